This is an optimization exercise on Yosys and OpenROAD, whose aim is small area and a short achievable clock period, not a production implementation. RTL that was checked went through simulation tests only; none was proved equivalent to the original. Order is by start time. A run may have started before the one above it ended, and the first run may already hold edits. Not every run is shown, and edits may drop behaviour that the tests do not exercise. The RTL of run 2 was laid out without a check of its function. Power is estimated from default activity; no workload was simulated.

===== design/flow/config.mk =====
export PLATFORM = sky130hd
export DESIGN_NAME = ARMS2
export DESIGN_NICKNAME = ARMS2
export VERILOG_FILES = /design/flow/design.v
export SDC_FILE = /design/flow/constraint.sdc
export NUM_CORES = 4
export LEC_CHECK = 0
export CAP_MARGIN = 20
export CORE_MARGIN = 2
export CORE_UTILIZATION = 40
export SLEW_MARGIN = 20

===== design/flow/constraint.sdc =====
create_clock -name core_clock -period 15.0 [get_ports {clk}]
set_input_delay 3.0000 -clock core_clock [delete_from_list [all_inputs] [get_ports {clk}]]
set_output_delay 3.0000 -clock core_clock [all_outputs]
set_load 0.01 [all_outputs]

===== design/flow/design.v =====
module ARMS2( clk, ibus, enable, dataFromMuxAfterCache, reset,  daddrbus, dataFromProcessorToArbiter, opcode3, iaddrbus);
	input clk; 
	input [31:0] ibus; 
	input reset; 
	input enable; 
	input [63:0] dataFromMuxAfterCache; 
	output [63:0] dataFromProcessorToArbiter; 
	output [63:0] iaddrbus; 
	output [10:0] opcode3;  		 
	output [63:0] daddrbus; 
	wire [31:0] ibus_hold2;
	wire [31:0] ibus_hold3;
	wire [31:0] ibus_hold4;
	wire [63:0] currentAddress; 
	wire [63:0] oldAddress1; 
	wire [63:0] oldAddress2; 
	wire [31:0] ibus_hold; 
	wire Cin_hold1; 
	wire Cin; 
	wire [2:0] S_hold1; 
    wire [2:0] S; 
	wire [63:0] sign_hold1; 
	wire [63:0] sign_hold2; 
	wire [63:0] signed_address; 
	wire [31:0] Aselect; 
	wire [63:0] abus_hold1; 
	wire [63:0] abus; 
	wire [63:0] abus_hold2; 
    wire [31:0] Bselect; 
	wire [63:0] bbus_hold1; 
	wire [63:0] bbus_hold2; 
    wire [63:0] bbus; 
	wire [63:0] databusBuff; 
    wire [63:0] databus_hold1; 
	wire [63:0] dbus_hold0; 
	wire [63:0] dbus_hold1; 
	wire [63:0] daddrbus_hold1; 
	wire [63:0] dbus_hold2; 
	wire [31:0] Dselect;	   
	wire [31:0] Dselect_hold1; 
	wire [31:0] Dselect_hold2; 
	wire [31:0] Dselect_hold3; 
	wire [31:0] Dselect_hold4; 
	wire [10:0] opcode1; 		 
	wire [10:0] opcode2;  		 
	wire [10:0] opcode4;  		 
    wire [63:0] movedOutput1;	 
    wire [63:0] movedOutput2;	 
	wire Imm_hold1; 
	wire Imm_hold2; 
	wire branchFlag; 
	wire V; 
	wire C; 
	wire [3:0] NZVC;  
	wire [5:0] shamt1; 
	wire [5:0] shamt2;
	wire [5:0] shamt3;
	wire [5:0] shamt4;
	wire [63:0] shiftedValue1; 
	wire [63:0] shiftedValue2;
	wire [63:0] shiftedValue3;
	wire [63:0] shiftedValue4;
	wire [8:0]  DT_address1; 
	wire [8:0]  DT_address2;
	wire [63:0] DT_address_hold2; 
	wire [63:0] DT_address_hold3_OR_bbus; 
	wire [63:0] BR_address1; 
	wire [63:0] COND_BR_address1; 
	wire [31:0] Tselect; 
	wire [63:0] tbus_hold1; 
	wire [63:0] tbus_hold2; 
	wire [63:0] tbus_hold3; 
	wire [63:0] tbus_hold4; 
    wire [31:0] instructionAddressBus;
    wire [31:0] ibus;
	pc programCounterOLD(.clk(clk), .reset(reset), .enable(enable), .iaddrbus_in(currentAddress), .iaddrbus_out(iaddrbus));
	branchALUs branchALUS(.iaddrbus(iaddrbus), .sign_hold1(signed_address),  .oldAddress_in(oldAddress2),  .branchFlag2(branchFlag), .reset(reset), .clk(clk),
	                                                            .oldAddress_out(oldAddress1), .currentAddress(currentAddress) );
	instFetchBus IF_ID(.clk(clk),  	.ibus(ibus),            .oldAddress1(oldAddress1), .reset(reset), .enable(enable),
	                        	   	.ibus_hold(ibus_hold),  .oldAddress2(oldAddress2) );
    ARMdecoder myARM_Decoder( .ibus_hold(ibus_hold), 		.reset(reset), 
    						  .Aselect(Aselect), 			.Bselect(Bselect),	 		.Dselect_hold1(Dselect_hold1), 
                                           .Imm(Imm_hold1),   			.S(S_hold1),       			.Cin(Cin_hold1), 
                                           .opcode(opcode1), 	 		.sign_hold1(sign_hold1),	.shamt(shamt1),		 			 
                                           .DT_address(DT_address1), 	.BR_address(BR_address1), 	.COND_BR_address(COND_BR_address1), 
                                           .Tselect(Tselect),			.movedOutput(movedOutput1) 
                                           );
	assign signed_address = (reset == 1'b1) ? 64'h0000000000000000 :
							(opcode1 == 11'h0A0) ? BR_address1 :
							((opcode1 == 11'h2A0) ||  
							 (opcode1 == 11'h2A8) ||  
							 (opcode1 == 11'h2B8) ||  
							 (opcode1 == 11'h2C0) ||  
							 (opcode1 == 11'h5A0) ||  
							 (opcode1 == 11'h5A8)	  
							 ) ? COND_BR_address1 : 
							 COND_BR_address1;
	regfile myRegFile(.clk(clk), .Aselect(Aselect), .Bselect(Bselect), .Dselect(Dselect), .Tselect(Tselect), .dbus(dbus_hold2),
	               .Aaddr(ibus_hold[9:5]), .Baddr(ibus_hold[20:16]), .Taddr(ibus_hold[4:0]),
	                .abus(abus_hold1), .bbus(bbus_hold1), .tbus(tbus_hold1));
	logicalShifter ARM_LS(.abus_hold1(abus_hold1), .shamt1(shamt1), .opcode1(opcode1), .shiftedValue(shiftedValue1));
	ARM_BranchDecisions ARM_BranchDecisions(.reset(reset), .abus_hold1(abus_hold1), .bbus_hold1(bbus_hold1), .opcode1(opcode1), .branchFlag(branchFlag), .NZVC(NZVC), .tbus_hold1(tbus_hold1));
	executionBus exBus(	.clk(clk), .reset(reset),
	                    .enable(enable),
	           			.Imm_in(Imm_hold1),                 .Imm(Imm_hold2),
	           			.Cin_in(Cin_hold1),                 .Cin(Cin),
	           			.S_in(S_hold1),                     .S(S),
	           			.abus_hold(abus_hold1),             .abus(abus),
	           			.bbus_hold1(bbus_hold1),            .bbus_hold2(bbus_hold2),
	           			.sign_hold1(sign_hold1),            .sign_hold2(sign_hold2),
	           			.Dselect_hold1(Dselect_hold1),      .Dselect_hold2(Dselect_hold2), 
	           			.opcode_in(opcode1),                .opcode_out(opcode2), 
		       			.movedOutput1(movedOutput1),		.movedOutput2(movedOutput2),
		       			.shiftedValue1(shiftedValue1),		.shiftedValue2(shiftedValue2),
		       			.tbus_hold1(tbus_hold1),			.tbus_hold2(tbus_hold2),
		       			.DT_address1(DT_address1),          .DT_address2(DT_address2),
		       			.ibus_hold(ibus_hold),              .ibus_hold2(ibus_hold2)
		         		);
	myMux mux2(.ifTrue(sign_hold2), .ifFalse(bbus_hold2), .Imm(Imm_hold2), .mux_out(bbus));
    assign abus_hold2 = abus; 
    assign DT_address_hold2 = (DT_address2[8]) ? {55'h7F_FFFF_FFFF_FFFF, DT_address2} : {55'b0, DT_address2} ;
    assign DT_address_hold3_OR_bbus = (opcode2 == 11'h7C0 || opcode2 == 11'h7C2) ? DT_address_hold2 : bbus;
    assign tbus_hold3 = (opcode2 == 11'h7C0) ? tbus_hold2 : abus_hold2;
	alu64 alu64(.a(abus), .b(DT_address_hold3_OR_bbus), .d(dbus_hold0), .Cin(Cin), .S(S), .Cout(C), .V(V)); 
	NZVC_Register NZVC_Flags(.opcode2(opcode2), .dbus_hold0(dbus_hold0), .V(V), .C(C), .NZVC(NZVC));
	assign dbus_hold1 = (opcode2 == 11'h694) ? movedOutput2 :	 
						(opcode2 == 11'h69B || opcode2 == 11'h69A) ? shiftedValue2 :  
						dbus_hold0;
	memoryBus memBus(	.clk(clk), .reset(reset),
	                    .enable(enable),
						.dbus_hold(dbus_hold1), 			.dbus(daddrbus),
						.Dselect_hold2(Dselect_hold2),  	.Dselect(Dselect_hold3),
						.opcode_in(opcode2),  				.opcode_out(opcode3),
						.C(C),  				 			.C_hold1(C_hold1),
						.shiftedValue2(shiftedValue2), 		.shiftedValue3(shiftedValue3),
						.tbus_hold3(tbus_hold3),			.tbus_hold4(tbus_hold4),
						.ibus_hold2(ibus_hold2),            .ibus_hold3(ibus_hold3)
	           			);
    assign dataFromProcessorToArbiter = tbus_hold4; 
	writeback	wb(	.clk(clk), .reset(reset),
	                .enable(enable),
					.databus_in(dataFromMuxAfterCache),			.databus_out(databus_hold1),
					.daddrbus_in(daddrbus),      				.daddrbus_out(daddrbus_hold1),
					.Dselect_hold3(Dselect_hold3),  			.Dselect(Dselect_hold4),
					.opcode_in(opcode3),    					.opcode_out(opcode4),
					.shiftedValue3(shiftedValue3),				.shiftedValue4(shiftedValue4),
					.ibus_hold3(ibus_hold3),                    .ibus_hold4(ibus_hold4)
	          		);
	assign dbus_hold2 = (opcode4 == 11'h7C0 || opcode4 == 11'h7C2) ? databus_hold1 : daddrbus_hold1;
	assign Dselect = ( 	(opcode4 == 11'h7C0) ||  
						(opcode4 == 11'h2A0) ||  
						(opcode4 == 11'h2A1) ||  
						(opcode4 == 11'h2B8) ||  
						(opcode4 == 11'h2C0) ||  
						(opcode4 == 11'h0A0) ||  
						(opcode4 == 11'h5A8) ||  
						(opcode4 == 11'h5A0)
					 ) ? 64'h8000000000000000 : Dselect_hold4;
endmodule
module pc(clk, reset, enable, iaddrbus_in, iaddrbus_out);
    input clk;
    input reset;
    input enable;
    input [63:0] iaddrbus_in;
    output reg [63:0] iaddrbus_out; 
    always @(posedge clk) begin        
        if(enable) iaddrbus_out <= (reset) ? 32'b0 : iaddrbus_in;
    end
endmodule
module branchALUs(iaddrbus, sign_hold1, oldAddress_in, branchFlag2, reset, currentAddress, oldAddress_out, clk);
    input clk;
    input [63:0] iaddrbus; 
    input [63:0] sign_hold1;
    input [63:0] oldAddress_in;
    input branchFlag2;
    input reset;
    output [63:0] currentAddress; 
    output [63:0] oldAddress_out; 
    wire [63:0] oldAddress_out2; 
    wire [63:0] newAddress, newAddress2; 
    wire [63:0] sign_shift, sign_shift2; 
    wire [63:0] test; 
    assign sign_shift      = (reset == 1'b1) ? 64'h0000000000000000 : sign_shift2; 
    assign newAddress      = (reset == 1'b1) ? 64'h0000000000000000 : newAddress2;
    assign oldAddress_out  = (reset == 1'b1) ? 64'h0000000000000000 : oldAddress_out2;
    assign test = (reset) ? 64'h0000000000000000 : 64'h0000000000000004;
    assign branchFlag = (reset == 1'b1) ? 1'b0 : branchFlag2;
    assign sign_shift2 = sign_hold1 << 2;
    alu64 SignALU( .d(newAddress2), .Cout(), .V(), .a(sign_shift2), .b(oldAddress_in), .Cin(1'b0), .S(3'b010)); 
    assign currentAddress = (reset == 1'b1) ? 64'b0 : ( (branchFlag) ? newAddress : oldAddress_out);  
    alu64 pcALU(.d(oldAddress_out2), .Cout(), .V(), .a(test), .b(iaddrbus), .Cin(1'b0), .S(3'b010)); 
endmodule
module instFetchBus(clk, ibus, ibus_hold, oldAddress1, oldAddress2, reset, enable);
	input clk;
	input reset;
	input [31:0] ibus;
	input [63:0] oldAddress1;
	input enable;
	output reg [31:0] ibus_hold;
	output reg [63:0] oldAddress2;
	always @(posedge clk) begin
	   if(enable)begin
           if(reset)begin
              ibus_hold <= 32'b0;
              oldAddress2 <= 64'b0; 
           end else begin
              ibus_hold <= ibus;
              oldAddress2 <= oldAddress1;
           end
	   end
	end
endmodule
module ARMdecoder(ibus_hold, reset, Aselect, Bselect, Dselect_hold1, Imm, S, Cin, opcode, sign_hold1, DT_address, BR_address, COND_BR_address, movedOutput, shamt, Tselect);
    input reset;
    input  [31:0] ibus_hold;
    output [31:0] Aselect, Bselect;
    output [31:0] Tselect; 
    output [31:0] Dselect_hold1;
    output [2:0] S;
    output Imm;
    output Cin;
    output [10:0] opcode; 
    output [63:0] sign_hold1; 
    output [8:0] DT_address; 
    output [63:0] BR_address; 
    output [63:0] COND_BR_address; 
    output [63:0] movedOutput; 
    output [5:0] shamt; 
    wire [15:0] MOVE_immediate; 
 	assign Tselect = Dselect_hold1;
    assign shamt = ibus_hold[15:10];
    assign DT_address = ibus_hold[20:12];
    assign MOVE_immediate = ibus_hold[20:5];
    ARMopcode ARMopcode_decoder(.ibus_hold(ibus_hold), .Imm(Imm), .S(S), .Cin(Cin), .gen_opcode(opcode) ); 
    ARM_rn_decoder rnDecoderA(.rnBits(ibus_hold[9:5]  ), .rn_out(Aselect)); 
    ARM_rm_decoder rmDecoderB(.rmBits(ibus_hold[20:16]), .rm_out(Bselect)); 
    ARM_rd_decoder rdDecoderD(.rdBits(ibus_hold[4:0]  ), .rd_out(Dselect_hold1)); 
    ARM_sign_extension ARM_Sign_Extend(.ibus_hold(ibus_hold), .sign_hold1(sign_hold1) ); 
    branchExtension BranchExtension(.ibus_hold(ibus_hold), .branchAddress(BR_address));
    CondBranchExtension CondBranchExtension(.ibus_hold(ibus_hold), .COND_BR_address(COND_BR_address));
    ARM_Moves ARM_MoveWide(.ibus_hold(ibus_hold), .MOVE_immediate(MOVE_immediate), .movedOutput(movedOutput));
endmodule
module ARMopcode(ibus_hold, Imm, S, Cin, gen_opcode);
    input [31:0] ibus_hold;
    output reg [2:0] S;
    output reg Imm;
    output reg Cin;
    output reg [10:0] gen_opcode; 
    reg [10:0] opcodeZ;
    always @(*) begin
    	opcodeZ = ibus_hold[31:21];
		Imm = 1'b0;
		S = 3'b000;
		Cin = 1'b0;
		gen_opcode = 11'b00000000000;
		if(opcodeZ[10:5] == 6'b000101)begin 
			Imm = 1'b0;
			S = 3'b010;
			Cin = 1'b0;
			gen_opcode = 11'b00010100000;
		end
		else if(opcodeZ[10:3] == 8'b01010101)begin 
			Imm = 1'b0;
			S = 3'b010;
			Cin = 1'b0;
			gen_opcode = 11'b01010101000;
		end
		else if(opcodeZ[10:3] == 8'b01010110)begin 
			Imm = 1'b0;
			S = 3'b010;
			Cin = 1'b0;	
			gen_opcode = 11'b01010110000;
		end
		else if(opcodeZ[10:3] == 8'b01010111)begin 
			Imm = 1'b0;
			S = 3'b010;
			Cin = 1'b0;
			gen_opcode = 11'b01010111000;	
		end
		else if(opcodeZ[10:3] == 8'b01011000)begin 
			Imm = 1'b0;
			S = 3'b010;
			Cin = 1'b0;
			gen_opcode = 11'b01011000000;	
		end
		else if(opcodeZ[10:3] == 8'b10110101)begin 
			Imm = 1'b0;
			S = 3'b010;
			Cin = 1'b0;
			gen_opcode = 11'b10110101000;
		end
		else if(opcodeZ[10:3] == 8'b10110100)begin 
			Imm = 1'b0;
			S = 3'b010;
			Cin = 1'b0;
			gen_opcode = 11'b10110100000;
		end
		else if((opcodeZ[4:1] == 4'b0100 || opcodeZ[4:1] == 4'b1000) && opcodeZ[7:5] == 3'b100)begin
			gen_opcode = opcodeZ[10:1] << 1; 
			case(opcodeZ[10:8])
				3'b100:	begin
							case(opcodeZ[4])
								1'b1:	begin 
											S = 3'b110;
											Cin = 1'b0;
											Imm = 1'b1;
										end
								1'b0:	begin 
											S = 3'b010;
											Cin = 1'b0;
											Imm = 1'b1;
										end
							endcase
						end
				3'b101:	begin
							case(opcodeZ[4])
								1'b1:	begin 
											S = 3'b100;
											Cin = 1'b0;
											Imm = 1'b1;
										end
								1'b0:	begin 
											S = 3'b010;
											Cin = 1'b0;
											Imm = 1'b1;
										end
							endcase
						end
				3'b110:	begin
							case(opcodeZ[4])
								1'b1:	begin 
											S = 3'b000;
											Cin = 1'b0;
											Imm = 1'b1;
										end
								1'b0:	begin 
								        	S = 3'b011;
											Cin = 1'b1;
											Imm = 1'b1;
										end
							endcase
						end
				3'b111:	begin
							case(opcodeZ[4])
								1'b1:	begin 
                   							S = 3'b110;
											Cin = 1'b0;
											Imm = 1'b1;
										end
								1'b0:	begin 
											S = 3'b011;
											Cin = 1'b1;
											Imm = 1'b1;
										end
							endcase
						end
			endcase
		end
		else if(opcodeZ == 11'b11111000010)begin 
			S = 3'b010; 
			Cin = 1'b0; 
			Imm = 1'b0;
			gen_opcode = opcodeZ;
		end
		else if(opcodeZ == 11'b11111000000)begin 
			S = 3'b010; 
			Cin = 1'b0; 
			Imm = 1'b0;
			gen_opcode = opcodeZ;
		end
		else if(opcodeZ[10:2] == 9'b110100101)begin 
			S = 3'b010;
			Cin = 1'b0;
			Imm = 1'b1;
			gen_opcode = 11'b11010010100;
		end
		else if(opcodeZ[2:0] == 3'b000 && opcodeZ[6:4] == 3'b101)begin
			gen_opcode = opcodeZ;
			case(opcodeZ[10:7])
				4'b1000:	begin
								case(opcodeZ[3])
									1'b1:	begin 
						                    	S = 3'b010;
												Cin = 1'b0;
												Imm = 1'b0;	
											end
									1'b0: 	begin 
								            	S = 3'b110;
												Cin = 1'b0;
												Imm = 1'b0;
											end
								endcase
							end
				4'b1010:	begin
								case(opcodeZ[3])
									1'b1:	begin 
												S = 3'b010;
												Cin = 1'b0;
												Imm = 1'b0;
											end
									1'b0: 	begin 
												S = 3'b100;
												Cin = 1'b0;
												Imm = 1'b0;
											end
								endcase
							end
				4'b1100:	begin
								case(opcodeZ[3])
									1'b1:	begin 
												S = 3'b011;
												Cin = 1'b1;
												Imm = 1'b0;
											end
									1'b0: 	begin 
												S = 3'b000;
												Cin = 1'b0;
												Imm = 1'b0;
											end
								endcase
							end
				4'b1110:	begin
								case(opcodeZ[3])
									1'b1:	begin 
												S = 3'b011;
												Cin = 1'b1;
												Imm = 1'b0;
											end
									1'b0: 	begin 
                   								S = 3'b110;
												Cin = 1'b0;
												Imm = 1'b0;
											end
								endcase
							end
			endcase
		end 
		else if(opcodeZ == 11'b11010011011)begin 
			S = 3'b010;
			Cin = 1'b0;
			Imm = 1'b0;
			gen_opcode = opcodeZ;
		end
		else if(opcodeZ == 11'b11010011010)begin 
			S = 3'b010;
			Cin = 1'b0;
			Imm = 1'b0;
			gen_opcode = opcodeZ;
		end
    end 
endmodule
module ARM_rn_decoder(rnBits, rn_out);
	input [4:0] rnBits;
	output [31:0] rn_out;
	wire [31:0] slider;
	assign slider = 32'h00000001;
	assign rn_out = slider << rnBits;
endmodule
module ARM_rm_decoder(rmBits, rm_out);
	input [4:0] rmBits;
	output [31:0] rm_out;
	wire [31:0] slider;
	assign slider = 32'h00000001;
	assign rm_out = slider << rmBits;
endmodule
module ARM_rd_decoder(rdBits, rd_out);
	input [4:0] rdBits;
	output [31:0] rd_out;
	wire [31:0] slider;
	assign slider = 32'h00000001;
	assign rd_out = slider << rdBits;
endmodule
module ARM_sign_extension(ibus_hold, sign_hold1);
    input [31:0] ibus_hold;
    output [63:0] sign_hold1;
    assign sign_hold1[63:12] = 52'h0000000000000;
    assign sign_hold1[11:0]  = ibus_hold[21:10]; 
endmodule
module branchExtension(ibus_hold, branchAddress);
	input [31:0] ibus_hold;
	output reg [63:0] branchAddress;
	always @(*)begin
		case(ibus_hold[25])
			1'b1:	branchAddress[63:26] = 38'h3FFFFFFFFF;
			1'b0:	branchAddress[63:26] = 38'h0000000000;
			default: branchAddress = 64'h0000000000000000;
		endcase
		branchAddress[25:0] = ibus_hold[25:0];
	end
endmodule
module CondBranchExtension(ibus_hold, COND_BR_address);
	input [31:0] ibus_hold;
	output reg [63:0] COND_BR_address;
	always @(*)begin
		case(ibus_hold[23])
			1'b1:	COND_BR_address[63:19] = 45'h1FFFFFFFFFFF;
			1'b0:	COND_BR_address[63:19] = 45'h000000000000;
			default:	COND_BR_address = 64'h0000000000000000;
		endcase
		COND_BR_address[18:0] = ibus_hold[23:5];
	end
endmodule
module ARM_Moves(ibus_hold, MOVE_immediate, movedOutput);
	input [31:0] ibus_hold;
	input [15:0] MOVE_immediate;
	output reg [63:0] movedOutput;
	always @(*)begin
		movedOutput = 64'h0000000000000000;
		case(ibus_hold[31:23]) 
			11'b110100101:	begin 
								case(ibus_hold[22:21]) 
									2'b00:	movedOutput = MOVE_immediate << 0; 
									2'b01:	movedOutput = MOVE_immediate << 16; 
									2'b10:	movedOutput = MOVE_immediate << 32; 
									2'b11:  movedOutput = MOVE_immediate << 48; 
								endcase
							end
		endcase
	end
endmodule
module regfile(clk, Aselect, Bselect, Dselect, Tselect, Aaddr, Baddr, Taddr, dbus, abus, bbus, tbus);
	input clk;
	input [31:0] Aselect, Bselect, Dselect, Tselect; 
	input [4:0] Aaddr, Baddr, Taddr; 
	input [63:0] dbus; 
	output [63:0] abus, bbus, tbus;
	reg [63:0] registerVal [0:30];
	reg [4:0] Daddr; 
	integer k;
	always @(*) begin
		Daddr = 5'd0;
		for(k = 0; k < 31; k = k + 1)
			if(Dselect[k]) Daddr = Daddr | k[4:0];
	end
	always @(negedge clk)begin
		if(|Dselect[30:0]) registerVal[Daddr] <= dbus;
	end
	assign abus = (Aaddr == 5'd31) ? 64'b0 : registerVal[Aaddr];
	assign bbus = (Baddr == 5'd31) ? 64'b0 : registerVal[Baddr];
	assign tbus = (Taddr == 5'd31) ? 64'b0 : registerVal[Taddr];
endmodule
module logicalShifter(abus_hold1, shamt1, opcode1, shiftedValue);
	input [63:0] abus_hold1;
	input [5:0] shamt1; 
	input [10:0] opcode1; 
	output [63:0] shiftedValue;
	assign shiftedValue = 	(opcode1 == 11'h69B) ? abus_hold1 << shamt1 :
						  	(opcode1 == 11'h69A) ? abus_hold1 >> shamt1 : 
						  	64'b0;
endmodule
module ARM_BranchDecisions(reset, abus_hold1, bbus_hold1, ibus_hold, opcode1, branchFlag, NZVC, tbus_hold1);
    input reset;
    input [3:0] NZVC;
    input [31:0] ibus_hold;
    input [63:0] abus_hold1;
    input [63:0] bbus_hold1;
    input [63:0] tbus_hold1;
    input [10:0] opcode1;
    output reg branchFlag;
	always @(*)begin
		if(reset)begin
			branchFlag = 1'b0;
		end 
		else begin
			branchFlag =( opcode1 == 11'h0A0) ? 1'b1 :  
						((opcode1 == 11'h5A0) && (tbus_hold1 == 64'b0)) ? 1'b1 :  
						((opcode1 == 11'h5A8) && (tbus_hold1 != 64'b0)) ? 1'b1 :  
						((opcode1 == 11'h2A8) && (NZVC[2] == 1'b1)) ? 1'b1 :  
						((opcode1 == 11'h2B0) && (NZVC[2] == 1'b0)) ? 1'b1 :  
						((opcode1 == 11'h2B8) && (NZVC[3] != NZVC[1])) ? 1'b1 :  
						((opcode1 == 11'h2C0) && (NZVC[3] == NZVC[1])) ? 1'b1 :  
						1'b0;
		end
	end
endmodule
module executionBus(clk, 
					reset,
					enable, 
					Imm_in, 			Imm, 
					Cin_in, 			Cin, 
					S_in, 				S, 
					abus_hold, 			abus, 
					bbus_hold1, 		bbus_hold2, 
					sign_hold1, 		sign_hold2, 
					Dselect_hold1, 		Dselect_hold2, 
					opcode_in, 			opcode_out, 
					movedOutput1, 		movedOutput2, 
					shiftedValue1, 		shiftedValue2,  
					tbus_hold1, 		tbus_hold2,
					DT_address1,        DT_address2,
					ibus_hold,          ibus_hold2
					);
	input clk;							
	input reset;
	input enable;                    	
	input Imm_in;                   	output reg Imm;                                 
	input Cin_in;                   	output reg Cin;                 
	input [2:0] S_in;               	output reg [2:0] S;             
	input [63:0] abus_hold;         	output reg [63:0] abus;         
	input [63:0] bbus_hold1;        	output reg [63:0] bbus_hold2;   
	input [63:0] sign_hold1;	    	output reg [63:0] sign_hold2;   
	input [31:0] Dselect_hold1;     	output reg [31:0] Dselect_hold2;
	input [10:0] opcode_in;         	output reg [10:0] opcode_out;      
	input [63:0] movedOutput1;      	output reg [63:0] movedOutput2; 
	input [63:0] shiftedValue1;     	output reg [63:0] shiftedValue2;
	input [63:0] tbus_hold1;        	output reg [63:0] tbus_hold2;   
	input [8:0] DT_address1;            output reg [8:0] DT_address2;
	input [31:0] ibus_hold;             output reg [31:0]ibus_hold2;
	always @(posedge clk) begin
	   if(enable)begin
           if(reset)begin
                Imm <= 1'b0;
                Cin <= 1'b0;
                S <= 3'b0;
                abus <= 64'b0;
                bbus_hold2 <= 64'b0;
                sign_hold2 <= 64'b0;
                Dselect_hold2 <= 32'b0;
                opcode_out <= 12'b0;
                movedOutput2 <= 64'b0;
                shiftedValue2 <= 64'b0;
                tbus_hold2 <= 64'b0;
                DT_address2 <= 9'b0;
                ibus_hold2 <= 32'b0;
           end else begin
                Imm <= Imm_in;
                Cin <= Cin_in;
                S <= S_in;
                abus <= abus_hold;
                bbus_hold2 <= bbus_hold1;
                sign_hold2 <= sign_hold1;
                Dselect_hold2 <= Dselect_hold1;
                opcode_out <= opcode_in;
                movedOutput2 <= movedOutput1;
                shiftedValue2 <= shiftedValue1;
                tbus_hold2 <= tbus_hold1;
                DT_address2 <= DT_address1;
                ibus_hold2 <= ibus_hold;
           end
       end
	end
endmodule
module myMux(ifTrue, ifFalse, Imm, mux_out);
	input [63:0] ifTrue;
	input [63:0] ifFalse;
	input Imm;
	output [63:0] mux_out;
	assign mux_out = Imm ? ifTrue : ifFalse;
endmodule
module alu64 (d, Cout, V, a, b, Cin, S);
   output[63:0] d;
   output Cout, V;
   input [63:0] a, b;
   input Cin;
   input [2:0] S;
   wire [63:0] c, g, p;
   wire gout, pout;
   alu_cell mycell[63:0] (.d(d), .g(g), .p(p), .a(a), .b(b), .c(c), .S(S));
   lac6 lac(.c(c), .gout(gout), .pout(pout), .Cin(Cin), .g(g), .p(p));
   overflow ov(.Cout(Cout), .V(V), .g(gout), .p(pout), .c31(c[63]), .Cin(Cin));   
endmodule
module alu_cell (d, g, p, a, b, c, S);
   output d, g, p;
   input a, b, c;
   input [2:0] S;      
   reg g,p,d,cint,bint;
   always @(*) begin 
     bint = S[0] ^ b;
     g = a & bint;
     p = a ^ bint;
     cint = S[1] & c;
      if(S[2]==0)
         begin
            d = p ^ cint;
         end
       else
          begin
             if((S[1]==0) & (S[0]==0)) begin
                d = a | b;
                end
             else if ((S[1]==0) & (S[0]==1)) begin
                d = ~(a | b);
                end
             else if ((S[1]==1) & (S[0]==0)) begin
                d = (a & b);
                end   
             else
                d = 0;
                end
       end             
endmodule
module overflow (Cout, V, g, p, c31, Cin);
   output Cout, V;
   input g, p, c31, Cin;
   assign Cout = g|(p&Cin);
   assign V = Cout^c31;   
endmodule
module lac(c, gout, pout, Cin, g, p);
   output [1:0] c;
   output gout;
   output pout;
   input Cin;
   input [1:0] g;
   input [1:0] p;
   assign c[0] = Cin;
   assign c[1] = g[0] | ( p[0] & Cin );
   assign gout = g[1] | ( p[1] & g[0] );
   assign pout = p[1] & p[0];
endmodule
module lac2 (c, gout, pout, Cin, g, p);
   output [3:0] c;
   output gout, pout;
   input Cin;
   input [3:0] g, p;
   wire [1:0] cint, gint, pint;
   lac leaf0(.c(c[1:0]), .gout(gint[0]), .pout(pint[0]), .Cin(cint[0]), .g(g[1:0]), .p(p[1:0]));
   lac leaf1(.c(c[3:2]), .gout(gint[1]), .pout(pint[1]), .Cin(cint[1]), .g(g[3:2]), .p(p[3:2]));
   lac root(.c(cint), .gout(gout), .pout(pout), .Cin(Cin), .g(gint), .p(pint) );
endmodule   
module lac3 (c, gout, pout, Cin, g, p);
   output [7:0] c;
   output gout, pout;
   input Cin;
   input [7:0] g, p;
   wire [1:0] cint, gint, pint;
   lac2 leaf0( .c(c[3:0]), .gout(gint[0]), .pout(pint[0]), .Cin(cint[0]), .g(g[3:0]), .p(p[3:0]));
   lac2 leaf1(.c(c[7:4]), .gout(gint[1]), .pout(pint[1]), .Cin(cint[1]), .g(g[7:4]), .p(p[7:4]));
   lac root(.c(cint), .gout(gout), .pout(pout), .Cin(Cin), .g(gint), .p(pint));
endmodule
module lac4 (c, gout, pout, Cin, g, p);
   output [15:0] c;
   output gout, pout;
   input Cin;
   input [15:0] g, p;
   wire [1:0] cint, gint, pint;
   lac3 leaf0(.c(c[7:0]), .gout(gint[0]), .pout(pint[0]), .Cin(cint[0]), .g(g[7:0]), .p(p[7:0]));
   lac3 leaf1(.c(c[15:8]), .gout(gint[1]), .pout(pint[1]), .Cin(cint[1]), .g(g[15:8]), .p(p[15:8]));
   lac root(.c(cint), .gout(gout), .pout(pout), .Cin(Cin), .g(gint), .p(pint));
endmodule
module lac5 (c, gout, pout, Cin, g, p);
   output [31:0] c;
   output gout, pout;
   input Cin;
   input [31:0] g, p;
   wire [1:0] cint, gint, pint;
   lac4 leaf0(.c(c[15:0]), .gout(gint[0]), .pout(pint[0]), .Cin(cint[0]), .g(g[15:0]), .p(p[15:0]));
   lac4 leaf1(.c(c[31:16]), .gout(gint[1]), .pout(pint[1]), .Cin(cint[1]), .g(g[31:16]), .p(p[31:16]));
   lac root(.c(cint), .gout(gout), .pout(pout), .Cin(Cin), .g(gint), .p(pint));
endmodule
module lac6(c, gout, pout, Cin, g, p);
	output [63:0] c;
   output gout, pout;
   input Cin;
   input [63:0] g, p;
	wire [1:0] cint, gint, pint;
	lac5 leaf0( .c(c[31:0]), .gout(gint[0]), .pout(pint[0]), .Cin(cint[0]), .g(g[31:0]), .p(p[31:0]) );
	lac5 leaf1( .c(c[63:32]), .gout(gint[1]), .pout(pint[1]), .Cin(cint[1]), .g(g[63:32]), .p(p[63:32]) );
	lac root(.c(cint), .gout(gout), .pout(pout), .Cin(Cin), .g(gint), .p(pint));
endmodule
module NZVC_Register(opcode2, dbus_hold0, V, C, NZVC);
	input [10:0] opcode2; 
	input [63:0] dbus_hold0; 
	input V; 
	input C; 
	output reg [3:0] NZVC; 
	always @(*)begin
		NZVC[3] = (dbus_hold0[63] == 1'b1) ? 1'b1 : 1'b0; 
		NZVC[2] = (dbus_hold0 == 64'b0) ? 1'b1 : 1'b0; 
		NZVC[1] = V; 
		NZVC[0] = C; 
	end
endmodule
module memoryBus(	clk, 
					reset,
					enable, 
					dbus_hold, 		dbus, 
					Dselect_hold2, 	Dselect, 
					opcode_in, 		opcode_out, 
					C, 				C_hold1, 
					shiftedValue2, 	shiftedValue3, 
					tbus_hold3, 	tbus_hold4,
					ibus_hold2,     ibus_hold3 
					);
	input clk;
	input reset;
	input enable;
	input [63:0] dbus_hold;				output reg [63:0] dbus;
	input [31:0] Dselect_hold2;			output reg [31:0] Dselect;
	input C;							output reg C_hold1;
	input [10:0] opcode_in;				output reg [10:0] opcode_out;
	input [63:0] shiftedValue2;			output reg [63:0] shiftedValue3;
	input [63:0] tbus_hold3;			output reg [63:0] tbus_hold4;
	input [31:0] ibus_hold2;            output reg [31:0] ibus_hold3;
	always @(posedge clk) begin
           if(enable)begin
           if(reset) begin
                dbus <= 64'b0;
                Dselect <= 32'b0;
                C_hold1 <= 1'b0;
                opcode_out <= 12'b0;
                shiftedValue3 <= 64'b0;
                tbus_hold4 <= 64'b0;
                ibus_hold3 <= 32'b0;
           end else begin
                dbus <= dbus_hold;
                Dselect <= Dselect_hold2;
                C_hold1 <= C;
                opcode_out <= opcode_in;
                shiftedValue3 <= shiftedValue2;
                tbus_hold4 <= tbus_hold3;
                ibus_hold3 <= ibus_hold2;
           end
        end
	end
endmodule
module ARM_databus_driver(databus, reset, tbus_hold4_buff, opcode3, databus_out);
	inout [63:0] databus;
	input reset;
	input [63:0] tbus_hold4_buff;
	input [10:0] opcode3;
	output [63:0] databus_out;
	assign databus 		= (reset == 1'b1) ? 64'h0000000000000000 : (opcode3 == 11'h7C0) ? tbus_hold4_buff : 64'bzzzzzzzzzzzzzzzzzzzzzzzzzzzzzzzzzzzzzzzzzzzzzzzzzzzzzzzzzzzzzzzz; 
    assign databus_out	= (reset == 1'b1) ? 64'h0000000000000000 : databus ;   
endmodule
module writeback(	clk, 
					reset,
					enable,
					databus_in, 	databus_out,
					daddrbus_in,  	daddrbus_out, 
					Dselect_hold3, 	Dselect, 
					opcode_in, 		opcode_out,  
					shiftedValue3, 	shiftedValue4,
					ibus_hold3,     ibus_hold4
					);
    input clk;
    input reset;
    input enable;    
    input [63:0] databus_in;		    output reg [63:0] databus_out;
    input [63:0] daddrbus_in;		    output reg [63:0] daddrbus_out;
    input [10:0] opcode_in;			    output reg [10:0] opcode_out;
    input [31:0] Dselect_hold3;		    output reg [31:0] Dselect;
    input [63:0] shiftedValue3;		    output reg [63:0] shiftedValue4;
    input [31:0] ibus_hold3;            output reg [31:0] ibus_hold4;
    always @(posedge clk)begin
        if(enable)begin
            if(reset) begin
                databus_out <= 64'b0;  
                daddrbus_out <= 64'b0;
                Dselect <= 32'b0;
                opcode_out <= 12'b0;
                shiftedValue4 <= 64'b0;
                ibus_hold4 <= 32'b0;
            end else begin
                databus_out <= databus_in;
                daddrbus_out <= daddrbus_in;
                Dselect <= Dselect_hold3;
                opcode_out <= opcode_in;
                shiftedValue4 <= shiftedValue3;
                ibus_hold4 <= ibus_hold3;
            end
        end
    end
endmodule

===== design/flow/run.sh =====
#!/bin/bash
# synth_recipe.tcl (not shown) runs the flow's synth.tcl, then flattens the netlist and writes it again
# the make line also repeats each setting of config.mk as NAME=value (left out here)
make -C /OpenROAD-flow-scripts/flow DESIGN_CONFIG=/design/flow/config.mk WORK_HOME=/design/flow/orfs CLKGATE_MAP_FILE= SYNTH_SCRIPT=/design/flow/synth_recipe.tcl finish

==> results.ini, run 1 <==
[outcome]
status = timing/DRC/antenna clean

[route]
wl_per_cell_um = 34.2
num_vias = 114000
via_per_inst = 6.35
drc = 0
final_antenna_net_count = 0
drt_first_pass_iters = 12
drt_iter0_markers = 15600
wirelength_um = 617000

[placement]
placed_cells = 15400
dpl_cell_area_sq_um = 170000
gp_congestion = 0.997
portBuffers = 301
place_hpwl_um = 386000

[clock_tree]
clk_pin_slew_worst_paths_ps = 60
cts-root-buf = clkbuf_16
cts_max_level = 5
cts_resized = 0
clockBufferDepth = 4
cts_made_buffers = 326
tritoncts = yes
holdBufCountCts = 0
clock_latency_ps = 970
cts_setup_buffers = 0
clock_sinks = 2863

[layout]
fin_cells = 18000
largest_reg_flops = 1984
nFillCells = 34900
syn_to_final_growth_pct = 17.3
nets = 12700
top_register = myRegFile.registerVal
post-route-cell-area_sq_um = 189000
drive_gt1_frac = 0.221

[worst_setup_path]
rr_endpoint = programCounterOLD.iaddrbus_out[1]$_SDFFCE_PP0P_
critPathMaxFanout = 47
crit_slowest_cell = a21oi_1
crit_start = myRegFile.registerVal[10][9]$_DFFE_NP_
max_stage_delay_ps = 970
cp-start-kind = flop
worstPathRequired_ps = 15680
regToRegStartpoint = myRegFile.registerVal[10][9]$_DFFE_NP_
path_class = flop to flop
r2r_cells = 13
path_cells = mux4_2, mux4_2, nor2b_1, a21oi_1, nand4_1, nor4_1, nand4_1, mux2i_1, o21ai_0, a221oi_2, o21ai_4, buf_12, mux2_2
critPathTopFamily = simple AND/OR/NAND/NOR gates
end_kind = flop
cp.arrival_ps = 14600
cp_num_buf_inv = 1
regToRegSetupSlack_ps = 1080

[global_route]
grt-ovfl-total = 0
grt_pass1_wl_um = 855000
grt_usage = 0.297
grt_pass1_vias = 115000
antenna_found_initial = 49
grt_start_max_net_pins = 171

[logic_synthesis]
syn_area_sq_um = 161000
synthAdderAreaFrac = 0.0183
synth_mux_area_frac = 0.289
synth_cells = 10500
yosysSeqAreaShare = 0.534
synth_top_family_by_area = multiplexers
synth_compound_area_frac = 0.0491
synth_common_cells = 2863 x edfxtp_1, 1731 x mux4_2, 771 x nor2_1
synthTopCellsByArea = edfxtp_1 53%, mux4_2 24%, mux2i_1 3.4%
synth_area_per_cell_sq_um = 15.3
synth_top_area_share = 0.534
synthSimpleGateAreaFrac = 0.0738
ys_warn_count = 16
ys_seq_elements = 2863
yosys_most_used_dff = edfxtp_1
synth-xor-area-share = 0.00909
post-synth-top-count-cell = edfxtp_1
ys_types = 96
synth-edff-count = 2863
synth-async-reset-ratio = 0
yosysTopAreaCell = edfxtp_1

[sta]
clock_skew_ps = 68.3
tns_ps = 0
hold_viol = 0
worst_pin_slew_ps = 1290
setup_violations = 0
rsz0062_at_grt = false
finalMaxSlewViolations = 0
relSlewSlack = 0.141

[pwr]
ir_drop_mv = 0.0954
powerDensity_nw_per_um2 = 127
leakagePower_nw = 70.6

[floorplanning]
die_y_um = 638
dieWidth_um = 638
ios = 302
fp.dieArea_sq_um = 407000
core_sq_um = 400000
rows = 232
start_util = 0.402

[hold_path]
min_path_cells = 1
min_path_type = flop to flop
min_from = exBus.Dselect_hold2[2]$_SDFFCE_PP0P_
hold_path_end = memBus.Dselect[2]$_SDFFCE_PP0P_

[job]
maxCapViolations = 0

-- report_power, final --
group / switching (mW) / internal (mW)
clock network: 4.98 / 5.68
registers: 0.177 / 9.12
logic: 2.45 / 1.54
total: 7.61 / 16.3
-- cell usage in the layout, fill, tap and decap left out, types with 32 or more instances in the layout --
master / count
a211oi_1: 92
a21o_1: 59
a21oi_1: 479
and2_1: 155
buf_12: 57
buf_4: 214
bufinv_16: 43
clkbuf_1: 32
clkbuf_16: 336
clkdlybuf4s50_1: 299
clkinvlp_2: 38
edfxtp_1: 2863
ha_1: 154
inv_1: 2140
maj3_1: 40
mux2_2: 103
mux2_4: 60
mux2i_1: 535
mux4_2: 1731
nand2_1: 597
nand3_1: 35
nand4_1: 73
nor2_1: 735
nor2_4: 33
nor2b_1: 482
nor3_1: 159
o211ai_1: 46
o21ai_0: 328
o22ai_1: 55
xnor2_1: 117
xor2_1: 50
-- routing by layer --
metal  global-route usage  vias up  routed length, um
met1                0.385    59200             228000
met4                0.169       20              37300
li1                     -    46300                  -
met5                    0        -                120
met3               0.0819     1440              71300
met2                0.451     7494             280000
-- how the worst max path moves through the flow --
| stage | endpoint | slack, ps | depth (start not counted) |
|---|---|---|---|
| after detailed placement | programCounterOLD.iaddrbus_out[1]$_SDFFCE_PP0P_ | 1260 | 13 |
| final | programCounterOLD.iaddrbus_out[1]$_SDFFCE_PP0P_ | 1080 | 13 |
| after global routing | programCounterOLD.iaddrbus_out[1]$_SDFFCE_PP0P_ | 1110 | 13 |
| after floorplan | myRegFile.registerVal[6][0]$_DFFE_NP_ | 830 | 11 |
| after global placement | programCounterOLD.iaddrbus_out[1]$_SDFFCE_PP0P_ | 970 | 13 |
| after CTS | programCounterOLD.iaddrbus_out[1]$_SDFFCE_PP0P_ | 1280 | 13 |
-- final cells by class --
cell class,instances,area (sq um),area share
clock inverters,2200,9950,0.0527
flip-flops and latches,2863,86000,0.456
multi-input cells,6581,71100,0.377
clock buffers,384,8750,0.0464
inverters,131,497,0.00263
repair buffers,573,5780,0.0306
well taps,5265,6590,0.0349
diodes,31,77.6,0.000411
-- cell families (layout without fill, tap and decap cells) --
kind of cell | Yosys count | in the layout
flops | 2863 | 2863
simple gates | 2452 | 2452
mux | 2435 | 2435
compound gates | 1302 | 1302
buf+inv | 1040 | 3288
fa+ha+maj | 225 | 225
xor+xnor | 167 | 167
other cells | 0 | 31
-- through the flow --
step	hold slack [ps]	worst slack (ps)	util	power (mW)
finish	530	1080	0.472	23.9
global route	550	1110	0.472	24.9
CTS	533	1280	0.471	24.0
detailed placement	518	1260	0.425	14.1
global placement	513	973	0.425	14.1
floorplan	509	831	-	12.5
==> run 2: changes to the inputs <==
==> design/flow/design.v (replaced) <==
module ARMS2( clk, ibus, enable, dataFromMuxAfterCache, reset, daddrbus, dataFromProcessorToArbiter, opcode3, iaddrbus);
	input clk;
	input [31:0] ibus;
	input reset;
	input enable;
	input [63:0] dataFromMuxAfterCache;
	output [63:0] dataFromProcessorToArbiter;
	output [63:0] iaddrbus;
	output [10:0] opcode3;
	output [63:0] daddrbus;
	reg [63:2] pc;           
	reg [31:0] ir;           
	reg [63:2] npc;          
	reg [63:0] ex_a;         
	reg [63:0] ex_b;         
	reg [11:0] ex_imm;       
	reg        ex_fill;      
	reg        ex_useimm;    
	reg [1:0]  ex_op;        
	reg        ex_cin;
	reg        ex_sh;        
	reg        ex_lsr;
	reg        ex_movz;
	reg [5:0]  ex_shamt;
	reg [15:0] ex_imm16;
	reg        ex_we;
	reg [4:0]  ex_rd;
	reg        ex_ld, ex_st;
	reg [63:0] mem_d;        
	reg [63:0] mem_sd;       
	reg        mem_we;
	reg [4:0]  mem_rd;
	reg        mem_ld, mem_st;
	reg        wb_we;        
	reg [4:0]  wb_rd;
	reg [15:0] wb_zp;        
	wire [64*32-1:0] rfv;    
	wire [31:0] zf;          
	assign iaddrbus = {pc, 2'b00};
	assign daddrbus = mem_d;
	assign dataFromProcessorToArbiter = mem_sd;
	assign opcode3 = {{5{mem_ld | mem_st}}, 4'b0000, mem_ld, 1'b0};
	wire [10:0] opZ = ir[31:21];
	reg [2:0] S;
	reg Imm, Cin;
	reg [10:0] gop;
	always @(*) begin
		Imm = 1'b0; S = 3'b000; Cin = 1'b0; gop = 11'b0;
		if (opZ[10:5] == 6'b000101) begin S = 3'b010; gop = 11'h0A0; end
		else if (opZ[10:3] == 8'b01010101) begin S = 3'b010; gop = 11'h2A8; end
		else if (opZ[10:3] == 8'b01010110) begin S = 3'b010; gop = 11'h2B0; end
		else if (opZ[10:3] == 8'b01010111) begin S = 3'b010; gop = 11'h2B8; end
		else if (opZ[10:3] == 8'b01011000) begin S = 3'b010; gop = 11'h2C0; end
		else if (opZ[10:3] == 8'b10110101) begin S = 3'b010; gop = 11'h5A8; end
		else if (opZ[10:3] == 8'b10110100) begin S = 3'b010; gop = 11'h5A0; end
		else if ((opZ[4:1] == 4'b0100 || opZ[4:1] == 4'b1000) && opZ[7:5] == 3'b100) begin
			gop = {opZ[10:1], 1'b0};
			case (opZ[10:8])
				3'b100: begin Imm = 1'b1; S = opZ[4] ? 3'b110 : 3'b010; end
				3'b101: begin Imm = 1'b1; S = opZ[4] ? 3'b100 : 3'b010; end
				3'b110: begin Imm = 1'b1; S = opZ[4] ? 3'b000 : 3'b011; Cin = ~opZ[4]; end
				3'b111: begin Imm = 1'b1; S = opZ[4] ? 3'b110 : 3'b011; Cin = ~opZ[4]; end
				default: ;
			endcase
		end
		else if (opZ == 11'h7C2) begin S = 3'b010; gop = opZ; end
		else if (opZ == 11'h7C0) begin S = 3'b010; gop = opZ; end
		else if (opZ[10:2] == 9'b110100101) begin S = 3'b010; Imm = 1'b1; gop = 11'h694; end
		else if (opZ[2:0] == 3'b000 && opZ[6:4] == 3'b101) begin
			gop = opZ;
			case (opZ[10:7])
				4'b1000: S = opZ[3] ? 3'b010 : 3'b110;
				4'b1010: S = opZ[3] ? 3'b010 : 3'b100;
				4'b1100: begin S = opZ[3] ? 3'b011 : 3'b000; Cin = opZ[3]; end
				4'b1110: begin S = opZ[3] ? 3'b011 : 3'b110; Cin = opZ[3]; end
				default: ;
			endcase
		end
		else if (opZ == 11'h69B) begin S = 3'b010; gop = opZ; end
		else if (opZ == 11'h69A) begin S = 3'b010; gop = opZ; end
	end
	wire d_B    = (gop == 11'h0A0);
	wire d_BEQ  = (gop == 11'h2A8);
	wire d_BNE  = (gop == 11'h2B0);
	wire d_BLT  = (gop == 11'h2B8);
	wire d_BGE  = (gop == 11'h2C0);
	wire d_CBZ  = (gop == 11'h5A0);
	wire d_CBNZ = (gop == 11'h5A8);
	wire d_LD   = (gop == 11'h7C2);
	wire d_ST   = (gop == 11'h7C0);
	wire d_MOVZ = (gop == 11'h694);
	wire d_LSL  = (gop == 11'h69B);
	wire d_LSR  = (gop == 11'h69A);
	wire d_we   = ~(d_ST | d_BLT | d_BGE | d_B | d_CBNZ | d_CBZ) & (ir[4:0] != 5'd31);
	wire st_raw = (ir[31:21] == 11'h7C0);
	wire [4:0] ra = ir[9:5];
	wire [4:0] rb = st_raw ? ir[4:0] : ir[20:16];
	wire [4:0] rt = ir[4:0];
	wire [63:0] rdA = rfv[64*ra +: 64];
	wire [63:0] rdB = rfv[64*rb +: 64];
	wire t_zero = (wb_we && wb_rd == rt) ? (&wb_zp) : zf[rt];
	wire [63:0] bop = {ex_useimm ? {52{ex_fill}} : ex_b[63:12], ex_useimm ? ex_imm : ex_b[11:0]};
	wire [63:0] p = ex_a ^ bop;
	wire [65:0] sum2 = {1'b0, ex_a, 1'b1} + {1'b0, bop, ex_cin};
	wire [64:0] sum = sum2[65:1];
	wire c64 = sum[64];
	wire c63 = p[63] ^ sum[63];
	reg  [63:0] alu;
	always @(*) begin
		case (ex_op)
			2'd0: alu = p;
			2'd1: alu = sum[63:0];
			2'd2: alu = ex_a | bop;
			default: alu = ex_a & bop;
		endcase
	end
	wire [63:0] zadd = ~(p ^ {ex_a[62:0] | bop[62:0], ex_cin});
	reg fZ;
	always @(*) begin
		case (ex_op)
			2'd0: fZ = ~|p;
			2'd1: fZ = &zadd;
			2'd2: fZ = ~|(ex_a | bop);
			default: fZ = ~|(ex_a & bop);
		endcase
	end
	wire fN = alu[63];
	wire fV = c64 ^ c63;
	function [63:0] rev64;
		input [63:0] x;
		integer k;
		begin
			for (k = 0; k < 64; k = k + 1) rev64[k] = x[63 - k];
		end
	endfunction
	wire [63:0] sh_in  = ex_movz ? {48'b0, ex_imm16} : (ex_lsr ? rev64(ex_a) : ex_a);
	wire [63:0] sh_l   = sh_in << ex_shamt;
	wire [63:0] sh_out = ex_lsr ? rev64(sh_l) : sh_l;
	wire [63:0] ex_res = ex_sh ? sh_out : alu;
	wire taken = d_B | (d_CBZ & t_zero) | (d_CBNZ & ~t_zero) |
	             (d_BEQ & fZ) | (d_BNE & ~fZ) |
	             (d_BLT & (fN ^ fV)) | (d_BGE & ~(fN ^ fV));
	wire [63:2] boff   = d_B ? {{38{ir[25]}}, ir[25:0]} : {{45{ir[23]}}, ir[23:5]};
	wire [63:2] target = npc + boff;
	wire [63:2] pc4    = pc + 62'd1;
	wire [63:0] wdata = mem_ld ? dataFromMuxAfterCache : mem_d;
	wire        wen   = enable & ~reset & mem_we;
	wire [15:0] wzp;
	assign rfv[64*31 +: 64] = 64'b0;
	assign zf[31] = 1'b1;
	genvar gi;
	generate
		for (gi = 0; gi < 16; gi = gi + 1) begin : g_zp
			assign wzp[gi] = ~|wdata[4*gi+3:4*gi];
		end
		for (gi = 0; gi < 31; gi = gi + 1) begin : g_rf
			reg [63:0] x;
			reg z;
			always @(posedge clk) begin
				if (wen && mem_rd == gi) x <= wdata;
				if (wb_we && wb_rd == gi) z <= &wb_zp;
			end
			assign rfv[64*gi +: 64] = x;
			assign zf[gi] = z;
		end
	endgenerate
	always @(posedge clk) begin
		wb_we <= wen;
		wb_rd <= mem_rd;
		wb_zp <= wzp;
	end
	always @(posedge clk) begin
		if (enable) begin
			pc  <= reset ? 62'b0 : (taken ? target : pc4);
			ir  <= reset ? 32'b0 : ibus;
			npc <= pc4;
			ex_a      <= rdA;
			ex_b      <= rdB ^ {64{S[0] & ~Imm}};
			ex_imm    <= ((d_LD | d_ST) ? {{3{ir[20]}}, ir[20:12]} : ir[21:10]) ^ {12{S[0]}};
			ex_fill   <= ((d_LD | d_ST) & ir[20]) ^ S[0];
			ex_useimm <= Imm | d_LD | d_ST;
			ex_op     <= (S[2:1] == 2'b00) ? 2'd0 : (S[2:1] == 2'b01) ? 2'd1 : (S[2:1] == 2'b10) ? 2'd2 : 2'd3;
			ex_cin    <= Cin;
			ex_sh     <= d_LSL | d_LSR | d_MOVZ;
			ex_lsr    <= d_LSR;
			ex_movz   <= d_MOVZ;
			ex_shamt  <= d_MOVZ ? {ir[22:21], 4'b0} : ir[15:10];
			ex_imm16  <= ir[20:5];
			ex_rd     <= ir[4:0];
			ex_we     <= reset ? 1'b0 : d_we;
			ex_ld     <= reset ? 1'b0 : d_LD;
			ex_st     <= reset ? 1'b0 : d_ST;
			mem_d  <= ex_res;
			mem_sd <= ex_b;
			mem_rd <= ex_rd;
			mem_we <= reset ? 1'b0 : ex_we;
			mem_ld <= reset ? 1'b0 : ex_ld;
			mem_st <= reset ? 1'b0 : ex_st;
		end
	end
endmodule
==> run 2 against run 1 <==
Design area shrank 22%. Critical path type unchanged. Cell count down 15%. Clock power decreased by 34%. Sequential share of layout area is 5.3 points higher. Count of clock-buffer cells in the layout is 37 lower. Non-clock buffer count shrank 53. Highest routed layer unchanged. Register-to-register slack improved by 6500 ps. Sequential cell count fell by 356. Critical path depth increased by 4. Via count decreased by 14%. Die area decreased by 19%.
==> results.ini, run 2 <==
[outcome]
status = timing/DRC/antenna clean

[route]
drt_iter0_markers = 16600
wl_per_cell_um = 35.1
drc = 0
drt_first_pass_iters = 6
wirelength_um = 537000
num_vias = 98900
via_per_inst = 6.46
final_antenna_net_count = 0

[hold_path]
min_path_type = flop to flop
min_path_cells = 0

[logic_synthesis]
synth-edff-count = 2485
ys_warn_count = 1
synth_cells = 10700
yosys_most_used_dff = edfxtp_1
yosysTopAreaCell = edfxtp_1
ys_seq_elements = 2507
synth_top_area_share = 0.570
syn_area_sq_um = 131000
synthTopCellsByArea = edfxtp_1 57%, mux4_2 11%, nand2_1 5.8%
ys_types = 95
post-synth-top-count-cell = edfxtp_1
synth_common_cells = 2485 x edfxtp_1, 2014 x nand2_1, 1072 x a21oi_1
synth_area_per_cell_sq_um = 12.2
yosysSeqAreaShare = 0.573
synth-async-reset-ratio = 0

[sta]
clock_skew_ps = 75.6
relSlewSlack = 0.0831
worst_pin_slew_ps = 1360
max_freq_mhz = 135
tns_ps = 0
hold_viol = 0
setup_violations = 0
rsz0062_at_grt = false
finalMaxSlewViolations = 0
finalCritPeriodShare = 0.494
holdWs_ps = 418
min_period_ps = 7410

[placement]
gp_congestion = 1.02
place_hpwl_um = 339000
portBuffers = 294
placed_cells = 14800
dpl_cell_area_sq_um = 138000

[clock_tree]
clockBufferDepth = 4
cts_setup_buffers = 0
cts_max_level = 5
holdBufCountCts = 0
tritoncts = yes
cts_made_buffers = 282
cts_resized = 0
cts-root-buf = clkbuf_16
clk_pin_slew_worst_paths_ps = 60
clock_latency_ps = 940
clock_sinks = 2507

[pwr]
pwr-share-comb = 0.192
leakagePower_nw = 50.8
switching_share = 0.301
switching_power_mw = 5.76
ir_drop_mv = 0.0939
powerDensity_nw_per_um2 = 130
cellInternalPower_mw = 13.4
p_clk_frac = 0.369
pwr-share-seq = 0.440

[worst_setup_path]
path_class = flop to flop
critPathMaxFanout = 59
cp-start-kind = flop
r2r_cells = 17
worstPathRequired_ps = 15740
end_kind = flop
cp.arrival_ps = 8160

[global_route]
grt_pass1_vias = 94400
antenna_found_initial = 56
grt_start_max_net_pins = 140
grt-ovfl-total = 0
grt_pass1_wl_um = 737000
grt_usage = 0.315

[floorplanning]
start_util = 0.401
fp.dieArea_sq_um = 332000
die_y_um = 576
ios = 302
dieWidth_um = 576
core_sq_um = 327000
rows = 210

[layout]
fin_cells = 15300
largest_reg_flops = 1984
mostFrequentLayoutCells = 2485 x edfxtp_1, 2010 x nand2_1, 1072 x a21oi_1
post-route-cell-area_sq_um = 148000
nets = 11000
final_common_cell = edfxtp_1
drive_gt1_frac = 0.141
syn_to_final_growth_pct = 12.7
top_register = g_rf.x

[job]
maxCapViolations = 0

## run 2: cell types whose count changed in the layout (fill, tap and decap cells not counted), sizes merged, moves of 159 or more
cell | previous run | this run
nand2 | 598 | 2016
nor4 | 32 | 191
mux4 | 1731 | 628
a21oi | 482 | 1073
nand3 | 35 | 280
inv | 2196 | 207
mux2i | 541 | 298
edfxtp | 2863 | 2485
nor2b | 483 | 57
nor2 | 771 | 488
## run 2: critical path: stages (launching register included)
cell	delay, ps
edfxtp_1	920
and2_2	570
buf_4	590
a21oi_1	120
ha_1	620
nand4_1	250
nor4_1	660
nand4_1	210
or3_1	340
o22a_1	270
a211o_1	330
a21o_1	220
a21oi_2	440
nand2_1	290
a31o_2	290
buf_4	320
or4_1	590
a21oi_1	160
## run 2: metal layers
metal,vias to the layer above,global-route usage,routed length [um]
li1,40600,-,-
met5,-,0,194
met3,1199,0.0767,68300
met2,7199,0.467,232000
met1,49900,0.438,209000
met4,26,0.138,27300
## run 2: cell type report
type                            instances  area (sq um)
Antenna cell                           11          27.5
Clock buffer                          347          7600
Clock inverter                        155          1710
Fill cell                           29000        179000
Inverter                              196           737
Multi-Input combinational cell       7222         52200
Sequential cell                      2507         75100
Tap cell                             4346          5440
Timing Repair Buffer                  520          4800
## run 2: logic make-up (layout without fill, tap and decap cells)
family	count (synthesis)	count (layout)	synth area share
other	1	18	0.0000286
DFF	2507	2507	0.573
AOI/OAI and AO/OA	2098	2098	0.0922
xor gates and xnor gates	317	317	0.0212
buffers and inverters	1004	1218	0.0315
and+or+nand+nor	3501	3501	0.117
adders and majority gates	195	195	0.0187
muxes	1104	1104	0.146
## run 2: path summary, 6_finish.rpt
check / slack [ps] / startpoint / endpoint
max reg2reg: 7590 / ex_useimm$_DFFE_PP_ / pc[7]$_SDFFCE_PP0P_
max: 7590 / ex_useimm$_DFFE_PP_ / pc[7]$_SDFFCE_PP0P_
min: 420 / ex_rd[0]$_DFFE_PP_ / mem_rd[0]$_DFFE_PP_
min reg2reg: 420 / ex_rd[0]$_DFFE_PP_ / mem_rd[0]$_DFFE_PP_
## run 2: power by group through the flow
| stage | combinational (mW) | clock, mW | sequential [mW] |
|---|---|---|---|
| after CTS | 3.57 | 7.11 | 8.40 |
| after floorplan | 2.14 | 0 | 8.34 |
| final | 3.67 | 7.06 | 8.42 |
| after detailed placement | 3.56 | 0 | 8.55 |
| after global placement | 3.56 | 0 | 8.54 |
| after global routing | 3.84 | 7.39 | 8.42 |
## run 2: metrics by stage
| stage | util | setup WS [ps] | power [mW] |
|---|---|---|---|
| floorplan | - | 6470 | 10.5 |
| global placement | 0.423 | 7940 | 12.1 |
| detailed placement | 0.423 | 7850 | 12.1 |
| CTS | 0.452 | 7840 | 19.1 |
| global route | 0.452 | 7480 | 19.6 |
| finish | 0.452 | 7590 | 19.2 |
==> run 3: changes to the inputs <==
--- a/design/flow/design.v
+++ b/design/flow/design.v
@@ -12,9 +12,8 @@
 	reg [31:0] ir;           
 	reg [63:2] npc;          
+	reg [25:0] boff;         
 	reg [63:0] ex_a;         
 	reg [63:0] ex_b;         
-	reg [11:0] ex_imm;       
-	reg        ex_fill;      
-	reg        ex_useimm;    
+	reg [63:0] ex_sd;        
 	reg [1:0]  ex_op;        
 	reg        ex_cin;
@@ -31,5 +30,5 @@
 	reg        mem_we;
 	reg [4:0]  mem_rd;
-	reg        mem_ld, mem_st;
+	reg        mem_ld, mem_ls;   
 	reg        wb_we;        
 	reg [4:0]  wb_rd;
@@ -40,5 +39,5 @@
 	assign daddrbus = mem_d;
 	assign dataFromProcessorToArbiter = mem_sd;
-	assign opcode3 = {{5{mem_ld | mem_st}}, 4'b0000, mem_ld, 1'b0};
+	assign opcode3 = {{5{mem_ls}}, 4'b0000, mem_ld, 1'b0};
 	wire [10:0] opZ = ir[31:21];
 	reg [2:0] S;
@@ -80,25 +79,32 @@
 		else if (opZ == 11'h69A) begin S = 3'b010; gop = opZ; end
 	end
-	wire d_B    = (gop == 11'h0A0);
-	wire d_BEQ  = (gop == 11'h2A8);
-	wire d_BNE  = (gop == 11'h2B0);
-	wire d_BLT  = (gop == 11'h2B8);
-	wire d_BGE  = (gop == 11'h2C0);
-	wire d_CBZ  = (gop == 11'h5A0);
-	wire d_CBNZ = (gop == 11'h5A8);
-	wire d_LD   = (gop == 11'h7C2);
-	wire d_ST   = (gop == 11'h7C0);
-	wire d_MOVZ = (gop == 11'h694);
-	wire d_LSL  = (gop == 11'h69B);
-	wire d_LSR  = (gop == 11'h69A);
+	wire d_B    = (opZ[10:5] == 6'b000101);
+	wire d_BEQ  = (opZ[10:3] == 8'b01010101);
+	wire d_BNE  = (opZ[10:3] == 8'b01010110);
+	wire d_BLT  = (opZ[10:3] == 8'b01010111);
+	wire d_BGE  = (opZ[10:3] == 8'b01011000);
+	wire d_CBZ  = (opZ[10:3] == 8'b10110100);
+	wire d_CBNZ = (opZ[10:3] == 8'b10110101);
+	wire d_LD   = (opZ == 11'h7C2);
+	wire d_ST   = (opZ == 11'h7C0);
+	wire d_MOVZ = (opZ[10:2] == 9'b110100101);
+	wire d_LSL  = (opZ == 11'h69B);
+	wire d_LSR  = (opZ == 11'h69A);
 	wire d_we   = ~(d_ST | d_BLT | d_BGE | d_B | d_CBNZ | d_CBZ) & (ir[4:0] != 5'd31);
-	wire st_raw = (ir[31:21] == 11'h7C0);
 	wire [4:0] ra = ir[9:5];
-	wire [4:0] rb = st_raw ? ir[4:0] : ir[20:16];
+	wire [4:0] rb = d_ST ? ir[4:0] : ir[20:16];
 	wire [4:0] rt = ir[4:0];
-	wire [63:0] rdA = rfv[64*ra +: 64];
-	wire [63:0] rdB = rfv[64*rb +: 64];
+	reg [63:0] rdA, rdB;
+	integer k;
+	always @(*) begin
+		rdA = 64'b0;
+		rdB = 64'b0;
+		for (k = 0; k < 31; k = k + 1) begin
+			rdA = rdA | ({64{ra == k}} & rfv[64*k +: 64]);
+			rdB = rdB | ({64{rb == k}} & rfv[64*k +: 64]);
+		end
+	end
 	wire t_zero = (wb_we && wb_rd == rt) ? (&wb_zp) : zf[rt];
-	wire [63:0] bop = {ex_useimm ? {52{ex_fill}} : ex_b[63:12], ex_useimm ? ex_imm : ex_b[11:0]};
+	wire [63:0] bop = ex_b;
 	wire [63:0] p = ex_a ^ bop;
 	wire [65:0] sum2 = {1'b0, ex_a, 1'b1} + {1'b0, bop, ex_cin};
@@ -125,6 +131,5 @@
 		endcase
 	end
-	wire fN = alu[63];
-	wire fV = c64 ^ c63;
+	wire fLT = (ex_op == 2'd1) ? (p[63] ^ c64) : (alu[63] ^ c64 ^ c63);
 	function [63:0] rev64;
 		input [63:0] x;
@@ -140,7 +145,6 @@
 	wire taken = d_B | (d_CBZ & t_zero) | (d_CBNZ & ~t_zero) |
 	             (d_BEQ & fZ) | (d_BNE & ~fZ) |
-	             (d_BLT & (fN ^ fV)) | (d_BGE & ~(fN ^ fV));
-	wire [63:2] boff   = d_B ? {{38{ir[25]}}, ir[25:0]} : {{45{ir[23]}}, ir[23:5]};
-	wire [63:2] target = npc + boff;
+	             (d_BLT & fLT) | (d_BGE & ~fLT);
+	wire [63:2] target = npc + {{36{boff[25]}}, boff};
 	wire [63:2] pc4    = pc + 62'd1;
 	wire [63:0] wdata = mem_ld ? dataFromMuxAfterCache : mem_d;
@@ -175,9 +179,8 @@
 			ir  <= reset ? 32'b0 : ibus;
 			npc <= pc4;
+			boff <= (ibus[31:26] == 6'b000101) ? ibus[25:0] : {{7{ibus[23]}}, ibus[23:5]};
 			ex_a      <= rdA;
-			ex_b      <= rdB ^ {64{S[0] & ~Imm}};
-			ex_imm    <= ((d_LD | d_ST) ? {{3{ir[20]}}, ir[20:12]} : ir[21:10]) ^ {12{S[0]}};
-			ex_fill   <= ((d_LD | d_ST) & ir[20]) ^ S[0];
-			ex_useimm <= Imm | d_LD | d_ST;
+			ex_b      <= ((d_LD | d_ST) ? {{55{ir[20]}}, ir[20:12]} : Imm ? {52'b0, ir[21:10]} : rdB) ^ {64{S[0]}};
+			ex_sd     <= rdB;
 			ex_op     <= (S[2:1] == 2'b00) ? 2'd0 : (S[2:1] == 2'b01) ? 2'd1 : (S[2:1] == 2'b10) ? 2'd2 : 2'd3;
 			ex_cin    <= Cin;
@@ -192,9 +195,9 @@
 			ex_st     <= reset ? 1'b0 : d_ST;
 			mem_d  <= ex_res;
-			mem_sd <= ex_b;
+			mem_sd <= ex_sd;
 			mem_rd <= ex_rd;
 			mem_we <= reset ? 1'b0 : ex_we;
 			mem_ld <= reset ? 1'b0 : ex_ld;
-			mem_st <= reset ? 1'b0 : ex_st;
+			mem_ls <= reset ? 1'b0 : (ex_ld | ex_st);
 		end
 	end
==> design/flow/flow/run.sh (new file) <==
#!/bin/bash
# Standard layout, but with repair_timing asked for extra setup margin so that the
# optimiser works towards a shorter period than the 15 ns clock needs.
set -euo pipefail
bash standard.sh synth > synth.log 2>&1
bash standard.sh SETUP_SLACK_MARGIN=10.5 finish > layout.log 2>&1
==> design/flow/standard.sh (new file) <==
#!/bin/bash
# synth_recipe.tcl (not shown) runs the flow's synth.tcl, then flattens the netlist and writes it again
# the make line also repeats each setting of config.mk as NAME=value (left out here)
make -C /OpenROAD-flow-scripts/flow DESIGN_CONFIG=/design/flow/config.mk WORK_HOME=/design/flow/orfs CLKGATE_MAP_FILE= SYNTH_SCRIPT=/design/flow/synth_recipe.tcl "${@:-finish}"
removed: design/flow/run.sh
==> run 3 against run 2 <==
Still clean on timing, DRC and antenna. Worst hold slack worse by 8.4 ps. Register-to-register slack gained 2600 ps. Sequential power up 2%. First-iteration DRC count is 63% higher. Design area decreased by 0.34%. Via count rose by 9.3%. Non-clock buffer count grew 437. Maximum frequency up 54%.
==> results.ini, run 3 <==
[placement]
place_hpwl_um = 374000
portBuffers = 294
pre_cts_ws_ps = 8330
gp_congestion = 1.04

[layout]
syn_to_final_growth_pct = 19.2
mostFrequentLayoutCells = 2561 x edfxtp_1, 1163 x a22oi_1, 409 x buf_4
nFillCells = 26400
drive_gt1_frac = 0.195
final_common_cell = edfxtp_1
top_register = g_rf.x
nets = 9991
seqCellArea_sq_um = 77300
multi_input_area_sq_um = 44600
largest_reg_flops = 1984

[route]
drt_first_pass_iters = 14
drc = 0
drt_iter0_markers = 27000
num_vias = 108000
final_antenna_net_count = 0
wl_per_cell_um = 48.1
wirelength_um = 678000
via_per_inst = 7.66

[floorplanning]
ios = 302
rows = 203
dieWidth_um = 559
start_util = 0.403
die_y_um = 559
core_sq_um = 306000
fp.dieArea_sq_um = 313000

[worst_setup_path]
worstPathRequired_ps = 15570
path_class = flop to flop
cp.arrival_ps = 5400
critPathMaxFanout = 32
cp-start-kind = flop
end_kind = flop

[logic_synthesis]
synth-edff-count = 2561
ys_seq_elements = 2583
synth_cells = 9133
yosysSeqAreaShare = 0.627
synth_area_per_cell_sq_um = 13.5
syn_area_sq_um = 123000
synth-async-reset-ratio = 0
synthTopCellsByArea = edfxtp_1 62%, a22oi_1 7.1%, a22o_1 2.2%
yosys_most_used_dff = edfxtp_1
synth_common_cells = 2561 x edfxtp_1, 1168 x a22oi_1, 437 x clkbuf_1
ys_warn_count = 1
yosysTopAreaCell = edfxtp_1
synth_top_area_share = 0.623
ys_types = 97
post-synth-top-count-cell = edfxtp_1

[clock_tree]
clock_sinks = 2583
holdBufCountCts = 0
clockBufferDepth = 4
cts_max_level = 5
clock_latency_ps = 920
cts_made_buffers = 282
cts-root-buf = clkbuf_16
clk_pin_slew_worst_paths_ps = 70
tritoncts = yes

[global_route]
grt_start_max_net_pins = 165
grt_pass1_vias = 96900
grt_usage = 0.402
grt-ovfl-total = 0
antenna_found_initial = 95
grt_pass1_wl_um = 861000

[sta]
finalMaxSlewViolations = 0
finalCritPeriodShare = 0.321
max_freq_mhz = 207
worst_pin_slew_ps = 1440
tns_ps = 0
holdWs_ps = 410
setup_violations = 0
finalWorstSetupSlack_ps = 10180
clock_skew_ps = 71.0
relSlewSlack = 0.0379
hold_viol = 0
min_period_ps = 4820
rsz0062_at_grt = true

[pwr]
leakagePower_nw = 49.5
power_mw = 20.1
ir_drop_mv = 0.0922
powerDensity_nw_per_um2 = 137

[job]
maxCapViolations = 0

[outcome]
status = timing/DRC/antenna clean

[hold_path]
min_path_type = flop to flop

run 3: changes by cell type after synthesis, moves of 301 or more:
cell / delta
nand2_1: -1669
a22oi_1: +1162
a21oi_1: -754
mux4_2: -550
a22o_1: +312
a221oi_1: +301
run 3: path summary, 6_finish.rpt:
kind | start | end | slack (ps) | cells past startpoint
hold reg to reg | ex_sd[31]$_DFFE_PP_ | mem_sd[31]$_DFFE_PP_ | 410 | 0
setup reg to reg | ir[6]$_SDFFCE_PP0P_ | ex_a[31]$_DFFE_PP_ | 10180 | 7
setup / recovery | ir[6]$_SDFFCE_PP0P_ | ex_a[31]$_DFFE_PP_ | 10180 | 7
hold / removal | ex_sd[31]$_DFFE_PP_ | mem_sd[31]$_DFFE_PP_ | 410 | 0
run 3: layout make-up:
class,count,share of cell area
Timing Repair Buffer,957,0.0680
Sequential cell,2583,0.526
Inverter,191,0.00491
Clock inverter,147,0.0101
Multi-Input combinational cell,5685,0.303
Tap cell,4100,0.0349
Antenna cell,103,0.00175
Clock buffer,347,0.0515
run 3: layer usage:
metal	vias up	track usage	share of wire
li1	38800	-	-
met1	52500	0.481	0.32
met5	-	0.00991	0.0029
met3	3959	0.200	0.18
met2	12800	0.560	0.39
met4	81	0.278	0.10
run 3: critical path, stage by stage, from the launching register on:
cell      delay, ps
edfxtp_1        510
nand2b_1        600
nor2_4          590
buf_4           920
buf_4           790
a22oi_1         190
nand3_1         150
or4_1           650
run 3: kinds of logic after synthesis:
kind of cell | share of synthesized area
multiplexers | 0.0435
flip-flops | 0.627
XOR/XNOR | 0.0209
adder cells (fa/ha/maj) | 0.0196
other | 0.0000304
AO/OA/AOI/OAI | 0.174
buffers and inverters | 0.0311
AND/OR/NAND/NOR | 0.0838
run 3: through the flow:
stage               instances  instance area [sq um]  utilization
detailed placement      13100                 131000        0.429
CTS                     13800                 143000        0.468
floorplan                9139                 124000            -
global placement        13100                 131000        0.429
global route            14000                 147000        0.480
finish                  14100                 147000        0.480
run 3: what timing repair did:
item	in CTS	in global routing
buffers inserted	163	185
gates resized for setup	1188	269
pin swaps	54	113
setup endpoints to repair	1900	788
cloned	25	39
run 3: where the power goes:
part	switching, mW	total (mW)	internal, mW
Combinational	2.98	4.38	1.41
Sequential	0.175	8.59	8.41
Clock	3.08	7.13	4.05
Total	6.23	20.1	13.9
==> run 4: changes to the inputs <==
--- a/design/flow/design.v
+++ b/design/flow/design.v
@@ -39,5 +39,5 @@
 	assign daddrbus = mem_d;
 	assign dataFromProcessorToArbiter = mem_sd;
-	assign opcode3 = {{5{mem_ls}}, 4'b0000, mem_ld, 1'b0};
+	assign opcode3 = {mem_ls, 4'b1111, 4'b0000, mem_ld, 1'b0};   
 	wire [10:0] opZ = ir[31:21];
 	reg [2:0] S;
==> run 4 against run 3 <==
Worst hold slack improved by 2.4 ps. Sequential share of layout area is 0.25 points lower. Design area is 0.48% higher. Non-clock buffer count shrank 18. Still clean on timing, DRC and antenna. Via count increased by 0.67%. Critical path type unchanged.
==> results.ini, run 4 <==
[outcome]
status = timing/DRC/antenna clean

[placement]
gp_congestion = 1.05
place_hpwl_um = 366000
portBuffers = 290

[route]
drt_first_pass_iters = 14
drt_iter0_markers = 27600
final_antenna_net_count = 0
drc = 0
wl_per_cell_um = 47.8
via_per_inst = 7.71
wirelength_um = 675000
num_vias = 109000

[floorplanning]
ios = 302
die_y_um = 559
start_util = 0.403
fp.dieArea_sq_um = 313000
core_sq_um = 306000
dieWidth_um = 559
rows = 203

[logic_synthesis]
synth_cells = 9134
yosys_most_used_dff = edfxtp_1
synthTopCellsByArea = edfxtp_1 62%, a22oi_1 7.1%, a22o_1 2.2%
ys_types = 97
ys_seq_elements = 2583
ys_warn_count = 1
synth-edff-count = 2561
yosysSeqAreaShare = 0.627
synth_top_area_share = 0.623
syn_area_sq_um = 123000
synth_area_per_cell_sq_um = 13.5
yosysTopAreaCell = edfxtp_1
post-synth-top-count-cell = edfxtp_1
synth_common_cells = 2561 x edfxtp_1, 1168 x a22oi_1, 437 x clkbuf_1
synth-async-reset-ratio = 0

[pwr]
power_mw = 20.1
powerDensity_nw_per_um2 = 136
switching_power_mw = 6.21
leakagePower_nw = 49.5
cellInternalPower_mw = 13.9
pwr-share-comb = 0.217
ir_drop_mv = 0.0903
p_clk_frac = 0.355
pwr-share-seq = 0.428
switching_share = 0.309

[worst_setup_path]
cp-start-kind = flop
max_stage_delay_ps = 710
regToRegSetupSlack_ps = 10160
crit_top_cell = buf_12
end_kind = flop
cp_num_buf_inv = 6
worstPathRequired_ps = 15660
crit_slowest_cell = buf_6
r2r_cells = 15
cp.arrival_ps = 5500
path_class = flop to flop
crit_start = ir[26]$_SDFFCE_PP0P_
rr_endpoint = ex_b[54]$_DFFE_PP_
critPathMaxFanout = 33
regToRegStartpoint = ir[26]$_SDFFCE_PP0P_
crit_cells = 15
critPathCapture = ex_b[54]$_DFFE_PP_
path_cells = or3_4, nor4_4, buf_12, buf_4, buf_4, mux2_8, buf_12, nor4_4, buf_12, buf_6, a22oi_1, nand4_1, or3_4, a21oi_1, xnor2_1
critPathTopFamily = buffers and inverters

[clock_tree]
cts_max_level = 5
clock_sinks = 2583
holdBufCountCts = 0
clockBufferDepth = 4
clk_pin_slew_worst_paths_ps = 60
clock_latency_ps = 950
cts_made_buffers = 279
cts-root-buf = clkbuf_16
tritoncts = yes

[layout]
nets = 9974
drive_gt1_frac = 0.192
nFillCells = 26300
final_common_cell = edfxtp_1
top_register = g_rf.x
seqCellArea_sq_um = 77300
multi_input_area_sq_um = 44800
largest_reg_flops = 1984
syn_to_final_growth_pct = 19.8
mostFrequentLayoutCells = 2561 x edfxtp_1, 1162 x a22oi_1, 369 x nand3_1

[sta]
tns_ps = 0
relSlewSlack = 0.154
clock_skew_ps = 92.9
worst_pin_slew_ps = 1270
finalMaxSlewViolations = 0
min_period_ps = 4840
holdWs_ps = 412
rsz0062_at_grt = true
hold_viol = 0
max_freq_mhz = 206
setup_violations = 0
finalCritPeriodShare = 0.323

[global_route]
grt_pass1_vias = 96000
grt_start_max_net_pins = 118
grt-ovfl-total = 0
antenna_found_initial = 95
grt_usage = 0.397
grt_pass1_wl_um = 851000

[hold_path]
min_path_type = flop to flop
min_from = ex_sd[36]$_DFFE_PP_

[job]
maxCapViolations = 0

## run 4: how the worst min path moves through the flow
stage,end,slack [ps],depth (start not counted)
6_report,mem_sd[36]$_DFFE_PP_,410,0
5_1_grt,mem_sd[27]$_DFFE_PP_,420,0
4_1_cts,mem_sd[36]$_DFFE_PP_,410,0
3_5_place_dp,mem_sd[53]$_DFFE_PP_,400,0
3_3_place_gp,mem_sd[36]$_DFFE_PP_,400,0
2_1_floorplan,wb_rd[0]$_DFF_P_,350,0
## run 4: power by group through the flow
stage | Combinational, mW | Sequential, mW | Clock (mW)
global placement | 3.57 | 8.77 | 0
CTS | 3.83 | 8.60 | 7.06
global route | 4.39 | 8.61 | 7.35
floorplan | 1.90 | 8.71 | 0
detailed placement | 3.58 | 8.78 | 0
finish | 4.37 | 8.60 | 7.13
## run 4: timing repair
item | CTS | global route
setup buffers | 156 | 183
pin swaps | 38 | 122
setup endpoints to repair | 2457 | 514
gates cloned | 22 | 39
gates resized for setup | 1136 | 345
## run 4: layout make-up
class	instances	area share
timing repair buffer	939	0.0707
multi-input combinational	5689	0.303
clock inverter	151	0.0120
antenna	126	0.00213
inverter	191	0.00488
tap	4100	0.0347
clock buffer	339	0.0492
sequential	2583	0.523
## run 4: per-stage QoR
stage	instances	worst slack (ps)	utilization	cell area, sq um
after global routing	14000	10270	0.482	148000
final	14100	10160	0.483	148000
after detailed placement	13100	8140	0.429	131000
after CTS	13800	10390	0.469	144000
after global placement	13100	8200	0.429	131000
after floorplan	9143	9270	-	124000
## run 4: worst reg2reg max path: stages (launching register included)
cell and delay (ps):
edfxtp_1 440, or3_4 410, nor4_4 340, buf_12 180
buf_4 140, buf_4 110, mux2_8 390, buf_12 170
nor4_4 260, buf_12 190, buf_6 720, a22oi_1 260
nand4_1 180, or3_4 280, a21oi_1 140, xnor2_1 420
## run 4: kinds of logic after synthesis
logic type               after synthesis  synth area share
XOR/XNOR                             295            0.0209
buffers and inverters                873            0.0311
adder cells (fa/ha/maj)              192            0.0196
AO/OA/AOI/OAI                       2869             0.174
flip-flops                          2583             0.627
multiplexers                         413            0.0435
other                                  2         0.0000609
AND/OR/NAND/NOR                     1907            0.0838
## run 4: routing by layer
metal  global-route usage  up-vias  wire length [um]
met3                0.188     4156            123000
met4                0.291       54             71900
met2                0.546    13400            261000
met5              0.00838        -              1530
met1                0.481    52400            218000
li1                     -    38800                 -
==> run 5: changes to the inputs <==
--- a/design/flow/design.v
+++ b/design/flow/design.v
@@ -12,4 +12,5 @@
 	reg [31:0] ir;           
 	reg [63:2] npc;          
+	reg [30:0] selA, selB;   
 	reg [25:0] boff;         
 	reg [63:0] ex_a;         
@@ -92,6 +93,6 @@
 	wire d_LSR  = (opZ == 11'h69A);
 	wire d_we   = ~(d_ST | d_BLT | d_BGE | d_B | d_CBNZ | d_CBZ) & (ir[4:0] != 5'd31);
-	wire [4:0] ra = ir[9:5];
-	wire [4:0] rb = d_ST ? ir[4:0] : ir[20:16];
+	wire [4:0] ra_if = ibus[9:5];
+	wire [4:0] rb_if = (ibus[31:21] == 11'h7C0) ? ibus[4:0] : ibus[20:16];
 	wire [4:0] rt = ir[4:0];
 	reg [63:0] rdA, rdB;
@@ -101,6 +102,6 @@
 		rdB = 64'b0;
 		for (k = 0; k < 31; k = k + 1) begin
-			rdA = rdA | ({64{ra == k}} & rfv[64*k +: 64]);
-			rdB = rdB | ({64{rb == k}} & rfv[64*k +: 64]);
+			rdA = rdA | ({64{selA[k]}} & rfv[64*k +: 64]);
+			rdB = rdB | ({64{selB[k]}} & rfv[64*k +: 64]);
 		end
 	end
@@ -157,4 +158,12 @@
 		for (gi = 0; gi < 16; gi = gi + 1) begin : g_zp
 			assign wzp[gi] = ~|wdata[4*gi+3:4*gi];
+		end
+		for (gi = 0; gi < 31; gi = gi + 1) begin : g_sel
+			always @(posedge clk) begin
+				if (enable) begin
+					selA[gi] <= reset ? (gi == 0) : (ra_if == gi);
+					selB[gi] <= reset ? (gi == 0) : (rb_if == gi);
+				end
+			end
 		end
 		for (gi = 0; gi < 31; gi = gi + 1) begin : g_rf
==> run 5 against run 4 <==
Non-clock buffer count decreased by 174. Die area up 0.21%. Sequential power decreased by 2%. Cell count down 0.20%. Sequential cell count rose by 62. Via count decreased by 2.9%. Critical path depth decreased by 1. Critical endpoint is now pc[9]$_SDFFCE_PP0P_. Largest cell class unchanged. Largest power group unchanged. Highest routed layer unchanged.
==> results.ini, run 5 <==
[global_route]
grt-ovfl-total = 0
grt_pass1_vias = 97400
grt_start_max_net_pins = 100
grt_usage = 0.389
grt_pass1_wl_um = 840000
antenna_found_initial = 90

[worst_setup_path]
crit_top_cell = nor4_1
critPathMaxFanout = 7
path_class = flop to flop
crit_slowest_cell = nor4_1
cp-start-kind = flop
worstPathRequired_ps = 15590
max_stage_delay_ps = 730
cp.arrival_ps = 5580
regToRegSetupSlack_ps = 10010
end_kind = flop
path_cells = ha_1, nor4_1, nand4_1, nor4_1, nor3_1, o41ai_2, buf_4, mux2i_2, o32ai_2, or4_4, buf_12, buf_16, nand3_2, a21oi_1
r2r_cells = 14
regToRegStartpoint = ex_a[22]$_DFFE_PP_
rr_endpoint = pc[9]$_SDFFCE_PP0P_

[route]
drt_iter0_markers = 25700
drc = 0
num_vias = 106000
drt_first_pass_iters = 14
wl_per_cell_um = 45.3
wirelength_um = 638000
via_per_inst = 7.50
final_antenna_net_count = 0

[logic_synthesis]
synth_common_cells = 2623 x edfxtp_1, 1276 x a22oi_1, 539 x clkbuf_1
synth_area_per_cell_sq_um = 13.3
syn_area_sq_um = 124000
synth_cells = 9313
yosys_most_used_dff = edfxtp_1
post-synth-top-count-cell = edfxtp_1
synth-async-reset-ratio = 0
synth-edff-count = 2623
synthTopCellsByArea = edfxtp_1 64%, a22oi_1 7.7%, nand3_1 2.0%
yosysSeqAreaShare = 0.640
synth_top_area_share = 0.637
ys_seq_elements = 2645
ys_types = 86
yosysTopAreaCell = edfxtp_1
ys_warn_count = 1

[layout]
drive_gt1_frac = 0.163
multi_input_area_sq_um = 43000
nFillCells = 27200
top_register = g_rf.x
mostFrequentLayoutCells = 2623 x edfxtp_1, 1276 x a22oi_1, 453 x nand3_1
fin_util = 0.473
final_common_cell = edfxtp_1
syn_to_final_growth_pct = 17.9
nets = 9925
largest_reg_flops = 1984
seqCellArea_sq_um = 79200

[sta]
relSlewSlack = 0.122
max_freq_mhz = 200
holdWs_ps = 413
hold_viol = 0
finalMaxSlewViolations = 0
setup_violations = 0
min_period_ps = 4990
rsz0062_at_grt = true
clock_skew_ps = 105
tns_ps = 0
worst_pin_slew_ps = 1320
finalCritPeriodShare = 0.333

[floorplanning]
core_sq_um = 308000
rows = 204
dieWidth_um = 560
fp.dieArea_sq_um = 314000
die_y_um = 560
start_util = 0.401
ios = 302

[placement]
portBuffers = 290
gp_congestion = 1.03
place_hpwl_um = 351000

[hold_path]
hold_path_end = ex_imm16[1]$_DFFE_PP_
min_path_type = flop to flop
min_path_cells = 0
min_from = ir[6]$_SDFFCE_PP0P_

[outcome]
status = timing/DRC/antenna clean

[clock_tree]
clk_pin_slew_worst_paths_ps = 60
clock_sinks = 2645
cts-root-buf = clkbuf_16
clockBufferDepth = 4
cts_made_buffers = 289
tritoncts = yes
holdBufCountCts = 0
cts_max_level = 5
clock_latency_ps = 960

[pwr]
leakagePower_nw = 48.0
ir_drop_mv = 0.0833
powerDensity_nw_per_um2 = 125

[job]
maxCapViolations = 0

## run 5: cell families after synthesis
family | after synthesis | synth area share
buf+inv | 935 | 0.0293
mux | 334 | 0.0339
other cells | 2 | 0.0000607
fa+ha+maj | 192 | 0.0195
compound gates | 2971 | 0.176
flops | 2645 | 0.640
xor+xnor | 305 | 0.0216
simple gates | 1929 | 0.0795
## run 5: worst max path at each step
| stage | start | depth (start not counted) | slack [ps] | to |
|---|---|---|---|---|
| 3_3_place_gp | enable | 5 | 7990 | ex_sd[23]$_DFFE_PP_ |
| 4_1_cts | mem_d[44]$_DFFE_PP_ | 1 | 10340 | daddrbus[44] |
| 6_report | ex_a[22]$_DFFE_PP_ | 14 | 10010 | pc[9]$_SDFFCE_PP0P_ |
| 2_1_floorplan | enable | 3 | 9310 | g_rf[1].x[0]$_DFFE_PP_ |
| 5_1_grt | ex_a[60]$_DFFE_PP_ | 16 | 10170 | pc[8]$_SDFFCE_PP0P_ |
| 3_5_place_dp | enable | 5 | 7870 | mem_sd[44]$_DFFE_PP_ |
## run 5: layer usage
| metal | GRT usage | part of all wire | up-vias |
|---|---|---|---|
| li1 | - | - | 38800 |
| met1 | 0.490 | 0.34 | 51800 |
| met2 | 0.540 | 0.40 | 11900 |
| met3 | 0.165 | 0.17 | 3221 |
| met4 | 0.263 | 0.091 | 52 |
| met5 | 0.000915 | 0.00089 | - |
## run 5: where the power goes
part	switching [mW]	internal, mW
Clock	3.16	4.35
Sequential	0.0903	8.32
Combinational	1.63	0.644
## run 5: worst max-delay path, delay by kind of cell, from the launching register on
family / cells / cell delay (ps)
flip-flops: 1 / 480
multiplexers: 1 / 280
buffers and inverters: 3 / 620
AO/OA/AOI/OAI: 3 / 300
AND/OR/NAND/NOR: 6 / 2560
adder cells (fa/ha/maj): 1 / 350
## run 5: per-stage QoR
| stage | power (mW) | area [sq um] | worst slack, ps | std cells |
|---|---|---|---|---|
| final | 18.2 | 146000 | 10010 | 14100 |
| after global routing | 18.4 | 146000 | 10170 | 14000 |
| after CTS | 18.0 | 144000 | 10340 | 13900 |
| after detailed placement | 10.5 | 132000 | 7870 | 13200 |
| after global placement | 10.5 | 132000 | 7990 | 13200 |
| after floorplan | 9.52 | 124000 | 9310 | 9322 |
## run 5: layout make-up
| class | instances | share of cell area |
|---|---|---|
| flip-flops and latches | 2645 | 0.543 |
| multi-input cells | 5745 | 0.295 |
| repair buffers | 765 | 0.0524 |
| clock buffers | 327 | 0.0518 |
| well taps | 4120 | 0.0354 |
| clock inverters | 194 | 0.0154 |
| inverters | 188 | 0.00488 |
| diodes | 106 | 0.00182 |
## run 5: what timing repair did
item / 4_1_cts / 5_1_grt
setup endpoints to repair: 2174 / 643
gates resized for setup: 1186 / 155
buffers inserted: 173 / 49
endpoints found under the hold margin: 0 / 0
cloned: 21 / 7
pin swaps: 81 / 42

[port drivers added, routing unchanged]
In the flow no input, the clock included, has a driving cell. The finished layouts below were timed again as built, in two steps. Step 1: set_driving_cell puts a clkbuf_16 on clk and a buf_2 on each other input, an assumption about the parent block. Step 2, shift: input delay + t, output delay - t, t = (earliest + latest rising clock arrival at the registers) / 2. This alone moves slack from input paths to output paths. a / b / c = ideal ports / drivers / drivers and shift; a / b = the first two.
run	t (ns)	setup slack, ns	worst register clock-pin slew, ns	worst slew at a driven data input, ns	cell pins on the clock port's net
run 2	1.016	7.587 / 7.587 / 7.587	0.07 / 0.07	0.09	1
run 3	0.998	10.178 / 10.178 / 9.455	0.07 / 0.07	0.10	1
run 4	1.002	10.155 / 10.155 / 9.288	0.07 / 0.07	0.16	1
run 5	1.018	10.010 / 10.010 / 9.287	0.07 / 0.07	0.26	1
After both steps every run listed still meets setup and hold. The setup slack of run 4, which loses most, moves by 0.000 ns with the drivers and by -0.867 ns with both steps.
